What follows belongs to an exercise in optimizing a design on an open flow for small area; a production flow would make more cautious choices. Where RTL was checked, it was by simulation tests only, not by an equivalence proof against the original. Runs are listed by start time; runs that overlapped did not see each other's results, and the first one shown may already differ from the original design. Not every run is shown, and edits may drop behaviour that the tests do not exercise. For runs 2 to 6, only the layout was checked, not whether the RTL still works. The clock cells of runs 11 to 15 come from the design's own scripts or RTL, not from TritonCTS. The clock port is modelled as an ideal driver, which makes a skipped or thinned clock tree look cheaper than it is; a real chip needs a root buffer or a tree.

==> design/flow/config.mk <==
export PLATFORM = sky130hd
export DESIGN_NAME = clock
export DESIGN_NICKNAME = clock
export VERILOG_FILES = /design/flow/design.v
export SDC_FILE = /design/flow/constraint.sdc
export NUM_CORES = 4
export LEC_CHECK = 0
export CAP_MARGIN = 20
export CORE_MARGIN = 2
export CORE_UTILIZATION = 40
export SLEW_MARGIN = 20
==> design/flow/constraint.sdc <==
create_clock -name core_clock -period 10.0 [get_ports {clk}]
set_input_delay 2.0000 -clock core_clock [delete_from_list [all_inputs] [get_ports {clk}]]
set_output_delay 2.0000 -clock core_clock [all_outputs]
set_load 0.01 [all_outputs]
==> design/flow/design.v <==
`timescale 1ns / 1ps
module sev_seg(
input clk,
input rst,
input [3:0] s_hourten, s_hour, s_minten, s_min,
output reg[3:0] an,  
output reg[6:0] seg  
    );
reg[1:0] current_place;  
reg[6:0] seg_out [3:0];  
reg [18:0] count;  
parameter max_count = 50;  
wire [3:0] four_b_data [3:0];
assign four_b_data[0] = s_min;
assign four_b_data[1] = s_minten;
assign four_b_data[2] = s_hour;
assign four_b_data[3] = s_hourten;
reg [6:0] dec;
always @(*) begin
    case(four_b_data[current_place])
        4'b0000: dec = 7'b1000000;
        4'b0001: dec = 7'b1111001;
        4'b0010: dec = 7'b0100100;
        4'b0011: dec = 7'b0110000;
        4'b0100: dec = 7'b0011001;
        4'b0101: dec = 7'b0010010;
        4'b0110: dec = 7'b0000010;
        4'b0111: dec = 7'b1111000;
        4'b1000: dec = 7'b0000000;
        4'b1001: dec = 7'b0011000;
        default: dec = 7'b0000000;
    endcase
end
always @(posedge clk) begin
    if(rst)
        begin
            count <= 0;
            current_place <= 0;
            seg_out[0] <= 7'b0000000;
            seg_out[1] <= 7'b0000000;
            seg_out[2] <= 7'b0000000;
            seg_out[3] <= 7'b0000000;
            an <= 4'b0000;
            seg <= 7'b0000000;
        end
    else
        begin
            if(count <= max_count)
                count <= count + 1;
            else
                begin
                    current_place <= current_place + 1;
                    count <= 0;
                end
            seg_out[current_place] <= dec;
            case(current_place)
                2'd0: begin an <= 4'b1110; seg <= seg_out[0]; end
                2'd1: begin an <= 4'b1101; seg <= seg_out[1]; end
                2'd2: begin an <= 4'b1011; seg <= seg_out[2]; end
                2'd3: begin an <= 4'b0111; seg <= seg_out[3]; end
            endcase
        end
end
endmodule
`timescale 1ns / 1ps
module clock(
input clk,
input rst,
input btnC, btnU, btnD, btnR, btnL,
input [3:0] sw,
output [6:0] seg,
output [3:0] an,
output reg [3:0] led
    );
reg [31:0] count;
parameter max_count = 100;
parameter set_count = 2500;
reg [5:0] mins, secs;
reg [5:0] hours;
reg [5:0] a_mins, a_hours;
reg [5:0] og_hours, og_secs, og_mins;
reg [3:0] c_hourten, c_hour, c_minten, c_min;
sev_seg display(.clk(clk), .rst(rst), .s_hourten(c_hourten), .s_hour(c_hour), .s_minten(c_minten), .s_min(c_min), .an(an), .seg(seg));
localparam normal_mode = 2'b00;
localparam set_alarm_clock = 2'b01;
localparam alarm_mode = 2'b10;
reg [1:0] current_mode;
reg [31:0] n_count;
reg [5:0] n_secs, n_mins, n_hours, n_a_mins, n_a_hours, n_og_secs, n_og_mins, n_og_hours;
reg [1:0] n_mode;
reg [3:0] n_led;
reg [5:0] v_secs, v_mins, v_hours;
always @(*) begin
    n_count = count;
    n_secs = secs;
    n_mins = mins;
    n_hours = hours;
    n_a_mins = a_mins;
    n_a_hours = a_hours;
    n_og_secs = og_secs;
    n_og_mins = og_mins;
    n_og_hours = og_hours;
    n_mode = current_mode;
    n_led = 4'b0000;
    v_secs = secs;
    v_mins = mins;
    v_hours = hours;
    case(current_mode)
        normal_mode:
            begin
                if(a_hours == hours && a_mins == mins)
                    n_led = 4'b1111;
                if(btnC)  
                    begin
                        n_count = 0;
                        n_secs = 0;
                        n_mode = set_alarm_clock;
                    end
                if(count < max_count)
                    n_count = count + 1;
                else
                    begin
                        n_count = 0;
                        n_secs = secs + 1;
                        n_og_secs = secs;
                        n_og_mins = mins;
                        n_og_hours = hours;
                    end
            end
        set_alarm_clock:
            begin
                n_count = 0;
                n_secs = 0;
                n_a_mins = mins;
                n_a_hours = hours;
                if(count < set_count)
                    n_count = count + 1;
                else
                    begin
                        if(btnU)  
                            n_mins = mins + 1;
                        if(btnD && mins > 0)  
                            n_mins = mins - 1;
                        if(btnL)
                            n_hours = hours + 1;
                        if(btnR && hours > 1)
                            n_hours = hours - 1;
                    end
                if(sw == 4'b0001)
                    n_mode = alarm_mode;
                else
                    n_mode = set_alarm_clock;
            end
        alarm_mode:
            begin
                if(sw == 4'b0000)
                    n_mode = normal_mode;
                if(sw == 4'b0001)
                    begin
                        v_secs = og_secs;
                        v_mins = og_mins;
                        v_hours = og_hours;
                        n_secs = og_secs;
                        n_mins = og_mins;
                        n_hours = og_hours;
                    end
            end
        default: ;
    endcase
    if(v_secs >= 60)
        begin
            n_secs = 0;
            n_mins = v_mins + 1;
        end
    if(v_mins >= 60)
        begin
            n_mins = 0;
            n_hours = v_hours + 1;
        end
    if(v_hours == 13)
        n_hours = 1;
end
always @(posedge clk) begin
    if(rst)
        begin
            count <= 0;
            secs <= 0;
            mins <= 0;
            hours <= 12;
            a_mins <= 0;
            a_hours <= 0;
            og_secs <= 0;
            og_mins <= 0;
            og_hours <= 0;
            current_mode <= normal_mode;
            led <= 4'b0000;
            c_min <= 0;
            c_minten <= 0;
            c_hour <= 0;
            c_hourten <= 0;
        end
    else
        begin
            count <= n_count;
            secs <= n_secs;
            mins <= n_mins;
            hours <= n_hours;
            a_mins <= n_a_mins;
            a_hours <= n_a_hours;
            og_secs <= n_og_secs;
            og_mins <= n_og_mins;
            og_hours <= n_og_hours;
            current_mode <= n_mode;
            led <= n_led;
            c_min <= v_mins % 10;
            c_minten <= v_mins / 10;
            c_hour <= v_hours % 10;
            c_hourten <= v_hours / 10;
        end
end
endmodule
==> design/flow/run.sh <==
#!/bin/bash
# synth_recipe.tcl (not shown) runs the flow's synth.tcl, then flattens the netlist and writes it again
# the make line also repeats each setting of config.mk as NAME=value (left out here)
make -C /OpenROAD-flow-scripts/flow DESIGN_CONFIG=/design/flow/config.mk WORK_HOME=/design/flow/orfs CLKGATE_MAP_FILE= SYNTH_SCRIPT=/design/flow/synth_recipe.tcl finish
==> flow_summary_export.csv, run 1 <==
group,metric,value,unit
synthesis,ys_warn_count,2,
job,maxCapViolCount,0,
grt,grt_usage,18.25,%
route,top_layer_used,"met4",
route,ant_nets,0,
clocking,htree_num_levels,4,
route,drc,0,
hold_path,hp-class,"register to register",
grt,grt_first_pass_wirelength,33040,um
sta,hold_viol_final,0,
sta,final.period_utilization,61.16,%
place,gp_congestion,0.8338,
worst_setup_path,r2r_start,"current_mode[0]",
clocking,post_cts_buffers,0,
place,hpwlAfterDp,13420,um
worst_setup_path,worst_setup_path_end_kind,"register",
clocking,root_buffer,"clkbuf_16",
sta,fin_tns_setup,0,ns
sta,tightest_slew,0.9866,ns
synthesis,ys_async_sr_fraction,0,%
worst_setup_path,critPathLaunchType,"primary input",
place,portBuffers,25,
grt,grt_max_degree,63,
floorplanning,core,21150,um^2
clocking,ctsLongestPathBuffers,2,
synthesis,synth_cell_type_count,75,
grt,grt_pass1_vias,6597,
synthesis,synth-seq-cells,157,
route,wl_met2,9114,um
synthesis,synth.cell_area,8665,um^2
floorplanning,io-pin-count,26,
synthesis,synth_edf_count,28,
clocking,clock-sinks,157,
worst_setup_path,r2r_slack,5.75,ns
synthesis,synth.area.top_cells,"dfxtp_1, edfxtp_1, nor2_1, ha_1, mux2i_1",
worst_setup_path,r2r-end,"c_hour[3]",
clocking,clk_latency,0.43,ns
clocking,cts_tree,"built",
sta,final-setup-viol-count,0,
synthesis,syn_inst,1016,
place,place_area,9104,um^2
final_layout,area_growth,12.13,%
run_status,status,"finished clean",
final_layout,drive_gt1_share,6.226,%
worst_setup_path,arrival,6.45,ns
floorplanning,die_h,151.2,um
sta,fmax,163.5,MHz
grt,grt-ovfl-total,0,
place,place_inst,1271,
clocking,postCtsHoldBufs,0,
worst_setup_path,critPathMaxFanout,28,
sta,slew_violations,0,
worst_setup_path,worstSetupPathType,"primary input to register",
floorplanning,die-area,22860,um^2
synthesis,synthFlopType,"dfxtp_1",
route,drt-met1-wl,9760,um
synthesis,synth_largest_area_cell,"dfxtp_1",
floorplanning,initial_core_util,40.96,%
route,wire_per_inst,15.41,um
worst_setup_path,endpoint,"c_min[3]",
sta,fin_worst_skew,0.01423,ns
worst_setup_path,crit_start,"sw[1]",
final_layout,utilization,45.93,%
worst_setup_path,cp.required,10.34,ns
sta,relSlewSlack,34.23,%
sta,grt_setup_unrepaired,"false",
route,vias,7086,
floorplanning,dieWidth,151.2,um
final_layout,fin_nets,1072,
clocking,path_clk_slew,0.06,ns
synthesis,seq_area_frac_synth,39.51,%
route,routed_wirelength,20080,um
final_layout,final_area,9716,um^2
final_layout,fillers,2048,
final_layout,diodes,0,
floorplanning,row_count,53,
clocking,cts_resized,0,
synthesis,syn_avg_cell_area,8.528,um^2
clocking,cts_made_buffers,17,
route,drtPass1Iterations,6,
grt,antenna_found_initial,0,
route,routed_via_density,5.438,
sta,min_period,6.116,ns
worst_setup_path,worstRegToRegCells,16,
route,wl_met3,784,um
synthesis,synth_top_area_share,29.81,%
final_layout,fin_cells,1303,
route,drt-initial-drc-count,480,
## critical path, cell delays in order
cell and delay [ns]:
clkdlybuf4s50_1 0.48, or4b_1 0.54, buf_4 0.25, nor2_8 0.39
mux2i_1 0.41, inv_1 0.11, ha_1 0.29, inv_1 0.05
a2111oi_2 0.35, a21o_1 0.21, a21bo_1 0.23, nor3b_2 0.19
xnor2_1 0.18, ha_1 0.24, or3_1 0.36, a31oi_1 0.17
## placed cells by master (no fill, tap or decap), types with 4 or more instances in the layout
| cell | n |
|---|---|
| nor3_1 | 16 |
| o32ai_1 | 4 |
| nand3_1 | 20 |
| o31ai_1 | 4 |
| clkbuf_16 | 17 |
| or3_1 | 12 |
| and3_1 | 10 |
| or2_2 | 5 |
| nor4_1 | 12 |
| mux2_2 | 6 |
| o21a_1 | 5 |
| buf_4 | 9 |
| xor2_1 | 17 |
| a41oi_1 | 4 |
| o22ai_1 | 8 |
| o21ai_1 | 4 |
| a22oi_1 | 10 |
| ha_1 | 45 |
| nand2b_1 | 17 |
| dfxtp_1 | 129 |
| a222oi_1 | 10 |
| clkdlybuf4s50_1 | 24 |
| edfxtp_1 | 28 |
| a311oi_1 | 4 |
| or4_1 | 4 |
| nand3b_1 | 6 |
| conb_1 | 13 |
| nand4_1 | 20 |
| nand2_1 | 59 |
| xnor2_1 | 33 |
| o21ai_0 | 33 |
| o211ai_1 | 5 |
| inv_1 | 53 |
| a31oi_1 | 13 |
| a221oi_1 | 7 |
| nor2_1 | 175 |
| mux2i_1 | 38 |
| a21oi_1 | 69 |
| a21o_1 | 12 |
## final cells by class
type	count	area [um^2]	area share [%]
Clock buffer	22	474.2	4.881
Clock inverter	10	137.6	1.417
Inverter	54	202.7	2.086
Multi-Input combinational cell	751	4821	49.62
Sequential cell	157	3423	35.23
Tap cell	275	344.1	3.542
Timing Repair Buffer	34	312.8	3.220
## per-stage QoR
stage,worst slack [ns],hold slack (ns)
floorplan,4.244,0.4256
global placement,3.648,0.4423
detailed placement,3.503,0.4514
CTS,3.931,0.4659
global route,3.613,0.4871
finish,3.884,0.4615
## registers in the layout, summed over array words and instances, names as in the netlist, 4 cells and up
| name | cells |
|---|---|
| og_mins | 6 |
| c_min | 4 |
| a_mins | 6 |
| og_hours | 6 |
| a_hours | 6 |
| c_hour | 4 |
| display.seg | 7 |
| display.count | 19 |
| display.seg_out | 28 |
| count | 32 |
| mins | 6 |
| hours | 6 |
| secs | 6 |
| og_secs | 6 |
| display.an | 4 |
## metal layers
metal	track usage, %	up-vias
li1	-	3582
met1	24.45	3329
met2	28.69	143
met3	4.157	32
met4	6.869	0
met5	0	-
## worst min path at each step
stage | start | to | depth (start not counted)
after global placement | display.count[0] | display.count[0] | 1
after CTS | display.count[0] | display.count[0] | 1
after detailed placement | display.count[0] | display.count[0] | 1
final | display.count[0] | display.count[0] | 1
after global routing | display.count[0] | display.count[0] | 1
after floorplan | display.count[0] | display.count[0] | 1
## synth_stat cells (5+ instances only)
master	n
a21o_1	12
a21oi_1	69
a221oi_1	7
a222oi_1	10
a22oi_1	10
a31oi_1	13
and3_1	10
buf_1	7
buf_4	5
clkbuf_1	50
dfxtp_1	129
edfxtp_1	28
ha_1	45
inv_1	53
mux2_2	6
mux2i_1	38
nand2_1	59
nand2b_1	17
nand3_1	20
nand3b_1	6
nand4_1	20
nor2_1	175
nor3_1	16
nor4_1	12
o211ai_1	5
o21a_1	5
o21ai_0	33
o22ai_1	8
or2_2	5
or3_1	12
xnor2_1	33
xor2_1	17
## logic make-up after synthesis
group	count (synthesis)	share of synthesized area, %
compound gates	225	17.57
xor+xnor	50	5.054
fa+ha+maj	46	6.729
buf+inv	120	5.473
flops	157	39.51
mux	44	5.170
other cells	1	0.04328
simple gates	373	20.45
Power of run 1 is not shown: the default activity estimate is doubtful for this run.
==> run 2, diff against run 1 <==
==> design/flow/design.v (replaced) <==
`timescale 1ns / 1ps
module sev_seg(
input clk,
input rst,
input s_hourten,
input [3:0] s_hour,
input [2:0] s_minten,
input [3:0] s_min,
output reg [3:0] an,
output [6:0] seg
    );
reg [1:0] current_place;
reg [5:0] count;
parameter max_count = 50;
wire wrap = (count > max_count);
wire [1:0] next_place = wrap ? current_place + 2'd1 : current_place;
function [3:0] code;
    input [3:0] d;
    code = {d[3] | (d[2] & d[1] & d[0]), d[2:0]};
endfunction
reg [3:0] sel;
always @(*) begin
    case(next_place)
        2'd0: sel = code(s_min);
        2'd1: sel = {1'b0, s_minten};
        2'd2: sel = code(s_hour);
        default: sel = {3'b000, s_hourten};
    endcase
end
reg [3:0] e;           
reg [3:0] so0, so2;    
reg [2:0] so1;
reg [1:0] so3;         
reg [3:0] s;           
reg [3:0] cur;
always @(*) begin
    case(current_place)
        2'd0: cur = so0;
        2'd1: cur = {1'b0, so1};
        2'd2: cur = so2;
        default: cur = {1'b0, so3[1], so3[1], so3[0]};
    endcase
end
always @(posedge clk) begin
    if(rst)
        begin
            count <= 0;
            current_place <= 0;
            e <= 0;
            so0 <= 4'd7;
            so1 <= 3'd7;
            so2 <= 4'd7;
            so3 <= 2'b11;
            s <= 4'd7;
            an <= 4'b0000;
        end
    else
        begin
            count <= wrap ? 6'd0 : count + 6'd1;
            current_place <= next_place;
            e <= sel;
            case(current_place)
                2'd0: so0 <= e;
                2'd1: so1 <= e[2:0];
                2'd2: so2 <= e;
                2'd3: so3 <= {1'b0, e[0]};
            endcase
            s <= cur;
            case(current_place)
                2'd0: an <= 4'b1110;
                2'd1: an <= 4'b1101;
                2'd2: an <= 4'b1011;
                2'd3: an <= 4'b0111;
            endcase
        end
end
reg [6:0] dec;
always @(*) begin
    case(s)
        4'd0: dec = 7'b1000000;
        4'd1: dec = 7'b1111001;
        4'd2: dec = 7'b0100100;
        4'd3: dec = 7'b0110000;
        4'd4: dec = 7'b0011001;
        4'd5: dec = 7'b0010010;
        4'd6: dec = 7'b0000010;
        4'd15: dec = 7'b1111000;
        4'd8: dec = 7'b0000000;
        4'd9: dec = 7'b0011000;
        4'd7: dec = 7'b0000000;
        default: dec = 7'bxxxxxxx;
    endcase
end
assign seg = dec;
endmodule
`timescale 1ns / 1ps
module clock(
input clk,
input rst,
input btnC, btnU, btnD, btnR, btnL,
input [3:0] sw,
output [6:0] seg,
output [3:0] an,
output [3:0] led
    );
reg [11:0] count;
reg [5:0] secs, og_secs;
reg [2:0] mt, a_mt, og_mt;      
reg [3:0] mu, a_mu, og_mu;      
reg [3:0] hr, a_hr, og_hr;      
reg [1:0] mode;                 
reg led_r;
assign led = {4{led_r}};
wire is_s = mode[0];
wire is_a = mode[1];
wire is_n = ~mode[0] & ~mode[1];
wire sw0 = (sw == 4'b0000);
wire sw1 = (sw == 4'b0001);
wire restore = is_a & sw1;
wire [5:0] v_s  = restore ? og_secs : secs;
wire [2:0] v_mt = restore ? og_mt : mt;
wire [3:0] v_mu = restore ? og_mu : mu;
wire [3:0] v_hr = restore ? og_hr : hr;
wire s60 = &v_s[5:2];
wire m60 = v_mt[2] & v_mt[1];
wire h13 = v_hr[3] & v_hr[2] & v_hr[0];
wire tick = (count >= 12'd100);
wire btn = (count >= 12'd2500);
wire m_pos = |{mt, mu};
wire h_gt1 = |hr[3:1];
wire step = is_s & btn;
wire m_dn = step & btnD & m_pos;
wire m_up = s60 | (step & btnU & ~m_dn);
wire h_dn = step & btnR & h_gt1;
wire h_up = m60 | (step & btnL & ~h_dn);
wire mu9 = v_mu[3] & v_mu[0];
wire mu0 = ~|v_mu;
wire [2:0] mt_inc = mu9 ? v_mt + 3'd1 : v_mt;
wire [3:0] mu_inc = mu9 ? 4'd0 : v_mu + 4'd1;
wire [2:0] mt_dec = mu0 ? v_mt - 3'd1 : v_mt;
wire [3:0] mu_dec = mu0 ? 4'd9 : v_mu - 4'd1;
reg [5:0] n_secs;
reg [2:0] n_mt;
reg [3:0] n_mu, n_hr;
always @(*) begin
    if (s60 | is_s | (is_n & btnC & ~tick))
        n_secs = 6'd0;
    else if (is_n & tick)
        n_secs = secs + 6'd1;
    else
        n_secs = v_s;
    if (m60)
        begin n_mt = 3'd0; n_mu = 4'd0; end
    else if (m_up)
        begin n_mt = mt_inc; n_mu = mu_inc; end
    else if (m_dn & ~s60)
        begin n_mt = mt_dec; n_mu = mu_dec; end
    else
        begin n_mt = v_mt; n_mu = v_mu; end
    if (h13)
        n_hr = 4'd1;
    else if (h_up)
        n_hr = v_hr + 4'd1;
    else if (h_dn & ~m60)
        n_hr = v_hr - 4'd1;
    else
        n_hr = v_hr;
end
always @(posedge clk) begin
    if (rst)
        begin
            count <= 0;
            secs <= 0;
            mt <= 0; mu <= 0;
            hr <= 4'd12;
            a_mt <= 0; a_mu <= 0; a_hr <= 0;
            og_secs <= 0; og_mt <= 0; og_mu <= 0; og_hr <= 0;
            mode <= 2'b00;
            led_r <= 1'b0;
        end
    else
        begin
            if (~is_a)
                count <= ((is_n & tick) | (is_s & btn)) ? 12'd0 : count + 12'd1;
            secs <= n_secs;
            mt <= n_mt; mu <= n_mu;
            hr <= n_hr;
            if (is_s)
                begin a_mt <= mt; a_mu <= mu; a_hr <= hr; end
            if (is_n & tick)
                begin og_secs <= secs; og_mt <= mt; og_mu <= mu; og_hr <= hr; end
            case (mode)
                2'b00: mode <= btnC ? 2'b01 : 2'b00;
                2'b01: mode <= sw1 ? 2'b10 : 2'b01;
                default: mode <= sw0 ? 2'b00 : 2'b10;
            endcase
            led_r <= is_n & (a_mt == mt) & (a_mu == mu) & (a_hr == hr);
        end
end
wire hten = v_hr[3] & (v_hr[2] | v_hr[1]);
wire [3:0] hun = hten ? {2'b00, v_hr[2], v_hr[0]} : v_hr;
sev_seg display(.clk(clk), .rst(rst), .s_hourten(hten), .s_hour(hun), .s_minten(v_mt), .s_min(v_mu), .an(an), .seg(seg));
endmodule
==> flow_summary_export.csv, run 2 <==
group,metric,value,unit
floorplanning,initial_core_util,40.84,%
clocking,cts_made_buffers,9,
sta,fin_worst_skew,0.007359,ns
clocking,postCtsHoldBufs,0,
grt,grt-ovfl-total,0,
floorplanning,dieWidth,114.5,um
grt,grt_first_pass_wirelength,18380,um
sta,final.period_utilization,52.52,%
grt,antenna_found_initial,0,
floorplanning,die-area,13110,um^2
sta,fin_tns_setup,0,ns
synthesis,syn_inst,544,
sta,min_period,5.252,ns
route,wire_per_inst,15.72,um
worst_setup_path,critPathLaunchType,"primary input",
sta,fmax,190.4,MHz
run_status,status,"finished clean",
clocking,clk_latency,0.34,ns
route,top_layer_used,"met4",
clocking,ctsLongestPathBuffers,2,
route,drt-met1-wl,5366,um
route,routed_wirelength,11040,um
synthesis,seq_area_frac_synth,39.34,%
worst_setup_path,arrival,5.49,ns
worst_setup_path,r2r_start,"mode[1]",
synthesis,yosysMostFrequentCell,"dfxtp_1",
final_layout,regMostFlops,"count",
final_layout,largest_reg_flops,12,
worst_setup_path,worst_setup_path_end_kind,"register",
worst_setup_path,cp.required,10.23,ns
route,wl_met2,5049,um
synthesis,synthFlopType,"dfxtp_1",
worst_setup_path,critPathMaxStageDelay,0.64,ns
sta,relSlewSlack,37.09,%
route,vias,3962,
final_layout,final_common_cell,"dfxtp_1",
job,maxCapViolCount,0,
synthesis,syn_avg_cell_area,8.979,um^2
clocking,cts_tree,"built",
sta,hold_viol_final,0,
worst_setup_path,critPathSlowestCell,"nand2_1",
final_layout,fin_nets,581,
route,ant_nets,0,
hold_path,holdPathEnd,"display.so3[1]",
synthesis,synth-seq-cells,96,
route,wl_met3,397,um
place,portBuffers,25,
synthesis,synth.area.top_cells,"dfxtp_1, mux2i_1, nor2_1, ha_1, xnor2_1",
grt,grt_max_degree,54,
sta,final-setup-viol-count,0,
worst_setup_path,crit_path_cell_trace,"clkdlybuf4s50_1, nor3_4, nand2_1, mux2i_1, ha_1, and4_1, a31oi_1, nor3_2, a22oi_1, mux2_1",
worst_setup_path,worstSetupPathType,"primary input to register",
synthesis,ys_async_sr_fraction,0,%
final_layout,multiInputGateArea,2749,um^2
clocking,post_cts_buffers,0,
synthesis,synth.cell_area,4885,um^2
final_layout,area_growth,12.24,%
clocking,root_buffer,"clkbuf_16",
grt,grt_usage,17.59,%
route,drt-initial-drc-count,353,
worst_setup_path,r2r_slack,6.41,ns
synthesis,synth_largest_area_cell,"dfxtp_1",
worst_setup_path,critPathMaxFanout,22,
route,routed_via_density,5.644,
sta,slew_violations,0,
clocking,clock-sinks,96,
final_layout,fillers,1167,
synthesis,synth_top_area_share,39.34,%
sta,grt_setup_unrepaired,"false",
place,gp_congestion,0.9028,
route,drtPass1Iterations,5,
floorplanning,core,11960,um^2
clocking,htree_num_levels,3,
final_layout,final_cell_mix,"dfxtp_1, nor2_1, mux2i_1, nand2_1, clkdlybuf4s50_1",
floorplanning,io-pin-count,26,
grt,grt_pass1_vias,3735,
final_layout,register_area,1922,um^2
synthesis,synth.top_cells.by_count,"dfxtp_1, nor2_1, mux2i_1, nand2_1",
sta,tightest_slew,0.9414,ns
floorplanning,die_h,114.5,um
worst_setup_path,worstRegToRegCells,9,
synthesis,synth_edf_count,0,
hold_path,worstHoldStart,"display.so3[1]",
hold_path,hp-class,"register to register",
clocking,path_clk_slew,0.07,ns
place,hpwlAfterDp,7721,um
hold_path,hold_depth,2,
synthesis,ys_warn_count,2,
clocking,cts_resized,0,
floorplanning,row_count,40,
route,drc,0,
final_layout,diodes,0,
synthesis,synth_cell_type_count,74,
worst_setup_path,r2r-end,"mt[2]",
final_layout,drive_gt1_share,7.387,%
run 2: cell types whose count changed after synthesis, sizes merged, moves of 11 or more:
cell	change
edfxtp	-28
mux2i	+17
ha	-26
nand2	-24
dfxtp	-33
nor2	-89
nand4	-12
nand2b	-11
xnor2	-16
inv	-38
clkbuf	-31
o21ai	-18
a21oi	-52
run 2: cell type report:
class,count,share of cell area [%]
repair buffers,27,4.747
flip-flops and latches,96,35.05
clock inverters,2,0.6846
well taps,147,3.355
inverters,16,1.095
clock buffers,13,4.929
multi-input cells,401,50.14
run 2: stage by stage:
step | cell area (um^2) | instances | hold WS (ns) | setup WS, ns | util (%)
global route | 5483 | 702 | 0.4870 | 4.490 | 45.84
global placement | 5175 | 687 | 0.4398 | 4.611 | 43.26
finish | 5483 | 702 | 0.4607 | 4.748 | 45.84
floorplan | 4885 | 544 | 0.4258 | 5.788 | -
detailed placement | 5175 | 687 | 0.4558 | 4.435 | 43.26
CTS | 5483 | 702 | 0.4656 | 4.788 | 45.84
run 2: worst max-delay path by stage:
stage | start | end | slack [ns] | cells past startpoint
3_3_place_gp | sw[1] | mt[2] | 4.61 | 10
3_5_place_dp | sw[1] | mt[2] | 4.43 | 10
6_report | sw[1] | mt[2] | 4.75 | 10
5_1_grt | sw[1] | mt[2] | 4.49 | 10
2_1_floorplan | sw[1] | mt[2] | 5.79 | 10
4_1_cts | sw[1] | mt[2] | 4.79 | 10
run 2: worst max-delay path, delay by kind of cell:
family	cells	cell delay, ns
AOI/OAI and AO/OA	2	0.25
adders and majority gates	1	0.31
buffers and inverters	1	0.47
muxes	2	0.87
and+or+nand+nor	4	1.59
run 2: routing by layer:
metal  GRT usage, %  vias up
met5              0        -
met4          8.699        0
met3          3.017       15
met2          27.69       98
met1          23.29     1900
li1               -     1949
run 2: logic make-up after synthesis:
logic type	count (synthesis)	synth area share, %
AND/OR/NAND/NOR	207	21.00
XOR/XNOR	25	4.483
flip-flops	96	39.34
buffers and inverters	47	4.662
multiplexers	59	12.19
AO/OA/AOI/OAI	91	13.45
adder cells (fa/ha/maj)	19	4.867
Power of run 2 is not shown: the default activity estimate is doubtful for this run.
==> run 3, diff against run 2 <==
--- a/design/flow/design.v
+++ b/design/flow/design.v
@@ -13,9 +13,4 @@
 reg [5:0] count;
-parameter max_count = 50;
-wire wrap = (count > max_count);
-wire [1:0] next_place = wrap ? current_place + 2'd1 : current_place;
-function [3:0] code;
-    input [3:0] d;
-    code = {d[3] | (d[2] & d[1] & d[0]), d[2:0]};
-endfunction
+wire wrap = count[5] & count[4] & count[1] & count[0];    
+wire [1:0] next_place = current_place + {1'b0, wrap};
 reg [3:0] sel;
@@ -23,5 +18,5 @@
     case(next_place)
-        2'd0: sel = code(s_min);
+        2'd0: sel = {s_min[3] | (s_min[2] & s_min[1] & s_min[0]), s_min[2:0]};
         2'd1: sel = {1'b0, s_minten};
-        2'd2: sel = code(s_hour);
+        2'd2: sel = {s_hour[3] | (s_hour[2] & s_hour[1] & s_hour[0]), s_hour[2:0]};
         default: sel = {3'b000, s_hourten};
@@ -68,28 +63,15 @@
             s <= cur;
-            case(current_place)
-                2'd0: an <= 4'b1110;
-                2'd1: an <= 4'b1101;
-                2'd2: an <= 4'b1011;
-                2'd3: an <= 4'b0111;
-            endcase
+            an[0] <= ~(current_place == 2'd0);
+            an[1] <= ~(current_place == 2'd1);
+            an[2] <= ~(current_place == 2'd2);
+            an[3] <= ~(current_place == 2'd3);
         end
 end
-reg [6:0] dec;
-always @(*) begin
-    case(s)
-        4'd0: dec = 7'b1000000;
-        4'd1: dec = 7'b1111001;
-        4'd2: dec = 7'b0100100;
-        4'd3: dec = 7'b0110000;
-        4'd4: dec = 7'b0011001;
-        4'd5: dec = 7'b0010010;
-        4'd6: dec = 7'b0000010;
-        4'd15: dec = 7'b1111000;
-        4'd8: dec = 7'b0000000;
-        4'd9: dec = 7'b0011000;
-        4'd7: dec = 7'b0000000;
-        default: dec = 7'bxxxxxxx;
-    endcase
-end
-assign seg = dec;
+assign seg[0] = (s[2] & ~s[1] & ~s[0]) | (~s[3] & ~s[2] & ~s[1] & s[0]);
+assign seg[1] = (s[2] & ~s[1] & s[0]) | (s[2] & s[1] & ~s[0]);
+assign seg[2] = (~s[2] & s[1] & ~s[0]);
+assign seg[3] = (s[3] & s[1]) | (s[2] & ~s[1] & ~s[0]) | (~s[2] & ~s[1] & s[0]);
+assign seg[4] = (s[3] & s[1]) | (~s[2] & s[0]) | (s[2] & ~s[1]);
+assign seg[5] = (~s[2] & s[1]) | (s[3] & s[1]) | (~s[3] & ~s[2] & s[0]);
+assign seg[6] = (~s[3] & ~s[2] & ~s[1]) | (s[3] & s[1]);
 endmodule
@@ -127,3 +109,3 @@
 wire tick = (count >= 12'd100);
-wire btn = (count >= 12'd2500);
+wire btn = count[11] & count[8] & count[7] & count[6] & count[2];
 wire m_pos = |{mt, mu};
@@ -147,6 +129,6 @@
         n_secs = 6'd0;
-    else if (is_n & tick)
-        n_secs = secs + 6'd1;
+    else if (restore)
+        n_secs = og_secs;
     else
-        n_secs = v_s;
+        n_secs = secs + {5'd0, is_n & tick};
     if (m60)
@@ -182,4 +164,3 @@
         begin
-            if (~is_a)
-                count <= ((is_n & tick) | (is_s & btn)) ? 12'd0 : count + 12'd1;
+            count <= ((is_n & tick) | (is_s & btn)) ? 12'd0 : count + {11'd0, ~is_a};
             secs <= n_secs;
--- a/design/flow/config.mk
+++ b/design/flow/config.mk
@@ -7,2 +7,3 @@
 export LEC_CHECK = 0
+export ABC_AREA = 1
 export CAP_MARGIN = 20
@@ -10,2 +11,5 @@
 export CORE_UTILIZATION = 40
+export CTS_BUF_LIST = sky130_fd_sc_hd__clkbuf_16
+export CTS_CLUSTER_DIAMETER = 500
+export CTS_CLUSTER_SIZE = 100
 export SLEW_MARGIN = 20
==> flow_summary_export.csv, run 3 <==
group,metric,value,unit
sta,hold_viol_final,0,
place,gp_congestion,0.8159,
synthesis,synthFlopType,"dfxtp_1",
synthesis,synth-xor-area-share,1.891,%
final_layout,fin_nets,676,
worst_setup_path,arrival,4.46,ns
synthesis,synth_compound_area_share,15.10,%
sta,slew_violations,0,
job,maxCapViolCount,0,
route,routed_via_density,5.044,
worst_setup_path,endpoint,"mt[1]",
synthesis,synth_top_area_share,40.19,%
floorplanning,initial_core_util,40.74,%
synthesis,synth.top_cells.by_count,"nand2_1, dfxtp_1, inv_1, nor2_1, a21oi_1",
worst_setup_path,worst_setup_path_end_kind,"register",
worst_setup_path,crit_start,"sw[0]",
sta,fmax,237.1,MHz
synthesis,yosysMostFrequentCell,"nand2_1",
clocking,post_cts_buffers,0,
clocking,ctsLongestPathBuffers,2,
floorplanning,dieWidth,111.6,um
synthesis,synth-seq-cells,93,
floorplanning,die-area,12460,um^2
clocking,root_buffer,"clkbuf_16",
sta,grt_setup_unrepaired,"false",
grt,grt-ovfl-total,0,
synthesis,seq_area_frac_synth,40.19,%
worst_setup_path,cp.required,10.24,ns
synthesis,syn_avg_cell_area,7.283,um^2
synthesis,synth_edf_count,0,
grt,antenna_found_initial,0,
synthesis,synth.cell_area,4632,um^2
clocking,htree_num_levels,3,
worst_setup_path,critPathMaxStageDelay,0.48,ns
worst_setup_path,worstSetupPathType,"primary input to register",
worst_setup_path,critPathSlowestCell,"clkdlybuf4s50_1",
sta,fin_tns_setup,0,ns
worst_setup_path,crit_path_cell_trace,"clkdlybuf4s50_1, inv_1, nor2_4, nand3_4, o21ai_2, inv_1, ha_1, o21ai_0, a21oi_1, nand2_1, inv_1",
place,portBuffers,25,
route,drc,0,
sta,final-setup-viol-count,0,
worst_setup_path,critPathLaunchType,"primary input",
worst_setup_path,critPathMaxFanout,33,
place,hpwlAfterDp,7138,um
route,vias,4030,
clocking,cts_made_buffers,9,
grt,grt_max_degree,47,
clocking,cts_tree,"built",
floorplanning,die_h,111.6,um
final_layout,regMostFlops,"count",
route,ant_nets,0,
final_layout,drive_gt1_share,9.909,%
route,drt-initial-drc-count,322,
clocking,clk_latency,0.34,ns
floorplanning,row_count,39,
sta,tightest_slew,0.8384,ns
hold_path,hp-class,"register to register",
worst_setup_path,r2r_slack,7.06,ns
run_status,status,"finished clean",
final_layout,largest_reg_flops,12,
final_layout,diodes,0,
synthesis,muxShareOfSynthArea,0,%
route,drtPass1Iterations,5,
synthesis,syn_inst,636,
sta,final.period_utilization,42.17,%
place,place_area,4950,um^2
synthesis,synth.area.top_cells,"dfxtp_1, nand2_1, inv_1, a21oi_1, nor2_1",
route,routed_wirelength,9870,um
grt,grt_pass1_vias,3745,
synthesis,ys_async_sr_fraction,0,%
final_layout,final_cell_mix,"nand2_1, dfxtp_1, inv_1, nor2_1, a21oi_1",
final_layout,final_area,5233,um^2
final_layout,utilization,46.02,%
sta,fin_worst_skew,0.006712,ns
clocking,postCtsHoldBufs,0,
synthesis,synth_top_family_by_area,"simple AND/OR/NAND/NOR gates",
synthesis,ys_warn_count,2,
sta,relSlewSlack,43.93,%
synthesis,synth_largest_area_cell,"dfxtp_1",
clocking,cts_resized,0,
grt,grt_first_pass_wirelength,17320,um
synthesis,synth_cell_type_count,46,
grt,grt_usage,16.71,%
worst_setup_path,crit_top_cell,"inv_1",
final_layout,area_growth,12.97,%
floorplanning,core,11370,um^2
synthesis,synthAdderAreaFrac,3.512,%
floorplanning,io-pin-count,26,
clocking,path_clk_slew,0.06,ns
worst_setup_path,worstRegToRegCells,11,
route,wire_per_inst,12.35,um
sta,min_period,4.217,ns
worst_setup_path,r2r-end,"secs[4]",
clocking,clock-sinks,93,
synthesis,synth-simple-area-share,29.93,%
final_layout,final_common_cell,"nand2_1",
worst_setup_path,r2r_start,"count[2]",
run 3: cell types whose count changed in the layout (fill, tap and decap cells not counted), moves of 10 or more:
cell,delta
nand4_1,+14
inv_1,+60
xnor2_1,-10
a21oi_1,+36
nand3_1,+22
nor2_1,-24
nand2_2,+12
o21ai_0,+22
nand2_1,+89
mux2i_1,-55
run 3: logic make-up after synthesis:
family          count (synthesis)
flops                          93
xor+xnor                       10
fa+ha+maj                      13
buf+inv                       103
simple gates                  294
compound gates                123
run 3: worst min-delay path by stage:
stage	endpoint	start	cells past startpoint
after floorplan	display.so3[1]	display.so3[1]	2
final	display.so0[2]	display.so0[2]	2
after CTS	display.so0[2]	display.so0[2]	2
after global placement	display.so3[1]	display.so3[1]	2
after detailed placement	display.so0[2]	display.so0[2]	2
after global routing	display.s[3]	display.so2[3]	2
run 3: cell type report:
cell class                      instances  area [um^2]
Fill cell                            1112         6137
Sequential cell                        93         1862
Multi-Input combinational cell        440         2336
Inverter                               81        307.8
Clock inverter                          6        57.56
Clock buffer                            9        225.2
Tap cell                              143        178.9
Timing Repair Buffer                   27        265.3
run 3: layer usage:
| layer | wire length (um) | track usage [%] |
|---|---|---|
| met4 | 165 | 5.679 |
| met3 | 369 | 3.756 |
| met2 | 4391 | 26.26 |
| met5 | 0 | 0 |
| met1 | 4943 | 22.80 |
run 3: through the flow:
step	setup slack [ns]	hold WS, ns	instances
floorplan	6.502	0.4191	636
detailed placement	5.523	0.4459	784
global route	5.587	0.4854	799
CTS	5.852	0.4620	799
global placement	5.626	0.4364	784
finish	5.783	0.4571	799
run 3: worst max-delay path, delay by kind of cell:
| kind | cells | cell delay (ns) |
|---|---|---|
| fa+ha+maj | 1 | 0.33 |
| simple gates | 3 | 0.69 |
| buf+inv | 4 | 0.74 |
| compound gates | 3 | 0.68 |
Power of run 3 is not shown: the default activity estimate is doubtful for this run.
==> run 4, diff against run 3 <==
--- a/design/flow/config.mk
+++ b/design/flow/config.mk
@@ -11,5 +11,5 @@
 export CORE_UTILIZATION = 40
-export CTS_BUF_LIST = sky130_fd_sc_hd__clkbuf_16
-export CTS_CLUSTER_DIAMETER = 500
-export CTS_CLUSTER_SIZE = 100
+export CTS_BUF_LIST = sky130_fd_sc_hd__clkbuf_8
+export CTS_CLUSTER_DIAMETER = 100
+export CTS_CLUSTER_SIZE = 30
 export SLEW_MARGIN = 20
==> flow_summary_export.csv, run 4 <==
group,metric,value,unit
sta,fin_worst_skew,0.01340,ns
synthesis,synthAdderAreaFrac,3.512,%
synthesis,ys_warn_count,2,
synthesis,synthFlopType,"dfxtp_1",
sta,fin_tns_setup,0,ns
final_layout,final_cell_mix,"nand2_1, dfxtp_1, inv_1, nor2_1, a21oi_1",
sta,slew_violations,0,
synthesis,synth_top_family_by_area,"simple AND/OR/NAND/NOR gates",
sta,final.period_utilization,41.64,%
clocking,cts_made_buffers,9,
synthesis,synth.top_cells.by_count,"nand2_1, dfxtp_1, inv_1, nor2_1, a21oi_1",
worst_setup_path,crit_top_cell,"inv_1",
floorplanning,initial_core_util,40.74,%
route,ant_nets,0,
final_layout,diodes,0,
synthesis,synth_edf_count,0,
final_layout,fillers,1123,
final_layout,final_common_cell,"nand2_1",
worst_setup_path,crit_path_cell_trace,"clkdlybuf4s50_1, inv_1, nor2_4, nand3_4, o21ai_2, inv_1, ha_1, o21ai_0, a21oi_1, nand2_1, inv_1",
synthesis,synth-xor-area-share,1.891,%
clocking,path_clk_slew,0.08,ns
synthesis,synth-simple-area-share,29.93,%
clocking,postCtsHoldBufs,0,
synthesis,muxShareOfSynthArea,0,%
final_layout,largest_reg_flops,12,
sta,hold_viol_final,0,
worst_setup_path,cp.required,10.28,ns
grt,antenna_found_initial,0,
synthesis,syn_inst,636,
final_layout,fin_nets,676,
clocking,clk_latency,0.38,ns
worst_setup_path,critPathMaxStageDelay,0.48,ns
synthesis,synth-seq-cells,93,
route,drc,0,
final_layout,register_area,1862,um^2
final_layout,utilization,45.22,%
synthesis,synth.area.top_cells,"dfxtp_1, nand2_1, inv_1, a21oi_1, nor2_1",
final_layout,final_area,5141,um^2
run_status,status,"finished clean",
route,drt-initial-drc-count,255,
route,wire_per_inst,12.35,um
sta,tightest_slew,0.8340,ns
synthesis,synth.cell_area,4632,um^2
job,maxCapViolCount,0,
route,routed_wirelength,9870,um
clocking,cts_resized,0,
final_layout,area_growth,10.99,%
worst_setup_path,critPathSlowestCell,"clkdlybuf4s50_1",
clocking,root_buffer,"clkbuf_8",
floorplanning,dieWidth,111.6,um
synthesis,ys_async_sr_fraction,0,%
route,drtPass1Iterations,5,
sta,relSlewSlack,44.23,%
synthesis,synth_compound_area_share,15.10,%
clocking,cts_tree,"built",
hold_path,hp-class,"register to register",
sta,min_period,4.164,ns
synthesis,synth_top_area_share,40.19,%
floorplanning,row_count,39,
sta,final-setup-viol-count,0,
final_layout,regMostFlops,"count",
clocking,ctsLongestPathBuffers,2,
place,place_area,4950,um^2
sta,holdWs,0.4596,ns
grt,grt_first_pass_wirelength,17280,um
synthesis,seq_area_frac_synth,40.19,%
final_layout,multiInputGateArea,2336,um^2
floorplanning,io-pin-count,26,
floorplanning,core,11370,um^2
worst_setup_path,critPathMaxFanout,33,
floorplanning,die-area,12460,um^2
clocking,htree_num_levels,3,
synthesis,syn_avg_cell_area,7.283,um^2
grt,grt_usage,16.83,%
clocking,clock-sinks,93,
synthesis,synth_cell_type_count,46,
sta,fmax,240.2,MHz
route,vias,4039,
clocking,post_cts_buffers,0,
grt,grt_max_degree,47,
place,gp_congestion,0.8159,
synthesis,synth_largest_area_cell,"dfxtp_1",
worst_setup_path,worstSetupPathType,"primary input to register",
grt,grt-ovfl-total,0,
worst_setup_path,arrival,4.44,ns
route,routed_via_density,5.055,
place,hpwlAfterDp,7138,um
worst_setup_path,critPathLaunchType,"primary input",
synthesis,yosysMostFrequentCell,"nand2_1",
floorplanning,die_h,111.6,um
grt,grt_pass1_vias,3753,
place,portBuffers,25,
final_layout,drive_gt1_share,10.06,%
sta,grt_setup_unrepaired,"false",
worst_setup_path,worst_setup_path_end_kind,"register",
==> run 4: cell counts after synthesis <==
Identical to the previous run, type by type.
==> run 4: worst max-delay path: cells and delay by family <==
| family | cells | cell delay (ns) |
|---|---|---|
| buf+inv | 4 | 0.74 |
| simple gates | 3 | 0.69 |
| compound gates | 3 | 0.67 |
| fa+ha+maj | 1 | 0.33 |
==> run 4: worst paths after layout <==
kind	startpoint	end	slack (ns)	cells after the start
max	sw[0]	mt[1]	5.84	11
min	display.so3[1]	display.so3[1]	0.46	2
max reg2reg	count[2]	secs[4]	6.99	11
min reg2reg	display.so3[1]	display.so3[1]	0.46	2
==> run 4: final cells by class <==
cell class                      instances  area share [%]
Clock inverter                          5           1.046
Clock buffer                           10           2.677
Timing Repair Buffer                   27           5.159
Multi-Input combinational cell        440           45.44
Inverter                               81           5.987
Tap cell                              143           3.480
Sequential cell                        93           36.21
==> run 4: stage by stage <==
| step | setup slack [ns] | std cells |
|---|---|---|
| after floorplan | 6.502 | 636 |
| after global placement | 5.626 | 784 |
| after detailed placement | 5.523 | 784 |
| after CTS | 5.901 | 799 |
| after global routing | 5.635 | 799 |
| final | 5.836 | 799 |
==> run 4: routing by layer <==
| metal | up-vias | track usage, % | wire length, um |
|---|---|---|---|
| li1 | 2119 | - | - |
| met1 | 1823 | 22.63 | 4843 |
| met4 | 0 | 7.160 | 214 |
| met5 | - | 0 | 0 |
| met3 | 16 | 3.702 | 441 |
| met2 | 81 | 26.22 | 4371 |
==> run 4: logic make-up after synthesis <==
family,Yosys count
and+or+nand+nor,294
AOI/OAI and AO/OA,123
buffers and inverters,103
DFF,93
adders and majority gates,13
xor gates and xnor gates,10
Power of run 4 is not shown: the default activity estimate is doubtful for this run.
==> run 5, diff against run 4 <==
--- a/design/flow/design.v
+++ b/design/flow/design.v
@@ -88,3 +88,4 @@
 reg [11:0] count;
-reg [5:0] secs, og_secs;
+reg [5:0] og_secs;
+reg [1:0] sf;
 reg [2:0] mt, a_mt, og_mt;      
@@ -101,3 +102,2 @@
 wire restore = is_a & sw1;
-wire [5:0] v_s  = restore ? og_secs : secs;
 wire [2:0] v_mt = restore ? og_mt : mt;
@@ -105,30 +105,19 @@
 wire [3:0] v_hr = restore ? og_hr : hr;
-wire s60 = &v_s[5:2];
+wire s60 = ~restore & sf[1] & og_secs[5] & og_secs[4] & og_secs[3] & ~og_secs[2] & og_secs[1] & og_secs[0];
 wire m60 = v_mt[2] & v_mt[1];
 wire h13 = v_hr[3] & v_hr[2] & v_hr[0];
-wire tick = (count >= 12'd100);
-wire btn = count[11] & count[8] & count[7] & count[6] & count[2];
+wire tick = is_n & (count >= 12'd100);
+wire btn = is_s & count[11] & count[8] & count[7] & count[6] & count[2];
 wire m_pos = |{mt, mu};
 wire h_gt1 = |hr[3:1];
-wire step = is_s & btn;
-wire m_dn = step & btnD & m_pos;
-wire m_up = s60 | (step & btnU & ~m_dn);
-wire h_dn = step & btnR & h_gt1;
-wire h_up = m60 | (step & btnL & ~h_dn);
+wire m_dn = btn & btnD & m_pos & ~s60;
+wire m_up = s60 | (btn & btnU & ~(btnD & m_pos));
+wire h_dn = btn & btnR & h_gt1 & ~m60;
+wire h_up = m60 | (btn & btnL & ~(btnR & h_gt1));
 wire mu9 = v_mu[3] & v_mu[0];
 wire mu0 = ~|v_mu;
-wire [2:0] mt_inc = mu9 ? v_mt + 3'd1 : v_mt;
-wire [3:0] mu_inc = mu9 ? 4'd0 : v_mu + 4'd1;
-wire [2:0] mt_dec = mu0 ? v_mt - 3'd1 : v_mt;
-wire [3:0] mu_dec = mu0 ? 4'd9 : v_mu - 4'd1;
-reg [5:0] n_secs;
 reg [2:0] n_mt;
 reg [3:0] n_mu, n_hr;
+reg [1:0] n_sf;
 always @(*) begin
-    if (s60 | is_s | (is_n & btnC & ~tick))
-        n_secs = 6'd0;
-    else if (restore)
-        n_secs = og_secs;
-    else
-        n_secs = secs + {5'd0, is_n & tick};
     if (m60)
@@ -136,5 +125,5 @@
     else if (m_up)
-        begin n_mt = mt_inc; n_mu = mu_inc; end
-    else if (m_dn & ~s60)
-        begin n_mt = mt_dec; n_mu = mu_dec; end
+        begin n_mt = v_mt + {2'd0, mu9}; n_mu = mu9 ? 4'd0 : v_mu + 4'd1; end
+    else if (m_dn)
+        begin n_mt = v_mt - {2'd0, mu0}; n_mu = mu0 ? 4'd9 : v_mu - 4'd1; end
     else
@@ -145,3 +134,3 @@
         n_hr = v_hr + 4'd1;
-    else if (h_dn & ~m60)
+    else if (h_dn)
         n_hr = v_hr - 4'd1;
@@ -149,2 +138,10 @@
         n_hr = v_hr;
+    if (s60 | is_s | (is_n & btnC & ~tick))
+        n_sf = 2'b00;
+    else if (tick)
+        n_sf = 2'b10;
+    else if (restore)
+        n_sf = 2'b01;
+    else
+        n_sf = sf;
 end
@@ -154,7 +151,8 @@
             count <= 0;
-            secs <= 0;
+            og_secs <= 0;
+            sf <= 2'b00;
             mt <= 0; mu <= 0;
             hr <= 4'd12;
-            a_mt <= 0; a_mu <= 0; a_hr <= 0;
-            og_secs <= 0; og_mt <= 0; og_mu <= 0; og_hr <= 0;
+            a_hr[3:1] <= 3'b111;    
+            og_mt <= 0; og_mu <= 0; og_hr <= 0;
             mode <= 2'b00;
@@ -164,4 +162,5 @@
         begin
-            count <= ((is_n & tick) | (is_s & btn)) ? 12'd0 : count + {11'd0, ~is_a};
-            secs <= n_secs;
+            count <= (tick | btn) ? 12'd0 : count + {11'd0, ~is_a};
+            og_secs <= (tick & ~sf[1] & ~sf[0]) ? 6'd0 : og_secs + {5'd0, tick & sf[1]};
+            sf <= n_sf;
             mt <= n_mt; mu <= n_mu;
@@ -169,5 +168,5 @@
             if (is_s)
-                begin a_mt <= mt; a_mu <= mu; a_hr <= hr; end
-            if (is_n & tick)
-                begin og_secs <= secs; og_mt <= mt; og_mu <= mu; og_hr <= hr; end
+                a_hr[3:1] <= hr[3:1];
+            if (tick)
+                begin og_mt <= mt; og_mu <= mu; og_hr <= hr; end
             case (mode)
@@ -180,2 +179,6 @@
 end
+always @(posedge clk) begin
+    if (is_s)
+        begin a_mt <= mt; a_mu <= mu; a_hr[0] <= hr[0]; end
+end
 wire hten = v_hr[3] & (v_hr[2] | v_hr[1]);
==> flow_summary_export.csv, run 5 <==
group,metric,value,unit
route,ant_nets,0,
clocking,ctsLongestPathBuffers,2,
synthesis,synth.cell_area,4295,um^2
synthesis,seq_area_frac_synth,43.34,%
synthesis,synth_edf_count,8,
synthesis,syn_inst,569,
synthesis,synthFlopType,"dfxtp_1",
final_layout,regMostFlops,"count",
grt,grt_max_degree,37,
synthesis,synth_top_family_by_area,"simple AND/OR/NAND/NOR gates",
final_layout,largest_reg_flops,12,
synthesis,muxShareOfSynthArea,0,%
worst_setup_path,critPathLaunchType,"primary input",
floorplanning,die_h,107.6,um
sta,final-setup-viol-count,0,
grt,antenna_found_initial,0,
place,portBuffers,25,
synthesis,synth_compound_area_share,10.25,%
floorplanning,initial_core_util,41.42,%
synthesis,synth.top_cells.by_count,"nand2_1, dfxtp_1, inv_1, nor2_1, nand3_1",
worst_setup_path,cp.required,10.24,ns
clocking,cts_made_buffers,9,
final_layout,diodes,0,
clocking,clock-sinks,89,
grt,grt-ovfl-total,0,
clocking,root_buffer,"clkbuf_8",
synthesis,synth_cell_type_count,40,
clocking,cts_resized,0,
route,vias,3563,
synthesis,yosysMostFrequentCell,"nand2_1",
synthesis,synth.area.top_cells,"dfxtp_1, nand2_1, inv_1, edfxtp_1, nor2_1",
final_layout,drive_gt1_share,7.370,%
route,drtPass1Iterations,4,
sta,grt_setup_unrepaired,"false",
route,drt-initial-drc-count,188,
synthesis,synth-seq-cells,89,
route,wire_per_inst,12.07,um
clocking,clk_latency,0.37,ns
sta,tightest_slew,0.8376,ns
final_layout,final_common_cell,"nand2_1",
hold_path,hp-class,"register to register",
sta,fmax,240.1,MHz
synthesis,synth_top_area_share,37.75,%
final_layout,final_cell_mix,"nand2_1, dfxtp_1, inv_1, nor2_1, nand3_1",
worst_setup_path,worstSetupPathType,"primary input to register",
sta,hold_viol_final,0,
worst_setup_path,worst_setup_path_end_kind,"register",
final_layout,area_growth,12.03,%
synthesis,synth-xor-area-share,4.486,%
synthesis,syn_avg_cell_area,7.549,um^2
grt,grt_usage,16.82,%
route,routed_wirelength,8850,um
run_status,status,"finished clean",
worst_setup_path,critPathMaxFanout,19,
clocking,htree_num_levels,3,
clocking,post_cts_buffers,0,
synthesis,ys_warn_count,2,
clocking,postCtsHoldBufs,0,
place,pre_cts_slack,5.481,ns
grt,grt_first_pass_wirelength,15410,um
worst_setup_path,arrival,4.41,ns
floorplanning,io-pin-count,26,
sta,slew_violations,0,
sta,fin_tns_setup,0,ns
sta,min_period,4.165,ns
floorplanning,die-area,11580,um^2
sta,fin_worst_skew,0.01761,ns
sta,setup_slack,5.835,ns
worst_setup_path,crit_path_cell_trace,"clkdlybuf4s50_1, inv_1, nor2_4, nand3_4, nand2_1, nand2_1, ha_1, nand3_1, inv_1, ha_1, ha_1, nand2_1, o211ai_1, a21oi_1",
place,hpwlAfterDp,6489,um
clocking,path_clk_slew,0.08,ns
sta,relSlewSlack,43.99,%
job,maxCapViolCount,0,
synthesis,synth_largest_area_cell,"dfxtp_1",
place,gp_congestion,0.8604,
final_layout,fin_nets,618,
worst_setup_path,critPathMaxStageDelay,0.48,ns
synthesis,synth-simple-area-share,29.51,%
route,drc,0,
floorplanning,dieWidth,107.6,um
route,routed_via_density,4.861,
floorplanning,row_count,37,
worst_setup_path,critPathSlowestCell,"clkdlybuf4s50_1",
sta,final.period_utilization,41.65,%
clocking,cts_tree,"built",
synthesis,synthAdderAreaFrac,4.369,%
synthesis,ys_async_sr_fraction,0,%
grt,grt_pass1_vias,3331,
floorplanning,core,10370,um^2
## run 5: critical path: cells and delay by family
family | cells | cell delay, ns
compound gates | 2 | 0.17
buf+inv | 3 | 0.61
simple gates | 6 | 0.92
fa+ha+maj | 3 | 0.71
## run 5: kinds of logic (layout without fill, tap and decap cells)
kind of cell,Yosys count,count (layout)
AOI/OAI and AO/OA,74,74
xor gates and xnor gates,22,22
adders and majority gates,15,15
buffers and inverters,85,113
DFF,89,89
and+or+nand+nor,284,284
## run 5: routing by layer
layer  GRT usage, %  part of all wire, %
met5              0                    0
met4          6.868                  1.6
met2          25.97                   44
met3          3.874                  4.7
met1          22.64                   50
## run 5: cell type report
cell class,count,area [um^2]
clock buffers,10,137.6
clock inverters,6,28.78
fillers,1062,5558
inverters,71,267.8
multi-input cells,395,2088
flip-flops and latches,89,1862
well taps,136,170.2
repair buffers,26,257.7
## run 5: final timing paths
check,startpoint,to,slack [ns],cells past startpoint
max,sw[0],mt[1],5.84,14
min,display.so3[1],display.so3[1],0.46,2
max reg2reg,mode[1],mt[1],7.62,11
min reg2reg,display.so3[1],display.so3[1],0.46,2
## run 5: through the flow
step           hold WS (ns)  instances  util, %  instance area [um^2]
3_3_place_gp         0.4371        717    44.80                  4646
3_5_place_dp         0.4407        717    44.80                  4646
2_1_floorplan        0.4191        569        -                  4295
5_1_grt              0.4713        733    46.40                  4812
6_report             0.4574        733    46.40                  4812
4_1_cts              0.4587        733    46.40                  4812
Power of run 5 is not shown: the default activity estimate is doubtful for this run.
==> run 6, diff against run 5 <==
==> design/flow/flow/run.sh (new file) <==
#!/bin/bash
# Standard layout with smaller port buffers and a clock tree without dummy loads.
# Every tool's output goes to flow_make.log here; ORFS keeps its own logs under orfs/logs.
set -euo pipefail
export BUFFER_PORTS_ARGS="-buffer_cell sky130_fd_sc_hd__buf_1"
export CTS_ARGS="-sink_clustering_enable -repair_clock_nets -dont_use_dummy_load -buf_list sky130_fd_sc_hd__clkbuf_8 -sink_clustering_size 30 -sink_clustering_max_diameter 100"
bash standard.sh > flow_make.log 2>&1
==> design/flow/standard.sh (new file) <==
#!/bin/bash
# synth_recipe.tcl (not shown) runs the flow's synth.tcl, then flattens the netlist and writes it again
# the make line also repeats each setting of config.mk as NAME=value (left out here)
make -C /OpenROAD-flow-scripts/flow DESIGN_CONFIG=/design/flow/config.mk WORK_HOME=/design/flow/orfs CLKGATE_MAP_FILE= SYNTH_SCRIPT=/design/flow/synth_recipe.tcl "${@:-finish}"
removed: design/flow/run.sh
==> flow_summary_export.csv, run 6 <==
group,metric,value,unit
grt,grt-ovfl-total,0,
worst_setup_path,r2r_start,"mode[1]",
worst_setup_path,critPathMaxFanout,19,
floorplanning,row_count,37,
sta,fmax,264.6,MHz
clocking,cts_resized,0,
sta,fin_worst_skew,0.01770,ns
grt,antenna_found_initial,0,
clocking,clock-sinks,89,
grt,grt_max_degree,25,
sta,grt_setup_unrepaired,"false",
synthesis,synthFlopType,"dfxtp_1",
worst_setup_path,worst_setup_path_end_kind,"register",
worst_setup_path,critPathMaxStageDelay,0.27,ns
clocking,post_cts_buffers,0,
final_layout,fin_nets,618,
floorplanning,core,10370,um^2
floorplanning,die-area,11580,um^2
sta,slew_violations,0,
sta,tightest_slew,0.8378,ns
worst_setup_path,worstSetupPathType,"primary input to register",
route,drtPass1Iterations,4,
synthesis,yosysMostFrequentCell,"nand2_1",
synthesis,syn_inst,569,
final_layout,final_common_cell,"nand2_1",
final_layout,largest_reg_flops,12,
synthesis,synth_top_area_share,37.75,%
synthesis,ys_async_sr_fraction,0,%
floorplanning,die_h,107.6,um
place,hpwlAfterDp,6624,um
sta,setup_slack,6.221,ns
worst_setup_path,arrival,4.05,ns
hold_path,hp-class,"register to register",
hold_path,worstHoldStart,"display.so2[1]",
synthesis,synth.top_cells.by_count,"nand2_1, dfxtp_1, inv_1, nor2_1, nand3_1",
clocking,postCtsHoldBufs,0,
floorplanning,initial_core_util,41.42,%
grt,grt_usage,16.29,%
clocking,path_clk_slew,0.08,ns
route,ant_nets,0,
final_layout,diodes,0,
final_layout,drive_gt1_share,6.780,%
synthesis,syn_avg_cell_area,7.549,um^2
sta,min_period,3.779,ns
worst_setup_path,crit_path_cell_trace,"buf_1, inv_1, nor2_4, nand3_4, nand2_1, nand2_1, ha_1, nand3_1, inv_1, ha_1, ha_1, nand2_1, o211ai_1, a21oi_1",
synthesis,synth_largest_area_cell,"dfxtp_1",
sta,final-setup-viol-count,0,
place,pre_cts_slack,5.868,ns
sta,relSlewSlack,44.15,%
final_layout,regMostFlops,"count",
worst_setup_path,critPathSlowestCell,"ha_1",
route,routed_wirelength,8832,um
clocking,clk_latency,0.35,ns
sta,fin_tns_setup,0,ns
sta,final.period_utilization,37.79,%
synthesis,synth.area.top_cells,"dfxtp_1, nand2_1, inv_1, edfxtp_1, nor2_1",
grt,grt_first_pass_wirelength,15060,um
sta,hold_viol_final,0,
worst_setup_path,cp.required,10.27,ns
synthesis,synth_cell_type_count,40,
synthesis,synth-seq-cells,89,
floorplanning,io-pin-count,26,
synthesis,seq_area_frac_synth,43.34,%
place,portBuffers,25,
route,routed_via_density,4.877,
run_status,status,"finished clean",
grt,grt_pass1_vias,3309,
clocking,root_buffer,"clkbuf_8",
route,drt-initial-drc-count,154,
route,wire_per_inst,12.17,um
final_layout,final_cell_mix,"nand2_1, dfxtp_1, inv_1, nor2_1, nand3_1",
worst_setup_path,critPathLaunchType,"primary input",
synthesis,synth.cell_area,4295,um^2
clocking,cts_tree,"built",
job,maxCapViolCount,0,
route,vias,3541,
worst_setup_path,crit_start,"sw[0]",
clocking,ctsLongestPathBuffers,2,
final_layout,area_growth,7.399,%
clocking,htree_num_levels,3,
synthesis,synth_edf_count,8,
place,gp_congestion,0.8829,
synthesis,ys_warn_count,2,
route,drc,0,
floorplanning,dieWidth,107.6,um
clocking,cts_made_buffers,9,
-- run 6: cell count changes in the layout (fill, tap and decap cells not counted), sizes merged --
cell / change
buf: +25
clkinv: -2
inv: -3
clkdlybuf4s50: -25
clkbuf: -1
clkinvlp: -1
-- run 6: cell type report --
class / instances / area [um^2]
inverters: 71 / 267.8
multi-input cells: 395 / 2088
clock buffers: 9 / 123.9
flip-flops and latches: 89 / 1862
fillers: 1085 / 5757
well taps: 136 / 170.2
repair buffers: 26 / 101.3
-- run 6: per-stage QoR --
step / hold slack, ns / util, % / instances / cell area, um^2
2_1_floorplan: 0.4191 / - / 569 / 4295
3_3_place_gp: 0.4375 / 43.29 / 717 / 4489
3_5_place_dp: 0.4436 / 43.29 / 717 / 4489
4_1_cts: 0.4638 / 44.49 / 726 / 4613
5_1_grt: 0.4750 / 44.49 / 726 / 4613
6_report: 0.4629 / 44.49 / 726 / 4613
-- run 6: final timing paths --
kind | end | slack [ns] | cells after the start
worst min-delay path | display.so2[1] | 0.46 | 2
worst min register to register | display.so2[1] | 0.46 | 2
worst max-delay path | mt[1] | 6.22 | 14
worst max register to register | mt[1] | 7.62 | 11
-- run 6: critical path: cells and delay by family --
kind | cells | cell delay, ns
buffers and inverters | 3 | 0.23
AO/OA/AOI/OAI | 2 | 0.21
AND/OR/NAND/NOR | 6 | 0.91
adder cells (fa/ha/maj) | 3 | 0.71
-- run 6: cell families after synthesis --
logic type / after synthesis / share of synthesized area, %
AND/OR/NAND/NOR: 284 / 29.51
adder cells (fa/ha/maj): 15 / 4.369
XOR/XNOR: 22 / 4.486
buffers and inverters: 85 / 8.039
flip-flops: 89 / 43.34
AO/OA/AOI/OAI: 74 / 10.25
-- run 6: per-layer routing --
layer / up-vias / global-route usage, % / routed length (um)
li1: 1876 / - / -
met1: 1586 / 23.22 / 4524
met2: 72 / 23.99 / 3783
met3: 7 / 3.087 / 438
met4: 0 / 6.868 / 86
met5: - / 0 / 0
Power of run 6 is not shown: the default activity estimate is doubtful for this run.
==> run 7, diff against run 6 <==
--- a/design/flow/design.v
+++ b/design/flow/design.v
@@ -8,3 +8,3 @@
 input [3:0] s_min,
-output reg [3:0] an,
+output [3:0] an,
 output [6:0] seg
@@ -13,3 +13,3 @@
 reg [5:0] count;
-wire wrap = count[5] & count[4] & count[1] & count[0];    
+wire wrap = &count[3:0];
 wire [1:0] next_place = current_place + {1'b0, wrap};
@@ -29,2 +29,4 @@
 reg [3:0] s;           
+reg [1:0] place_d;     
+reg an_on;             
 reg [3:0] cur;
@@ -49,3 +51,2 @@
             s <= 4'd7;
-            an <= 4'b0000;
         end
@@ -53,3 +54,3 @@
         begin
-            count <= wrap ? 6'd0 : count + 6'd1;
+            count <= wrap ? 6'd0 : {count[4:0], ~(count[5] ^ count[0])};
             current_place <= next_place;
@@ -63,8 +64,12 @@
             s <= cur;
-            an[0] <= ~(current_place == 2'd0);
-            an[1] <= ~(current_place == 2'd1);
-            an[2] <= ~(current_place == 2'd2);
-            an[3] <= ~(current_place == 2'd3);
-        end
-end
+        end
+end
+always @(posedge clk) begin
+    an_on <= ~rst;
+    place_d <= current_place;
+end
+assign an[0] = an_on & (place_d != 2'd0);
+assign an[1] = an_on & (place_d != 2'd1);
+assign an[2] = an_on & (place_d != 2'd2);
+assign an[3] = an_on & (place_d != 2'd3);
 assign seg[0] = (s[2] & ~s[1] & ~s[0]) | (~s[3] & ~s[2] & ~s[1] & s[0]);
@@ -87,3 +92,3 @@
     );
-reg [11:0] count;
+reg [6:0] count;                
 reg [5:0] og_secs;
@@ -108,4 +113,10 @@
 wire h13 = v_hr[3] & v_hr[2] & v_hr[0];
-wire tick = is_n & (count >= 12'd100);
-wire btn = is_s & count[11] & count[8] & count[7] & count[6] & count[2];
+wire [4:0] hi = {a_mt[0], a_mu};
+wire tick = is_n & count[6] & count[5] & (count[4] | count[3] | count[2]);
+wire btn = is_s & hi[4] & hi[1] & hi[0] & count[6] & count[2];
+wire [7:0] lo_inc = {1'b0, count} + {7'd0, ~is_a};
+wire [4:0] hi_inc = hi + {4'd0, lo_inc[7]};
+wire load_a = is_s & sw1;
+wire sat = load_a & (lo_inc[7] | (|hi));
+wire [4:0] n_hi = (is_s & ~load_a) ? (btn ? 5'd0 : hi_inc) : 5'd0;
 wire m_pos = |{mt, mu};
@@ -116,4 +127,18 @@
 wire h_up = m60 | (btn & btnL & ~(btnR & h_gt1));
-wire mu9 = v_mu[3] & v_mu[0];
-wire mu0 = ~|v_mu;
+wire [3:0] tg_mu;
+assign tg_mu[0] = m_up | m_dn;
+assign tg_mu[1] = (m_up & v_mu[0] & ~v_mu[3]) | (m_dn & ~v_mu[0] & (v_mu[1] | v_mu[2] | v_mu[3]));
+assign tg_mu[2] = (m_up & v_mu[1] & v_mu[0]) | (m_dn & ~v_mu[1] & ~v_mu[0] & (v_mu[2] | v_mu[3]));
+assign tg_mu[3] = (m_up & v_mu[0] & (v_mu[3] | (v_mu[2] & v_mu[1]))) | (m_dn & ~v_mu[2] & ~v_mu[1] & ~v_mu[0]);
+wire c_up = m_up & v_mu[3] & v_mu[0];
+wire c_dn = m_dn & ~v_mu[3] & ~v_mu[2] & ~v_mu[1] & ~v_mu[0];
+wire [3:0] tg_hr;
+assign tg_hr[0] = h_up | h_dn;
+assign tg_hr[1] = (h_up & v_hr[0]) | (h_dn & ~v_hr[0]);
+assign tg_hr[2] = (h_up & v_hr[1] & v_hr[0]) | (h_dn & ~v_hr[1] & ~v_hr[0]);
+assign tg_hr[3] = (h_up & v_hr[2] & v_hr[1] & v_hr[0]) | (h_dn & ~v_hr[2] & ~v_hr[1] & ~v_hr[0]);
+wire [2:0] tg_mt;
+assign tg_mt[0] = c_up | c_dn;
+assign tg_mt[1] = (c_up & v_mt[0]) | (c_dn & ~v_mt[0]);
+assign tg_mt[2] = (c_up & v_mt[1] & v_mt[0]) | (c_dn & ~v_mt[1] & ~v_mt[0]);
 reg [2:0] n_mt;
@@ -122,18 +147,5 @@
 always @(*) begin
-    if (m60)
-        begin n_mt = 3'd0; n_mu = 4'd0; end
-    else if (m_up)
-        begin n_mt = v_mt + {2'd0, mu9}; n_mu = mu9 ? 4'd0 : v_mu + 4'd1; end
-    else if (m_dn)
-        begin n_mt = v_mt - {2'd0, mu0}; n_mu = mu0 ? 4'd9 : v_mu - 4'd1; end
-    else
-        begin n_mt = v_mt; n_mu = v_mu; end
-    if (h13)
-        n_hr = 4'd1;
-    else if (h_up)
-        n_hr = v_hr + 4'd1;
-    else if (h_dn)
-        n_hr = v_hr - 4'd1;
-    else
-        n_hr = v_hr;
+    n_mu = m60 ? 4'd0 : v_mu ^ tg_mu;
+    n_mt = m60 ? 3'd0 : v_mt ^ tg_mt;
+    n_hr = h13 ? 4'd1 : v_hr ^ tg_hr;
     if (s60 | is_s | (is_n & btnC & ~tick))
@@ -162,3 +174,3 @@
         begin
-            count <= (tick | btn) ? 12'd0 : count + {11'd0, ~is_a};
+            count <= (tick | btn) ? 7'd0 : (lo_inc[6:0] | {sat, sat, 2'b00, sat, 2'b00});
             og_secs <= (tick & ~sf[1] & ~sf[0]) ? 6'd0 : og_secs + {5'd0, tick & sf[1]};
@@ -167,3 +179,3 @@
             hr <= n_hr;
-            if (is_s)
+            if (load_a)
                 a_hr[3:1] <= hr[3:1];
@@ -180,4 +192,8 @@
 always @(posedge clk) begin
-    if (is_s)
-        begin a_mt <= mt; a_mu <= mu; a_hr[0] <= hr[0]; end
+    if (load_a)
+        begin a_mt[2:1] <= mt[2:1]; a_hr[0] <= hr[0]; end
+    if (load_a)
+        {a_mt[0], a_mu} <= {mt[0], mu};
+    else if (is_s | (is_n & btnC))
+        {a_mt[0], a_mu} <= n_hi;
 end
==> flow_summary_export.csv, run 7 <==
group,metric,value,unit
worst_setup_path,r2r_start,"mode[1]",
floorplanning,core,9774,um^2
route,drt-initial-drc-count,179,
worst_setup_path,worstSetupPathType,"register to primary output",
grt,grt_first_pass_wirelength,14480,um
final_layout,diodes,0,
worst_setup_path,critPathMaxFanout,4,
job,maxCapViolCount,0,
final_layout,fillers,1032,
route,ant_nets,0,
synthesis,synth_largest_area_cell,"dfxtp_1",
place,gp_congestion,0.8281,
sta,final-setup-viol-count,0,
place,hpwlAfterDp,6408,um
final_layout,drive_gt1_share,6.039,%
sta,fmax,304.6,MHz
sta,min_period,3.283,ns
final_layout,fin_cells,696,
sta,relSlewSlack,49.08,%
final_layout,largest_reg_flops,7,
worst_setup_path,arrival,1.28,ns
clocking,cts_made_buffers,9,
grt,grt_max_degree,34,
grt,grt_pass1_vias,3170,
clocking,path_clk_slew,0.09,ns
grt,grt-ovfl-total,0,
floorplanning,initial_core_util,41.15,%
synthesis,ys_async_sr_fraction,0,%
sta,grt_setup_unrepaired,"false",
synthesis,synth_edf_count,8,
synthesis,ys_warn_count,2,
final_layout,final_common_cell,"nand2_1",
clocking,cts_resized,0,
route,wire_per_inst,12.24,um
synthesis,synthFlopType,"dfxtp_1",
clocking,root_buffer,"clkbuf_8",
synthesis,synth.area.top_cells,"dfxtp_1, nand2_1, edfxtp_1, inv_1, nor2_1",
synthesis,seq_area_frac_synth,43.30,%
final_layout,area_growth,7.807,%
sta,fin_tns_setup,0,ns
sta,slew_violations,0,
sta,hold_viol_final,0,
final_layout,regMostFlops,"count",
worst_setup_path,critPathLaunchType,"register",
synthesis,yosysMostFrequentCell,"nand2_1",
final_layout,register_area,1742,um^2
sta,final.period_utilization,32.83,%
worst_setup_path,worst_setup_path_end_kind,"primary output",
grt,grt_usage,16.35,%
clocking,post_cts_buffers,0,
synthesis,syn_inst,541,
synthesis,synth_cell_type_count,40,
route,drtPass1Iterations,4,
floorplanning,die_h,104.3,um
place,place_inst,687,
floorplanning,row_count,36,
worst_setup_path,crit_start,"display.s[2]",
route,routed_via_density,4.934,
grt,antenna_found_initial,0,
floorplanning,io-pin-count,26,
sta,fin_worst_skew,0.03051,ns
synthesis,synth_top_area_share,37.33,%
clocking,postCtsHoldBufs,0,
hold_path,worstHoldStart,"display.count[4]",
final_layout,multiInputGateArea,1934,um^2
synthesis,synth.top_cells.by_count,"nand2_1, dfxtp_1, inv_1, nor2_1, nand3_1",
synthesis,syn_avg_cell_area,7.436,um^2
floorplanning,dieWidth,104.3,um
worst_setup_path,cp.required,8.00,ns
clocking,cts_tree,"built",
place,portBuffers,25,
final_layout,final_cell_mix,"nand2_1, dfxtp_1, inv_1, nor2_1, nand3_1",
clocking,clock-sinks,83,
route,vias,3434,
run_status,status,"finished clean",
clocking,htree_num_levels,3,
route,routed_wirelength,8519,um
worst_setup_path,r2r_slack,7.69,ns
hold_path,hp-class,"register to register",
floorplanning,die-area,10870,um^2
synthesis,synth.cell_area,4023,um^2
sta,tightest_slew,0.7574,ns
final_layout,fin_nets,583,
clocking,clk_latency,0.36,ns
synthesis,synth-seq-cells,83,
route,drc,0,
clocking,ctsLongestPathBuffers,2,
==> run 7: changes by cell type in the layout (fill, tap and decap cells not counted), sizes merged, moves of 3 or more <==
cell,before,now
xnor2,3,17
nand2,138,129
o211ai,12,6
dfxtp,81,75
ha,15,7
xor2,19,8
o21ai,25,35
or2,4,1
a21oi,32,28
nor3,9,4
==> run 7: final cells by class <==
type / instances / area share (%)
Sequential cell: 83 / 40.16
Clock buffer: 9 / 2.856
Inverter: 69 / 6.030
Multi-Input combinational cell: 375 / 44.60
Timing Repair Buffer: 27 / 2.510
Tap cell: 133 / 3.837
==> run 7: final timing paths <==
check	endpoint	cells past startpoint
worst max-delay path	seg[0]	4
worst min-delay path	display.count[5]	2
worst max register to register	og_secs[4]	12
worst min register to register	display.count[5]	2
==> run 7: logic make-up after synthesis <==
group | count (synthesis) | share of synthesized area [%]
XOR/XNOR | 25 | 5.443
AO/OA/AOI/OAI | 80 | 11.98
AND/OR/NAND/NOR | 263 | 28.49
adder cells (fa/ha/maj) | 7 | 2.177
buffers and inverters | 83 | 8.616
flip-flops | 83 | 43.30
==> run 7: layer usage <==
layer  wire length (um)  track usage, %  up-vias  part of all wire [%]
met5                  0               0        -                     0
met3                440           2.632       11                   5.2
met4                153           7.529        0                   1.8
met1               4139           22.00     1569                    49
met2               3786           25.63       62                    44
li1                   -               -     1792                     -
==> run 7: worst max-delay path, stage by stage, from the launching register on <==
cell	delay, ns
dfxtp_1	0.34
nor2_1	0.15
nand2_1	0.09
o21ai_0	0.17
buf_1	0.17
==> run 7: through the flow <==
stage,util (%),setup WS (ns),instance area [um^2],hold slack (ns)
detailed placement,43.10,6.365,4213,0.4004
CTS,44.37,6.695,4337,0.4137
global placement,43.10,6.319,4213,0.3960
global route,44.37,6.529,4337,0.4281
finish,44.37,6.717,4337,0.4107
floorplan,-,6.791,4023,0.3880
Power of run 7 is not shown: the default activity estimate is doubtful for this run.
==> run 8, diff against run 7 <==
==> design/flow/flow/run.sh (replaced) <==
#!/bin/bash
# Standard layout with smaller port buffers and a clock tree without dummy loads.
# Every tool's output goes to flow_make.log here; ORFS keeps its own logs under orfs/logs.
set -euo pipefail
export BUFFER_PORTS_ARGS="-buffer_cell sky130_fd_sc_hd__buf_1"
export CTS_ARGS="-sink_clustering_enable -repair_clock_nets -dont_use_dummy_load -root_buf sky130_fd_sc_hd__clkbuf_16 -buf_list sky130_fd_sc_hd__clkbuf_4 -sink_clustering_size 30 -sink_clustering_max_diameter 100"
bash standard.sh > flow_make.log 2>&1
==> flow_summary_export.csv, run 8 <==
group,metric,value,unit
clocking,postCtsHoldBufs,0,
synthesis,synth.top_cells.by_count,"nand2_1, dfxtp_1, inv_1, nor2_1, nand3_1",
worst_setup_path,critPathMaxStageDelay,0.26,ns
worst_setup_path,worst_setup_path_end_kind,"register",
grt,grtUsageMet1,21.96,%
route,routed_wirelength,8620,um
synthesis,syn_avg_cell_area,7.436,um^2
route,wire_per_inst,12.39,um
sta,fin_worst_skew,0.01815,ns
worst_setup_path,worstSetupPathType,"primary input to register",
final_layout,fin_nets,583,
final_layout,area_growth,10.33,%
route,drtPass1Iterations,5,
sta,min_period,3.298,ns
floorplanning,core,9774,um^2
clocking,clk_latency,0.34,ns
synthesis,syn_inst,541,
worst_setup_path,r2r-end,"og_secs[4]",
grt,use_met3,3.571,%
clocking,post_cts_buffers,0,
sta,grt_setup_unrepaired,"false",
sta,setup_slack,6.702,ns
worst_setup_path,critPathSlowestCell,"nand3_4",
grt,grt_first_pass_wirelength,14520,um
sta,fin_tns_setup,0,ns
synthesis,synth_largest_area_cell,"dfxtp_1",
grt,antenna_found_initial,0,
grt,use_met2,25.96,%
worst_setup_path,r2r_slack,7.66,ns
sta,relSlewSlack,47.04,%
synthesis,synth.area.top_cells,"dfxtp_1, nand2_1, edfxtp_1, inv_1, nor2_1",
clocking,cts_resized,0,
synthesis,synth_edf_count,8,
sta,final-setup-viol-count,0,
synthesis,ys_warn_count,2,
synthesis,synth_cell_type_count,40,
synthesis,synth-seq-cells,83,
synthesis,seq_area_frac_synth,43.30,%
run_status,status,"finished clean",
worst_setup_path,r2r_start,"mode[1]",
synthesis,yosysMostFrequentCell,"nand2_1",
grt,grt_pass1_vias,3171,
sta,tightest_slew,0.7877,ns
clocking,htree_num_levels,3,
place,pre_cts_slack,6.365,ns
worst_setup_path,worstRegToRegCells,12,
grt,grt_max_degree,34,
worst_setup_path,crit_path_cell_trace,"buf_1, nor2_4, nand3_4, nand2_1, nand2_1, nand2_1, nand2_1, nand3_1, nand2_1, nand2_1, nand2_1, nand3_1, nand2_1",
clocking,cts_tree,"built",
final_layout,fillers,1021,
worst_setup_path,cp.required,10.22,ns
route,drc,0,
place,portBuffers,25,
synthesis,synth_top_area_share,37.33,%
final_layout,final_cell_mix,"nand2_1, dfxtp_1, inv_1, nor2_1, nand3_1",
floorplanning,die_h,104.3,um
floorplanning,row_count,36,
grt,top_usage_layer,"met2",
worst_setup_path,arrival,3.51,ns
final_layout,regMostFlops,"count",
floorplanning,dieWidth,104.3,um
final_layout,drive_gt1_share,6.039,%
grt,grt-ovfl-total,0,
final_layout,largest_reg_flops,7,
clocking,cts_made_buffers,9,
sta,hold_viol_final,0,
sta,fmax,303.2,MHz
worst_setup_path,crit_top_cell,"nand2_1",
floorplanning,initial_core_util,41.15,%
hold_path,holdPathEnd,"display.count[5]",
synthesis,synthFlopType,"dfxtp_1",
synthesis,ys_async_sr_fraction,0,%
job,maxCapViolCount,0,
hold_path,hold_depth,2,
floorplanning,die-area,10870,um^2
hold_path,worstHoldStart,"display.count[4]",
grt,grt_usage,16.51,%
clocking,path_clk_slew,0.06,ns
synthesis,synth.cell_area,4023,um^2
place,hpwlAfterDp,6408,um
sta,final.period_utilization,32.98,%
final_layout,final_area,4438,um^2
worst_setup_path,critPathMaxFanout,17,
place,place_area,4213,um^2
floorplanning,io-pin-count,26,
route,drt-initial-drc-count,175,
clocking,root_buffer,"clkbuf_16",
clocking,clock-sinks,83,
final_layout,diodes,0,
clocking,ctsLongestPathBuffers,2,
route,ant_nets,0,
place,gp_congestion,0.8281,
route,vias,3425,
route,routed_via_density,4.921,
hold_path,hp-class,"register to register",
final_layout,final_common_cell,"nand2_1",
worst_setup_path,critPathLaunchType,"primary input",
sta,slew_violations,0,
-- run 8: cell count changes in the layout (fill, tap and decap cells not counted) --
cell and change:
clkbuf_16 +9, clkbuf_8 -9
-- run 8: metal layers --
layer | vias up | wire length, um
li1 | 1788 | -
met1 | 1562 | 4213
met2 | 63 | 3827
met3 | 12 | 450
met4 | 0 | 128
met5 | - | 0
-- run 8: through the flow --
step / utilization (%) / hold WS (ns) / cells
2_1_floorplan: - / 0.3880 / 541
3_3_place_gp: 43.10 / 0.3960 / 687
3_5_place_dp: 43.10 / 0.4004 / 687
4_1_cts: 45.40 / 0.4104 / 696
5_1_grt: 45.40 / 0.4239 / 696
6_report: 45.40 / 0.4083 / 696
-- run 8: critical path: cells and delay by family --
family                 cells  cell delay (ns)
AND/OR/NAND/NOR           12             1.40
buffers and inverters      1             0.11
-- run 8: area by class of cell --
cell class | count | area, um^2 | area share, %
inverter | 69 | 261.5 | 5.892
timing repair buffer | 27 | 108.9 | 2.453
multi-input combinational | 375 | 1934 | 43.59
sequential | 83 | 1742 | 39.24
clock buffer | 9 | 225.2 | 5.075
tap | 133 | 166.4 | 3.750
-- run 8: cells by family (layout without fill, tap and decap cells) --
group | Yosys count | after routing | synth area share [%]
compound gates | 80 | 80 | 11.98
xor+xnor | 25 | 25 | 5.443
flops | 83 | 83 | 43.30
buf+inv | 83 | 105 | 8.616
simple gates | 263 | 263 | 28.49
fa+ha+maj | 7 | 7 | 2.177
-- run 8: how the worst max path moves through the flow --
stage / start / to / cells past startpoint
global placement: rst / mu[3] / 7
CTS: sw[3] / mt[2] / 10
global route: sw[3] / mt[2] / 12
detailed placement: rst / mu[3] / 7
finish: sw[3] / hr[3] / 13
floorplan: sw[3] / hr[3] / 11
Power of run 8 is not shown: the default activity estimate is doubtful for this run.
==> run 9, diff against run 8 <==
==> design/flow/flow/run.sh (replaced) <==
#!/bin/bash
# Standard layout with smaller port buffers and a clock tree without dummy loads.
# Every tool's output goes to flow_make.log here; ORFS keeps its own logs under orfs/logs.
set -euo pipefail
export BUFFER_PORTS_ARGS="-buffer_cell sky130_fd_sc_hd__buf_1"
export CTS_ARGS="-sink_clustering_enable -repair_clock_nets -dont_use_dummy_load -root_buf sky130_fd_sc_hd__clkbuf_8 -tree_buf sky130_fd_sc_hd__clkbuf_4 -buf_list sky130_fd_sc_hd__clkbuf_4 -sink_clustering_size 30 -sink_clustering_max_diameter 100"
bash standard.sh > flow_make.log 2>&1
==> flow_summary_export.csv, run 9 <==
group,metric,value,unit
run_status,status,"finished clean",
place,place_area,4213,um^2
synthesis,yosysMostFrequentCell,"nand2_1",
clocking,htree_num_levels,3,
worst_setup_path,cp_num_buf_inv,1,
clocking,clk_latency,0.36,ns
final_layout,final_area,4337,um^2
synthesis,synthFlopType,"dfxtp_1",
floorplanning,initial_core_util,41.15,%
place,portBuffers,25,
route,drt-initial-drc-count,179,
floorplanning,die-area,10870,um^2
grt,grt_max_degree,34,
job,maxCapViolCount,0,
clocking,post_cts_buffers,0,
worst_setup_path,worst_setup_path_end_kind,"primary output",
floorplanning,die_h,104.3,um
synthesis,synth_cell_type_count,40,
synthesis,synth_top_area_share,37.33,%
synthesis,syn_inst,541,
grt,grt_first_pass_wirelength,14480,um
sta,hold_viol_final,0,
route,vias,3434,
final_layout,drive_gt1_share,6.039,%
synthesis,ys_async_sr_fraction,0,%
final_layout,diodes,0,
floorplanning,core,9774,um^2
route,drtPass1Iterations,4,
sta,tightest_slew,0.7574,ns
synthesis,synth-seq-cells,83,
sta,final.period_utilization,32.83,%
final_layout,final_common_cell,"nand2_1",
sta,final-setup-viol-count,0,
clocking,path_clk_slew,0.09,ns
clocking,cts_tree,"built",
final_layout,final_cell_mix,"nand2_1, dfxtp_1, inv_1, nor2_1, nand3_1",
sta,fin_tns_setup,0,ns
floorplanning,dieWidth,104.3,um
worst_setup_path,crit_path_cell_trace,"nor2_1, nand2_1, o21ai_0, buf_1",
route,wl_met3,440,um
route,wl_met2,3786,um
grt,grt_usage,16.35,%
place,place_inst,687,
route,top_layer_used,"met4",
route,wire_per_inst,12.24,um
floorplanning,row_count,36,
synthesis,syn_avg_cell_area,7.436,um^2
worst_setup_path,critPathMaxStageDelay,0.34,ns
synthesis,synth.cell_area,4023,um^2
route,drc,0,
clocking,clock-sinks,83,
final_layout,largest_reg_flops,7,
worst_setup_path,worstSetupPathType,"register to primary output",
route,routed_wirelength,8519,um
route,ant_nets,0,
synthesis,synth_edf_count,8,
synthesis,ys_warn_count,2,
worst_setup_path,critPathTopFamily,"flip-flops",
clocking,cts_made_buffers,9,
sta,fmax,304.6,MHz
synthesis,seq_area_frac_synth,43.30,%
floorplanning,io-pin-count,26,
final_layout,regMostFlops,"count",
final_layout,fin_cells,696,
final_layout,area_growth,7.807,%
synthesis,synth_largest_area_cell,"dfxtp_1",
route,routed_via_density,4.934,
synthesis,synth.area.top_cells,"dfxtp_1, nand2_1, edfxtp_1, inv_1, nor2_1",
sta,grt_setup_unrepaired,"false",
hold_path,hp-class,"register to register",
worst_setup_path,critPathLaunchType,"register",
synthesis,synth.top_cells.by_count,"nand2_1, dfxtp_1, inv_1, nor2_1, nand3_1",
grt,grt_pass1_vias,3170,
sta,fin_worst_skew,0.03051,ns
sta,min_period,3.283,ns
place,gp_congestion,0.8281,
worst_setup_path,critPathSlowestCell,"dfxtp_1",
route,drt-met1-wl,4139,um
clocking,cts_resized,0,
worst_setup_path,critPathMaxFanout,4,
clocking,postCtsHoldBufs,0,
sta,slew_violations,0,
clocking,ctsLongestPathBuffers,2,
final_layout,fin_nets,583,
grt,grt-ovfl-total,0,
worst_setup_path,arrival,1.28,ns
clocking,root_buffer,"clkbuf_8",
grt,antenna_found_initial,0,
worst_setup_path,cp.required,8.00,ns
sta,relSlewSlack,49.08,%
place,hpwlAfterDp,6408,um
[run 9: cell count changes in the layout (fill, tap and decap cells not counted)]
cell       before  now
clkbuf_16       9    0
clkbuf_8        0    9
[run 9: layout make-up]
type,instances,area [um^2]
fill,1032,5438
clock buffer,9,123.9
inverter,69,261.5
timing repair buffer,27,108.9
sequential,83,1742
multi-input combinational,375,1934
tap,133,166.4
[run 9: worst paths after layout]
| check | startpoint | end | slack, ns | cells after the start |
|---|---|---|---|---|
| worst max-delay path | display.s[2] | seg[0] | 6.72 | 4 |
| worst max register to register | mode[1] | og_secs[4] | 7.69 | 12 |
| worst min register to register | display.count[4] | display.count[5] | 0.41 | 2 |
| worst min-delay path | display.count[4] | display.count[5] | 0.41 | 2 |
[run 9: cell families (layout without fill, tap and decap cells)]
kind of cell	count (synthesis)	in the layout	synth area share (%)
buffers and inverters	83	105	8.616
and+or+nand+nor	263	263	28.49
AOI/OAI and AO/OA	80	80	11.98
DFF	83	83	43.30
adders and majority gates	7	7	2.177
xor gates and xnor gates	25	25	5.443
[run 9: metrics by stage]
| stage | setup WS (ns) | utilization, % | hold slack (ns) |
|---|---|---|---|
| 2_1_floorplan | 6.791 | - | 0.3880 |
| 3_3_place_gp | 6.319 | 43.10 | 0.3960 |
| 3_5_place_dp | 6.365 | 43.10 | 0.4004 |
| 4_1_cts | 6.695 | 44.37 | 0.4137 |
| 5_1_grt | 6.529 | 44.37 | 0.4281 |
| 6_report | 6.717 | 44.37 | 0.4107 |
[run 9: routing by layer]
metal,vias up,track usage (%)
met5,-,0
met4,0,7.529
met3,11,2.632
met2,62,25.63
met1,1569,22.00
li1,1792,-
[run 9: tightest hold or removal path, stage by stage (launching register included)]
cell	delay (ns)
dfxtp_1	0.30
inv_1	0.04
nor2_1	0.03
Power of run 9 is not shown: the default activity estimate is doubtful for this run.
==> run 10, diff against run 9 <==
==> design/flow/flow/run.sh (replaced) <==
#!/bin/bash
# The standard layout (standard.sh) with three changes:
#  - synthesis maps the logic with an area-only ABC script (flow/synth_area.tcl, flow/area.abc);
#  - every port still gets a buffer, but the smallest one, sky130_fd_sc_hd__buf_1;
#  - the clock tree is built without dummy loads.
# The make output of all steps goes to flow_make.log here; ORFS keeps each step's log under orfs/logs.
set -euo pipefail
work=$(pwd)
export FLOW_WORK="$work"
export AREA_ABC_SCRIPT="$work/flow/area.abc"
export BUFFER_PORTS_ARGS="-buffer_cell sky130_fd_sc_hd__buf_1"
export CTS_ARGS="-sink_clustering_enable -repair_clock_nets -dont_use_dummy_load -buf_list sky130_fd_sc_hd__clkbuf_8 -sink_clustering_size 30 -sink_clustering_max_diameter 100"
sed "s#SYNTH_SCRIPT=[^ ]*#SYNTH_SCRIPT=$work/flow/synth_area.tcl#" standard.sh > flow_standard_area.sh
grep -q "SYNTH_SCRIPT=$work/flow/synth_area.tcl" flow_standard_area.sh
bash flow_standard_area.sh > flow_make.log 2>&1
==> design/flow/flow/area.abc (new file) <==
strash
balance -l; resub -K 6 -l; rewrite -l; resub -K 6 -N 2 -l; refactor -l; resub -K 8 -l; balance -l; resub -K 8 -N 2 -l; rewrite -l; resub -K 10 -l; rewrite -z -l; resub -K 10 -N 2 -l; balance -l; resub -K 12 -l; refactor -z -l; resub -K 12 -N 2 -l; rewrite -z -l; balance -l
dch -f
amap
strash
dch -f
amap
topo
==> design/flow/flow/synth_area.tcl (new file) <==
# The standard synthesis (synth_recipe.tcl, sourced unchanged) with one change: ABC maps
# the logic with flow/area.abc, an area-only script, instead of ORFS's own ABC script.
# Registers are mapped before ABC runs, so they come out as in the standard synthesis.
proc abc {args} {
  set i [lsearch -exact $args -script]
  if { $i >= 0 } {
    set args [lreplace $args [expr {$i + 1}] [expr {$i + 1}] $::env(AREA_ABC_SCRIPT)]
  }
  puts "abc with the area script: $args"
  yosys abc {*}$args
}
source $::env(FLOW_WORK)/synth_recipe.tcl
==> flow_summary_export.csv, run 10 <==
group,metric,value,unit
job,maxCapViolCount,0,
sta,tightest_slew,0.9537,ns
grt,grt_pass1_vias,2989,
final_layout,fillers,914,
worst_setup_path,worstSetupPathType,"primary input to register",
grt,grt_first_pass_wirelength,14160,um
place,portBuffers,25,
clocking,cts_tree,"built",
clocking,root_buffer,"clkbuf_8",
grt,grt_usage,17.89,%
route,routed_wirelength,8239,um
final_layout,multiInputGateArea,1600,um^2
sta,grt_setup_unrepaired,"false",
sta,slew_violations,0,
worst_setup_path,arrival,5.72,ns
synthesis,ys_async_sr_fraction,0,%
place,hpwlAfterDp,6019,um
route,wire_per_inst,14.38,um
floorplanning,core,8763,um^2
sta,final.period_utilization,54.69,%
worst_setup_path,critPathMaxFanout,14,
synthesis,synth.top_cells.by_count,"dfxtp_1, clkinv_1, nor2_1, o21ai_0, a21oi_1",
final_layout,regMostFlops,"count",
clocking,cts_made_buffers,9,
clocking,postCtsHoldBufs,0,
clocking,htree_num_levels,3,
place,pre_cts_slack,4.257,ns
grt,antenna_found_initial,0,
sta,hold_viol_final,0,
final_layout,utilization,45.16,%
clocking,cts_resized,0,
floorplanning,die-area,9817,um^2
synthesis,synthFlopType,"dfxtp_1",
place,gp_congestion,0.8736,
synthesis,seq_area_frac_synth,48.17,%
final_layout,final_cell_mix,"dfxtp_1, clkinv_1, nor2_1, o21ai_0, a21oi_1",
hold_path,hp-class,"register to register",
worst_setup_path,r2r-end,"mt[0]",
synthesis,syn_avg_cell_area,8.332,um^2
route,vias,3172,
synthesis,synth-seq-cells,83,
clocking,ctsLongestPathBuffers,2,
worst_setup_path,r2r_slack,6.09,ns
floorplanning,die_h,99.08,um
floorplanning,initial_core_util,41.26,%
clocking,clk_latency,0.36,ns
worst_setup_path,worstRegToRegCells,11,
sta,final-setup-viol-count,0,
clocking,post_cts_buffers,0,
hold_path,holdPathEnd,"display.place_d[0]",
sta,fin_worst_skew,0.03209,ns
run_status,status,"finished clean",
route,drtPass1Iterations,5,
final_layout,final_common_cell,"dfxtp_1",
route,routed_via_density,5.536,
floorplanning,dieWidth,99.08,um
worst_setup_path,cp.required,10.25,ns
final_layout,area_growth,9.446,%
worst_setup_path,critPathLaunchType,"primary input",
floorplanning,io-pin-count,26,
grt,grt-ovfl-total,0,
place,place_inst,564,
final_layout,diodes,0,
sta,min_period,5.469,ns
route,ant_nets,0,
synthesis,synth.area.top_cells,"dfxtp_1, clkinv_1, edfxtp_1, nor2_1, o22ai_1",
synthesis,synth_cell_type_count,38,
synthesis,synth_largest_area_cell,"dfxtp_1",
sta,relSlewSlack,36.18,%
sta,fmax,182.9,MHz
synthesis,synth.cell_area,3616,um^2
grt,grt_max_degree,30,
final_layout,fin_nets,485,
synthesis,ys_warn_count,2,
final_layout,largest_reg_flops,7,
hold_path,hold_depth,0,
floorplanning,row_count,34,
worst_setup_path,r2r_start,"mode[1]",
final_layout,drive_gt1_share,2.366,%
synthesis,yosysMostFrequentCell,"dfxtp_1",
route,drt-initial-drc-count,100,
final_layout,fin_cells,573,
synthesis,synth_top_area_share,41.52,%
sta,setup_slack,4.531,ns
route,drc,0,
worst_setup_path,crit_start,"sw[3]",
sta,fin_tns_setup,0,ns
hold_path,worstHoldStart,"display.current_place[0]",
final_layout,register_area,1742,um^2
worst_setup_path,worst_setup_path_end_kind,"register",
clocking,clock-sinks,83,
clocking,path_clk_slew,0.09,ns
synthesis,synth_edf_count,8,
synthesis,syn_inst,434,
## run 10: logic make-up after synthesis
kind of cell               count (synthesis)  share of synthesized area [%]
DFF                                       83                          48.17
AOI/OAI and AO/OA                        142                          25.29
and+or+nand+nor                          130                          16.23
adders and majority gates                  7                          2.422
buffers and inverters                     72                          7.889
## run 10: metal layers
layer	share of wire [%]	track usage (%)	up-vias
met4	1.2	5.058	0
li1	-	-	1639
met1	47	23.09	1457
met5	0	0	-
met2	47	29.52	67
met3	5.4	4.823	9
## run 10: final cells by class
cell class / instances / share of cell area, %
Sequential cell: 83 / 44.01
Multi-Input combinational cell: 279 / 40.44
Inverter: 68 / 6.450
Tap cell: 108 / 3.414
Clock buffer: 9 / 3.130
Timing Repair Buffer: 26 / 2.561
## run 10: how the worst max path moves through the flow
stage,endpoint,cells after the start
after floorplan,mt[0],12
after global placement,mt[0],13
after detailed placement,mt[0],13
after CTS,mt[0],13
after global routing,mt[0],13
final,mt[0],13
## run 10: metrics by stage
step	instance area, um^2	hold WS, ns
2_1_floorplan	3616	0.3830
3_3_place_gp	3827	0.4117
3_5_place_dp	3827	0.4126
4_1_cts	3951	0.4025
5_1_grt	3958	0.4135
6_report	3958	0.4062
## run 10: worst max-delay path: stages
cell and delay (ns):
buf_1 0.07, nor2_1 0.14, nand3b_1 0.16, nor2_1 0.76
clkinv_1 0.58, o22ai_1 0.36, clkinv_1 0.19, or4_1 0.54
o32ai_1 0.34, clkinv_1 0.15, nor2_1 0.16, nor2_1 0.05
a211oi_1 0.21
Power of run 10 is not shown: the default activity estimate is doubtful for this run.
==> run 11, diff against run 10 <==
--- a/design/flow/flow/run.sh
+++ b/design/flow/flow/run.sh
@@ -4,3 +4,4 @@
 #  - every port still gets a buffer, but the smallest one, sky130_fd_sc_hd__buf_1;
-#  - the clock tree is built without dummy loads.
+#  - the clock tree is flow/clock_tree.tcl: the clock port drives a few clkbuf_8, each
+#    driving the flip-flops nearest to it (ORFS runs it in place of its own CTS command).
 # The make output of all steps goes to flow_make.log here; ORFS keeps each step's log under orfs/logs.
@@ -11,3 +12,6 @@
 export BUFFER_PORTS_ARGS="-buffer_cell sky130_fd_sc_hd__buf_1"
-export CTS_ARGS="-sink_clustering_enable -repair_clock_nets -dont_use_dummy_load -buf_list sky130_fd_sc_hd__clkbuf_8 -sink_clustering_size 30 -sink_clustering_max_diameter 100"
+export PRE_CTS_TCL="$work/flow/clock_tree.tcl"
+export CLOCK_LEAVES=4
+export CLOCK_LEAF_CELL=sky130_fd_sc_hd__clkbuf_16
+export CTS_ARGS="-sink_clustering_enable"
 sed "s#SYNTH_SCRIPT=[^ ]*#SYNTH_SCRIPT=$work/flow/synth_area.tcl#" standard.sh > flow_standard_area.sh
==> design/flow/flow/clock_tree.tcl (new file) <==
# Replaces ORFS's clock tree with a small one: the clock port drives a few
# sky130_fd_sc_hd__clkbuf_8 buffers, each driving the flip-flops nearest to it.
# Sourced by ORFS's cts.tcl as PRE_CTS_TCL; the rest of cts.tcl runs as usual.
proc clock_tree_synthesis { args } {
  set nleaf 3
  if { [info exists ::env(CLOCK_LEAVES)] } { set nleaf $::env(CLOCK_LEAVES) }
  set block [ord::get_db_block]
  set db [ord::get_db]
  set cell sky130_fd_sc_hd__clkbuf_8
  if { [info exists ::env(CLOCK_LEAF_CELL)] } { set cell $::env(CLOCK_LEAF_CELL) }
  set master [$db findMaster $cell]
  set clk [$block findNet clk]
  set sinks {}
  foreach it [$clk getITerms] {
    if { [$it isInputSignal] } {
      set inst [$it getInst]
      set loc [$inst getLocation]
      lappend sinks [list [lindex $loc 0] [lindex $loc 1] $it]
    }
  }
  # k-means on the sink locations, started from sinks spread along x
  set sinks [lsort -integer -index 0 $sinks]
  set n [llength $sinks]
  set cent {}
  for { set k 0 } { $k < $nleaf } { incr k } {
    set s [lindex $sinks [expr { int(($k + 0.5) * $n / $nleaf) }]]
    lappend cent [list [lindex $s 0] [lindex $s 1]]
  }
  for { set iter 0 } { $iter < 30 } { incr iter } {
    set groups {}
    for { set k 0 } { $k < $nleaf } { incr k } { lappend groups {} }
    foreach s $sinks {
      set best 0
      set bd 1e18
      for { set k 0 } { $k < $nleaf } { incr k } {
        set c [lindex $cent $k]
        set d [expr { abs([lindex $s 0] - [lindex $c 0]) + abs([lindex $s 1] - [lindex $c 1]) }]
        if { $d < $bd } { set bd $d; set best $k }
      }
      lset groups $best [concat [lindex $groups $best] [list $s]]
    }
    set cent {}
    foreach g $groups {
      set sx 0; set sy 0
      foreach s $g { set sx [expr { $sx + [lindex $s 0] }]; set sy [expr { $sy + [lindex $s 1] }] }
      set m [expr { max(1, [llength $g]) }]
      lappend cent [list [expr { int($sx / $m) }] [expr { int($sy / $m) }]]
    }
  }
  for { set k 0 } { $k < $nleaf } { incr k } {
    set g [lindex $groups $k]
    if { [llength $g] == 0 } { continue }
    set buf [odb::dbInst_create $block $master "clkbuf_leaf_$k"]
    set net [odb::dbNet_create $block "clknet_leaf_$k"]
    $net setSigType CLOCK
    [$buf findITerm A] connect $clk
    [$buf findITerm X] connect $net
    foreach s $g {
      set it [lindex $s 2]
      $it disconnect
      $it connect $net
    }
    set c [lindex $cent $k]
    $buf setLocation [lindex $c 0] [lindex $c 1]
    $buf setPlacementStatus PLACED
    puts "clock leaf $k: [llength $g] sinks at $c"
  }
  set_propagated_clock [all_clocks]
}
==> flow_summary_export.csv, run 11 <==
group,metric,value,unit
clocking,clk_latency,0.16,ns
hold_path,hp-class,"register to register",
run_status,status,"finished clean",
worst_setup_path,arrival,5.68,ns
sta,fmax,178.1,MHz
worst_setup_path,critPathLaunchType,"primary input",
final_layout,fillers,916,
worst_setup_path,worst_setup_path_end_kind,"register",
synthesis,synth_edf_count,8,
synthesis,synth.cell_area,3616,um^2
synthesis,synth.area.top_cells,"dfxtp_1, clkinv_1, edfxtp_1, nor2_1, o22ai_1",
sta,min_period,5.614,ns
floorplanning,core,8763,um^2
route,routed_wirelength,8025,um
final_layout,regMostFlops,"count",
floorplanning,dieWidth,99.08,um
route,drtPass1Iterations,5,
floorplanning,die_h,99.08,um
route,vias,3133,
place,hpwlAfterDp,6019,um
route,routed_via_density,5.516,
grt,antenna_found_initial,0,
grt,grt_pass1_vias,2911,
sta,tightest_slew,0.9409,ns
floorplanning,row_count,34,
worst_setup_path,worstSetupPathType,"primary input to register",
synthesis,synthFlopType,"dfxtp_1",
sta,grt_setup_unrepaired,"false",
worst_setup_path,r2r_slack,6.14,ns
clocking,postCtsHoldBufs,0,
synthesis,ys_async_sr_fraction,0,%
sta,final.period_utilization,56.14,%
worst_setup_path,cp.required,10.06,ns
worst_setup_path,critPathMaxFanout,14,
grt,grt_max_degree,30,
final_layout,diodes,0,
job,maxCapViolCount,0,
clocking,path_clk_slew,0.09,ns
sta,relSlewSlack,37.04,%
sta,hold_viol_final,0,
route,drt-initial-drc-count,107,
sta,fin_worst_skew,0.01719,ns
place,gp_congestion,0.8736,
synthesis,seq_area_frac_synth,48.17,%
floorplanning,die-area,9817,um^2
final_layout,drive_gt1_share,1.304,%
synthesis,synth_cell_type_count,38,
final_layout,final_common_cell,"dfxtp_1",
synthesis,synth-seq-cells,83,
synthesis,ys_warn_count,2,
final_layout,multiInputGateArea,1600,um^2
final_layout,largest_reg_flops,7,
sta,final-setup-viol-count,0,
synthesis,yosysMostFrequentCell,"dfxtp_1",
grt,grt_usage,16.48,%
sta,fin_tns_setup,0,ns
route,wire_per_inst,14.13,um
grt,grt_first_pass_wirelength,13840,um
clocking,cts_resized,0,
synthesis,synth_largest_area_cell,"dfxtp_1",
final_layout,register_area,1742,um^2
place,portBuffers,25,
synthesis,syn_inst,434,
place,pre_cts_slack,4.257,ns
route,drc,0,
grt,grt-ovfl-total,0,
synthesis,synth_top_area_share,41.52,%
floorplanning,initial_core_util,41.26,%
final_layout,area_growth,8.789,%
final_layout,final_cell_mix,"dfxtp_1, clkinv_1, nor2_1, o21ai_0, a21oi_1",
synthesis,syn_avg_cell_area,8.332,um^2
final_layout,fin_nets,480,
route,ant_nets,0,
sta,slew_violations,0,
sta,setup_slack,4.386,ns
floorplanning,io-pin-count,26,
synthesis,synth.top_cells.by_count,"dfxtp_1, clkinv_1, nor2_1, o21ai_0, a21oi_1",
clocking,post_cts_buffers,0,
run 11: cell counts after synthesis:
No cell type changed its count.
run 11: worst paths after layout:
path / to / cells after the start / startpoint
min: display.count[4] / 2 / display.count[3]
max: mt[0] / 13 / sw[3]
max reg2reg: mt[0] / 11 / mode[1]
min reg2reg: display.count[4] / 2 / display.count[3]
run 11: routing by layer:
layer	GRT usage, %	part of all wire, %	vias to the layer above
li1	-	-	1629
met1	22.96	48	1444
met2	28.64	46	50
met3	1.560	3.8	10
met4	2.002	1.4	0
met5	0	0	-
run 11: metrics by stage:
step                cells  hold WS, ns  util [%]  instance area, um^2
floorplan             434       0.3830         -                 3616
global placement      564       0.4117     43.68                 3827
detailed placement    564       0.4126     43.68                 3827
CTS                   568       0.4261     44.82                 3928
global route          568       0.4442     44.89                 3934
finish                568       0.4230     44.89                 3934
run 11: area by class of cell:
class | count | area share, %
plain buffers | 4 | 2.545
inverters | 68 | 6.489
multi-input cells | 279 | 40.68
flip-flops and latches | 83 | 44.27
well taps | 108 | 3.435
repair buffers | 26 | 2.576
run 11: critical path, stage by stage:
cell,delay (ns)
buf_1,0.07
nor2_1,0.14
nand3b_1,0.16
nor2_1,0.75
clkinv_1,0.56
o22ai_1,0.37
clkinv_1,0.19
or4_1,0.54
o32ai_1,0.33
clkinv_1,0.14
nor2_1,0.16
nor2_1,0.05
a211oi_1,0.21
run 11: kinds of logic (layout without fill, tap and decap cells):
logic type / Yosys count / count (layout) / synth area share (%)
AOI/OAI and AO/OA: 142 / 142 / 25.29
and+or+nand+nor: 130 / 130 / 16.23
DFF: 83 / 83 / 48.17
buffers and inverters: 72 / 98 / 7.889
adders and majority gates: 7 / 7 / 2.422
Power of run 11 is not shown: the default activity estimate is doubtful for this run.
==> run 12, diff against run 11 <==
--- a/design/flow/flow/run.sh
+++ b/design/flow/flow/run.sh
@@ -13,3 +13,3 @@
 export PRE_CTS_TCL="$work/flow/clock_tree.tcl"
-export CLOCK_LEAVES=4
+export CLOCK_LEAVES=3
 export CLOCK_LEAF_CELL=sky130_fd_sc_hd__clkbuf_16
==> flow_summary_export.csv, run 12 <==
group,metric,value,unit
run_status,status,"finished clean",
sta,setup_slack,4.379,ns
hold_path,holdPathEnd,"display.count[4]",
synthesis,syn_avg_cell_area,8.332,um^2
final_layout,area_growth,8.097,%
worst_setup_path,critPathMaxFanout,14,
synthesis,synth_cell_type_count,38,
place,place_inst,564,
worst_setup_path,worstSetupPathType,"primary input to register",
grt,grt_usage,16.41,%
worst_setup_path,worstRegToRegCells,11,
route,vias,3142,
final_layout,regMostFlops,"count",
floorplanning,dieWidth,99.08,um
synthesis,ys_warn_count,2,
hold_path,hold_depth,2,
worst_setup_path,worst_setup_path_end_kind,"register",
sta,final-setup-viol-count,0,
sta,hold_viol_final,0,
clocking,path_clk_slew,0.11,ns
synthesis,synth.cell_area,3616,um^2
clocking,post_cts_buffers,0,
synthesis,ys_async_sr_fraction,0,%
final_layout,final_cell_mix,"dfxtp_1, clkinv_1, nor2_1, o21ai_0, a21oi_1",
synthesis,synth.top_cells.by_count,"dfxtp_1, clkinv_1, nor2_1, o21ai_0, a21oi_1",
final_layout,diodes,0,
synthesis,synth_top_area_share,41.52,%
grt,grt-ovfl-total,0,
worst_setup_path,cp.required,10.07,ns
hold_path,hp-class,"register to register",
route,wire_per_inst,14.10,um
final_layout,largest_reg_flops,7,
grt,grt_pass1_vias,2928,
sta,fin_worst_skew,0.02698,ns
grt,grt_first_pass_wirelength,13830,um
clocking,postCtsHoldBufs,0,
sta,fin_tns_setup,0,ns
route,drtPass1Iterations,4,
synthesis,syn_inst,434,
sta,fmax,177.9,MHz
synthesis,synth_largest_area_cell,"dfxtp_1",
sta,final.period_utilization,56.21,%
sta,tightest_slew,0.9046,ns
sta,grt_setup_unrepaired,"false",
final_layout,final_common_cell,"dfxtp_1",
route,routed_wirelength,7994,um
place,gp_congestion,0.8736,
synthesis,synthFlopType,"dfxtp_1",
grt,grt_max_degree,34,
worst_setup_path,arrival,5.69,ns
grt,antenna_found_initial,0,
floorplanning,die-area,9817,um^2
route,drt-initial-drc-count,100,
place,portBuffers,25,
clocking,clk_latency,0.17,ns
synthesis,synth_edf_count,8,
floorplanning,die_h,99.08,um
sta,slew_violations,0,
place,pre_cts_slack,4.257,ns
worst_setup_path,r2r_start,"mode[1]",
floorplanning,io-pin-count,26,
synthesis,yosysMostFrequentCell,"dfxtp_1",
floorplanning,core,8763,um^2
final_layout,fin_nets,479,
floorplanning,row_count,34,
place,hpwlAfterDp,6019,um
route,routed_via_density,5.541,
route,ant_nets,0,
worst_setup_path,r2r-end,"mt[0]",
floorplanning,initial_core_util,41.26,%
synthesis,synth-seq-cells,83,
final_layout,drive_gt1_share,1.089,%
final_layout,fin_cells,567,
worst_setup_path,critPathLaunchType,"primary input",
synthesis,synth.area.top_cells,"dfxtp_1, clkinv_1, edfxtp_1, nor2_1, o22ai_1",
sta,min_period,5.621,ns
synthesis,seq_area_frac_synth,48.17,%
sta,relSlewSlack,39.47,%
hold_path,worstHoldStart,"display.count[3]",
worst_setup_path,r2r_slack,6.09,ns
route,drc,0,
job,maxCapViolCount,0,
clocking,cts_resized,0,
-- run 12: cell count changes in the layout (fill, tap and decap cells not counted) --
| cell | delta |
|---|---|
| clkbuf_16 | -1 |
-- run 12: how the worst max path moves through the flow --
| stage | from | to | cells past startpoint |
|---|---|---|---|
| final | sw[3] | mt[0] | 13 |
| after CTS | sw[3] | mt[0] | 13 |
| after global placement | sw[3] | mt[0] | 13 |
| after floorplan | sw[3] | mt[0] | 12 |
| after detailed placement | sw[3] | mt[0] | 13 |
| after global routing | sw[3] | mt[0] | 13 |
-- run 12: area by class of cell --
cell class                 instances  area (um^2)
buffer                             3        75.07
fill                             921         4855
inverter                          68        255.2
multi-input combinational        279         1600
sequential                        83         1742
tap                              108        135.1
timing repair buffer              26        101.3
-- run 12: cell families (layout without fill, tap and decap cells) --
logic type / Yosys count / in the layout / synth area share (%)
adder cells (fa/ha/maj): 7 / 7 / 2.422
buffers and inverters: 72 / 97 / 7.889
AND/OR/NAND/NOR: 130 / 130 / 16.23
AO/OA/AOI/OAI: 142 / 142 / 25.29
flip-flops: 83 / 83 / 48.17
-- run 12: worst max-delay path, cell delays in order --
cell and delay [ns]:
buf_1 0.07, nor2_1 0.14, nand3b_1 0.16, nor2_1 0.72
clkinv_1 0.56, o22ai_1 0.37, clkinv_1 0.19, or4_1 0.55
o32ai_1 0.35, clkinv_1 0.15, nor2_1 0.16, nor2_1 0.05
a211oi_1 0.21
-- run 12: per-layer routing --
| metal | global-route usage, % | routed length, um | vias to the layer above |
|---|---|---|---|
| li1 | - | - | 1627 |
| met1 | 22.51 | 3799 | 1450 |
| met2 | 28.74 | 3777 | 55 |
| met3 | 1.135 | 268 | 10 |
| met4 | 2.950 | 149 | 0 |
| met5 | 0 | 0 | - |
-- run 12: per-stage QoR --
step                hold slack (ns)  utilization (%)  cell area, um^2
global placement             0.4117            43.68             3827
finish                       0.4258            44.60             3909
CTS                          0.4297            44.53             3902
detailed placement           0.4126            43.68             3827
global route                 0.4463            44.60             3909
floorplan                    0.3830                -             3616
Power of run 12 is not shown: the default activity estimate is doubtful for this run.
==> run 13, diff against run 12 <==
==> design/flow/flow/area.abc (replaced) <==
strash
&get -n
&deepsyn -T 60
&put
balance -l; resub -K 6 -l; rewrite -l; resub -K 6 -N 2 -l; refactor -l; resub -K 8 -l; balance -l; resub -K 8 -N 2 -l; rewrite -l; resub -K 10 -l; rewrite -z -l; resub -K 10 -N 2 -l; balance -l; resub -K 12 -l; refactor -z -l; resub -K 12 -N 2 -l; rewrite -z -l; balance -l
dch -f
amap
strash
dch -f
amap
topo
==> flow_summary_export.csv, run 13 <==
group,metric,value,unit
run_status,status,"finished clean",
route,routed_via_density,5.442,
worst_setup_path,worstSetupPathType,"primary input to register",
sta,final.period_utilization,55.98,%
final_layout,fillers,868,
sta,grt_setup_unrepaired,"false",
grt,grt_max_degree,32,
floorplanning,die-area,9755,um^2
synthesis,synth.top_cells.by_count,"dfxtp_1, clkinv_1, nor2_1, o22ai_1, nand2_1",
synthesis,ys_async_sr_fraction,0,%
final_layout,drive_gt1_share,1.087,%
job,maxCapViolCount,0,
grt,grt_pass1_vias,2755,
hold_path,hp-class,"register to register",
sta,hold_viol_final,0,
synthesis,yosysMostFrequentCell,"dfxtp_1",
synthesis,synthFlopType,"dfxtp_1",
grt,antenna_found_initial,0,
final_layout,largest_reg_flops,7,
synthesis,syn_avg_cell_area,8.277,um^2
worst_setup_path,worst_setup_path_end_kind,"register",
sta,fin_worst_skew,0.009064,ns
floorplanning,core,8721,um^2
synthesis,synth.area.top_cells,"dfxtp_1, clkinv_1, nor2_1, edfxtp_1, o22ai_1",
synthesis,seq_area_frac_synth,48.48,%
floorplanning,dieWidth,98.77,um
final_layout,regMostFlops,"count",
sta,slew_violations,0,
worst_setup_path,critPathSlowestCell,"nor2_1",
final_layout,final_common_cell,"dfxtp_1",
floorplanning,io-pin-count,26,
synthesis,synth-seq-cells,83,
worst_setup_path,critPathLaunchType,"primary input",
route,vias,3091,
sta,min_period,5.598,ns
route,drtPass1Iterations,5,
route,ant_nets,0,
synthesis,syn_inst,434,
clocking,post_cts_buffers,0,
route,drc,0,
synthesis,synth.cell_area,3592,um^2
final_layout,diodes,0,
worst_setup_path,arrival,5.63,ns
worst_setup_path,crit_path_cell_trace,"buf_1, or3_1, nand2b_1, nor2_1, clkinv_1, nand4_1, o311ai_0, nor3_1, nand2_1, nor2_1, nand2_1, nor2_1, nor2_1, a2111oi_0",
final_layout,final_cell_mix,"dfxtp_1, clkinv_1, nor2_1, o22ai_1, nand2_1",
grt,grt_first_pass_wirelength,13120,um
route,wire_per_inst,13.65,um
final_layout,fin_nets,480,
route,routed_wirelength,7751,um
clocking,postCtsHoldBufs,0,
sta,fmax,178.6,MHz
clocking,cts_resized,0,
grt,grt-ovfl-total,0,
sta,relSlewSlack,45.62,%
synthesis,ys_warn_count,2,
synthesis,synth_cell_type_count,37,
worst_setup_path,crit_top_cell,"nor2_1",
floorplanning,row_count,34,
clocking,clk_latency,0.17,ns
synthesis,synth_largest_area_cell,"dfxtp_1",
floorplanning,die_h,98.77,um
final_layout,area_growth,8.046,%
worst_setup_path,cp.required,10.04,ns
sta,tightest_slew,0.8128,ns
place,hpwlAfterDp,6001,um
place,portBuffers,25,
worst_setup_path,critPathMaxStageDelay,0.63,ns
route,drt-initial-drc-count,154,
sta,final-setup-viol-count,0,
worst_setup_path,critPathMaxFanout,13,
synthesis,synth_edf_count,8,
clocking,path_clk_slew,0.11,ns
sta,fin_tns_setup,0,ns
synthesis,synth_top_area_share,41.80,%
place,gp_congestion,0.9542,
grt,grt_usage,15.66,%
floorplanning,initial_core_util,41.19,%
[run 13: worst max-delay path, delay by kind of cell]
family          cells  cell delay [ns]
compound gates      2             0.63
buf+inv             2             0.61
simple gates       10             2.39
[run 13: worst paths after layout]
kind | to | startpoint | cells past startpoint | slack, ns
setup / recovery | mt[2] | sw[1] | 14 | 4.40
hold / removal | display.count[2] | display.count[1] | 2 | 0.42
setup reg to reg | mt[2] | mode[1] | 12 | 6.25
hold reg to reg | display.count[2] | display.count[1] | 2 | 0.42
[run 13: cells by family (layout without fill, tap and decap cells)]
kind of cell | after synthesis | count (layout) | share of synthesized area, %
simple gates | 144 | 144 | 17.66
compound gates | 125 | 125 | 23.16
flops | 83 | 83 | 48.48
buf+inv | 75 | 101 | 8.255
fa+ha+maj | 7 | 7 | 2.438
[run 13: layer usage]
layer  vias to the layer above  global-route usage, %  part of all wire, %  wire [um]
li1                       1594                      -                    -          -
met1                      1420                  23.76                   51       3920
met2                        70                  25.16                   44       3415
met3                         7                 0.9220                  4.0        308
met4                         0                  2.424                  1.4        107
met5                         -                      0                    0          0
[run 13: final cells by class]
cell class	count	area (um^2)	share of cell area, %
buffer	3	75.07	1.934
inverter	71	266.5	6.867
timing repair buffer	27	108.9	2.805
multi-input combinational	276	1554	40.04
sequential	83	1742	44.87
tap	108	135.1	3.482
[run 13: through the flow]
step                      utilization [%]  instances  hold WS (ns)  area (um^2)  worst slack [ns]
final                               44.51        568        0.4201         3881             4.402
after global routing                44.51        568        0.4440         3881             4.040
after CTS                           44.51        568        0.4244         3881             4.546
after detailed placement            43.64        565        0.4176         3806             4.380
after global placement              43.64        565        0.4076         3806             4.637
after floorplan                         -        434        0.3859         3592             5.087
Power of run 13 is not shown: the default activity estimate is doubtful for this run.
==> run 14, diff against run 13 <==
--- a/design/flow/design.v
+++ b/design/flow/design.v
@@ -27,6 +27,8 @@
 reg [2:0] so1;
-reg [1:0] so3;         
+reg so3;               
 reg [3:0] s;           
 reg [1:0] place_d;     
-reg an_on;             
+reg first;
+wire visit_start = ~|count;
+wire an_on = ~(first & visit_start & ~current_place[1] & ~current_place[0]);
 reg [3:0] cur;
@@ -37,3 +39,3 @@
         2'd2: cur = so2;
-        default: cur = {1'b0, so3[1], so3[1], so3[0]};
+        default: cur = {3'b000, so3};
     endcase
@@ -46,6 +48,3 @@
             e <= 0;
-            so0 <= 4'd7;
-            so1 <= 3'd7;
-            so2 <= 4'd7;
-            so3 <= 2'b11;
+            first <= 1'b1;
             s <= 4'd7;
@@ -57,13 +56,14 @@
             e <= sel;
-            case(current_place)
-                2'd0: so0 <= e;
-                2'd1: so1 <= e[2:0];
-                2'd2: so2 <= e;
-                2'd3: so3 <= {1'b0, e[0]};
-            endcase
-            s <= cur;
-        end
-end
-always @(posedge clk) begin
-    an_on <= ~rst;
+            s <= (first & visit_start) ? 4'd7 : cur;
+            if (wrap & current_place[1] & current_place[0])
+                first <= 1'b0;
+        end
+end
+always @(posedge clk) begin
+    case(current_place)
+        2'd0: so0 <= e;
+        2'd1: so1 <= e[2:0];
+        2'd2: so2 <= e;
+        2'd3: so3 <= e[0];
+    endcase
     place_d <= current_place;
==> flow_summary_export.csv, run 14 <==
group,metric,value,unit
floorplanning,io-pin-count,26,
run_status,status,"finished clean",
route,wl_met2,3218,um
floorplanning,row_count,34,
worst_setup_path,critPathLaunchType,"primary input",
worst_setup_path,worst_setup_path_end_kind,"register",
worst_setup_path,critPathTopFamily,"simple AND/OR/NAND/NOR gates",
worst_setup_path,r2r_slack,6.15,ns
worst_setup_path,cp.depth,14,
synthesis,syn_inst,413,
synthesis,synth_top_area_share,34.84,%
route,drc,0,
synthesis,ys_async_sr_fraction,0,%
route,wl_met3,324,um
sta,min_period,5.661,ns
final_layout,largest_reg_flops,7,
clocking,cts_resized,0,
grt,antenna_found_initial,0,
final_layout,drive_gt1_share,0.6865,%
clocking,postCtsHoldBufs,0,
hold_path,hp-class,"register to register",
synthesis,syn_avg_cell_area,8.625,um^2
final_layout,final_cell_mix,"clkinv_1, dfxtp_1, nor2_1, o22ai_1, nand2_1",
final_layout,fin_nets,457,
synthesis,seq_area_frac_synth,51.70,%
floorplanning,die_h,98.37,um
synthesis,synth.area.top_cells,"dfxtp_1, edfxtp_1, clkinv_1, nor2_1, o22ai_1",
route,drt-initial-drc-count,179,
route,drt-met1-wl,3754,um
sta,final.period_utilization,56.61,%
final_layout,diodes,0,
worst_setup_path,crit_start,"sw[1]",
place,hpwlAfterDp,5759,um
route,top_layer_used,"met4",
worst_setup_path,cp.required,10.03,ns
synthesis,ys_warn_count,2,
worst_setup_path,critPathSlowestCell,"nor2_1",
worst_setup_path,cp_num_buf_inv,4,
route,ant_nets,0,
clocking,clk_latency,0.17,ns
final_layout,regMostFlops,"count",
worst_setup_path,crit_top_cell,"clkinv_1",
sta,hold_viol_final,0,
synthesis,synth-seq-cells,82,
place,portBuffers,25,
grt,grt_pass1_vias,2610,
route,drtPass1Iterations,5,
route,routed_via_density,5.314,
synthesis,synth.top_cells.by_count,"clkinv_1, dfxtp_1, nor2_1, o22ai_1, nand2_1",
synthesis,synth_cell_type_count,34,
worst_setup_path,critPathMaxFanout,14,
sta,fmax,176.6,MHz
sta,final-setup-viol-count,0,
job,maxCapViolCount,0,
worst_setup_path,critPathMaxStageDelay,0.72,ns
worst_setup_path,r2r_start,"mode[1]",
floorplanning,core,8678,um^2
worst_setup_path,arrival,5.69,ns
sta,tightest_slew,0.9244,ns
final_layout,area_growth,7.692,%
route,wire_per_inst,13.59,um
floorplanning,die-area,9677,um^2
sta,slew_violations,0,
synthesis,synthFlopType,"dfxtp_1",
worst_setup_path,worstSetupPathType,"primary input to register",
grt,grt_usage,14.97,%
sta,relSlewSlack,38.14,%
synthesis,yosysMostFrequentCell,"clkinv_1",
sta,grt_setup_unrepaired,"false",
final_layout,final_common_cell,"clkinv_1",
synthesis,synth.cell_area,3562,um^2
sta,fin_worst_skew,0.02170,ns
route,vias,2896,
worst_setup_path,endpoint,"hr[2]",
route,routed_wirelength,7409,um
worst_setup_path,crit_path_cell_trace,"buf_1, nor3_1, nand2_1, nor2_1, clkinv_1, o22ai_1, clkinv_1, nor2_1, a21o_1, nand2_1, o21ai_0, clkinv_1, a22oi_1, o21ai_0",
grt,grt-ovfl-total,0,
hold_path,hold_depth,0,
place,gp_congestion,0.8602,
sta,fin_tns_setup,0,ns
floorplanning,dieWidth,98.37,um
synthesis,synth_edf_count,20,
synthesis,synth_largest_area_cell,"dfxtp_1",
grt,grt_first_pass_wirelength,12470,um
worst_setup_path,worstRegToRegCells,12,
clocking,path_clk_slew,0.12,ns
floorplanning,initial_core_util,41.05,%
grt,grt_max_degree,35,
worst_setup_path,r2r-end,"hr[2]",
clocking,post_cts_buffers,0,
run 14: how the worst min path moves through the flow:
stage / to / startpoint / slack [ns]
6_report: display.place_d[1] / display.current_place[1] / 0.40
2_1_floorplan: display.place_d[1] / display.current_place[1] / 0.37
4_1_cts: display.place_d[1] / display.current_place[1] / 0.40
3_5_place_dp: display.place_d[1] / display.current_place[1] / 0.38
3_3_place_gp: display.place_d[1] / display.current_place[1] / 0.38
5_1_grt: display.place_d[1] / display.current_place[1] / 0.41
run 14: metrics by stage:
step | setup slack, ns | std cells | instance area, um^2 | hold slack, ns | util, %
after floorplan | 5.090 | 413 | 3562 | 0.3684 | -
after global placement | 4.490 | 542 | 3761 | 0.3794 | 43.34
after detailed placement | 4.247 | 542 | 3761 | 0.3822 | 43.34
after CTS | 4.408 | 545 | 3836 | 0.3978 | 44.20
after global routing | 3.860 | 545 | 3836 | 0.4129 | 44.20
final | 4.339 | 545 | 3836 | 0.3962 | 44.20
run 14: kinds of logic (layout without fill, tap and decap cells):
| group | Yosys count | after routing | synth area share (%) |
|---|---|---|---|
| AOI/OAI and AO/OA | 110 | 110 | 20.06 |
| adders and majority gates | 7 | 7 | 2.459 |
| buffers and inverters | 73 | 97 | 8.114 |
| DFF | 82 | 82 | 51.70 |
| xor gates and xnor gates | 1 | 1 | 0.2459 |
| and+or+nand+nor | 140 | 140 | 17.42 |
run 14: final cells by class:
cell class / count / area [um^2]
Multi-Input combinational cell: 258 / 1431
Fill cell: 889 / 4842
Timing Repair Buffer: 25 / 93.84
Tap cell: 108 / 135.1
Inverter: 69 / 259.0
Buffer: 3 / 75.07
Sequential cell: 82 / 1842
run 14: worst register-to-register path, delay by kind of cell (launching register included):
family	cells	cell delay, ns
buf+inv	4	1.07
flops	1	0.37
compound gates	5	1.17
simple gates	3	1.11
run 14: metal layers:
| layer | global-route usage, % | vias up |
|---|---|---|
| met5 | 0 | - |
| met4 | 1.791 | 0 |
| met3 | 0.6442 | 6 |
| met2 | 23.65 | 62 |
| met1 | 23.52 | 1306 |
| li1 | - | 1522 |
Power of run 14 is not shown: the default activity estimate is doubtful for this run.
==> run 15, diff against run 14 <==
--- a/design/flow/flow/run.sh
+++ b/design/flow/flow/run.sh
@@ -4,4 +4,6 @@
 #  - every port still gets a buffer, but the smallest one, sky130_fd_sc_hd__buf_1;
-#  - the clock tree is flow/clock_tree.tcl: the clock port drives a few clkbuf_8, each
+#  - the clock tree is flow/clock_tree.tcl: the clock port drives three clkbuf_16, each
 #    driving the flip-flops nearest to it (ORFS runs it in place of its own CTS command).
+# synth_area.tcl reads FLOW_WORK and AREA_ABC_SCRIPT; clock_tree.tcl reads CLOCK_LEAVES
+# and CLOCK_LEAF_CELL.
 # The make output of all steps goes to flow_make.log here; ORFS keeps each step's log under orfs/logs.
--- a/design/flow/flow/clock_tree.tcl
+++ b/design/flow/flow/clock_tree.tcl
@@ -1,3 +1,4 @@
-# Replaces ORFS's clock tree with a small one: the clock port drives a few
-# sky130_fd_sc_hd__clkbuf_8 buffers, each driving the flip-flops nearest to it.
+# Replaces ORFS's clock tree with a small one: the clock port drives CLOCK_LEAVES
+# buffers of type CLOCK_LEAF_CELL (default 3 sky130_fd_sc_hd__clkbuf_8), each driving
+# the flip-flops nearest to it (k-means on their placed locations).
 # Sourced by ORFS's cts.tcl as PRE_CTS_TCL; the rest of cts.tcl runs as usual.
==> flow_summary_export.csv, run 15 <==
group,metric,value,unit
final_layout,regMostFlops,"count",
route,wl_met3,324,um
grt,grt_max_degree,35,
floorplanning,die_h,98.37,um
route,drtPass1Iterations,5,
worst_setup_path,worstSetupPathType,"primary input to register",
floorplanning,row_count,34,
synthesis,muxShareOfSynthArea,0,%
route,routed_wirelength,7409,um
worst_setup_path,arrival,5.69,ns
worst_setup_path,worst_setup_path_end_kind,"register",
synthesis,synth_top_area_share,34.84,%
synthesis,yosysMostFrequentCell,"clkinv_1",
synthesis,synth-simple-area-share,17.42,%
sta,hold_viol_final,0,
synthesis,synth.cell_area,3562,um^2
sta,slew_violations,0,
sta,fin_worst_skew,0.02170,ns
final_layout,final_common_cell,"clkinv_1",
final_layout,largest_reg_flops,7,
clocking,post_cts_buffers,0,
final_layout,area_growth,7.692,%
route,routed_via_density,5.314,
grt,grt-ovfl-total,0,
route,drt-met1-wl,3754,um
synthesis,synth.area.top_cells,"dfxtp_1, edfxtp_1, clkinv_1, nor2_1, o22ai_1",
route,top_layer_used,"met4",
route,wl_met2,3218,um
synthesis,syn_avg_cell_area,8.625,um^2
hold_path,hp-class,"register to register",
clocking,postCtsHoldBufs,0,
final_layout,final_cell_mix,"clkinv_1, dfxtp_1, nor2_1, o22ai_1, nand2_1",
synthesis,synth_compound_area_share,20.06,%
worst_setup_path,critPathLaunchType,"primary input",
place,portBuffers,25,
clocking,clk_latency,0.17,ns
place,hpwlAfterDp,5759,um
grt,grt_usage,14.97,%
synthesis,synthAdderAreaFrac,2.459,%
synthesis,ys_async_sr_fraction,0,%
floorplanning,dieWidth,98.37,um
synthesis,synth_largest_area_cell,"dfxtp_1",
worst_setup_path,critPathMaxFanout,14,
worst_setup_path,cp.required,10.03,ns
synthesis,ys_warn_count,2,
floorplanning,core,8678,um^2
synthesis,synth_edf_count,20,
worst_setup_path,r2r_slack,6.15,ns
sta,min_period,5.661,ns
route,drc,0,
synthesis,synth-seq-cells,82,
grt,grt_pass1_vias,2610,
clocking,path_clk_slew,0.12,ns
sta,grt_setup_unrepaired,"false",
route,drt-initial-drc-count,179,
place,gp_congestion,0.8602,
synthesis,seq_area_frac_synth,51.70,%
floorplanning,initial_core_util,41.05,%
grt,antenna_found_initial,0,
synthesis,synth.top_cells.by_count,"clkinv_1, dfxtp_1, nor2_1, o22ai_1, nand2_1",
final_layout,fin_nets,457,
final_layout,drive_gt1_share,0.6865,%
floorplanning,die-area,9677,um^2
synthesis,synth-xor-area-share,0.2459,%
synthesis,synth_top_family_by_area,"compound AO/OA/AOI/OAI gates",
job,maxCapViolCount,0,
floorplanning,io-pin-count,26,
sta,fmax,176.6,MHz
run_status,status,"finished clean",
route,wire_per_inst,13.59,um
synthesis,synth_cell_type_count,34,
synthesis,synthFlopType,"dfxtp_1",
clocking,cts_resized,0,
sta,final-setup-viol-count,0,
sta,tightest_slew,0.9244,ns
grt,grt_first_pass_wirelength,12470,um
sta,relSlewSlack,38.14,%
route,vias,2896,
synthesis,syn_inst,413,
sta,final.period_utilization,56.61,%
sta,fin_tns_setup,0,ns
final_layout,diodes,0,
route,ant_nets,0,
run 15: final cells by class:
class / count / area [um^2]
Inverter: 69 / 259.0
Buffer: 3 / 75.07
Multi-Input combinational cell: 258 / 1431
Timing Repair Buffer: 25 / 93.84
Tap cell: 108 / 135.1
Fill cell: 889 / 4842
Sequential cell: 82 / 1842
run 15: cell families after synthesis:
kind of cell | Yosys count
AND/OR/NAND/NOR | 140
AO/OA/AOI/OAI | 110
flip-flops | 82
buffers and inverters | 73
adder cells (fa/ha/maj) | 7
XOR/XNOR | 1
run 15: critical path, stage by stage:
cell and delay (ns):
buf_1 0.07, nor3_1 0.31, nand2_1 0.14, nor2_1 0.72
clkinv_1 0.55, o22ai_1 0.37, clkinv_1 0.22, nor2_1 0.27
a21o_1 0.14, nand2_1 0.10, o21ai_0 0.38, clkinv_1 0.15
a22oi_1 0.19, o21ai_0 0.09
run 15: worst paths after layout:
path,startpoint,to,cells past startpoint
worst min-delay path,display.current_place[1],display.place_d[1],0
worst min register to register,display.current_place[1],display.place_d[1],0
worst max register to register,mode[1],hr[2],12
worst max-delay path,sw[1],hr[2],14
run 15: per-stage QoR:
| step | setup slack (ns) | std cells | instance area, um^2 | hold slack [ns] | util (%) |
|---|---|---|---|---|---|
| after floorplan | 5.090 | 413 | 3562 | 0.3684 | - |
| after detailed placement | 4.247 | 542 | 3761 | 0.3822 | 43.34 |
| final | 4.339 | 545 | 3836 | 0.3962 | 44.20 |
| after CTS | 4.408 | 545 | 3836 | 0.3978 | 44.20 |
| after global placement | 4.490 | 542 | 3761 | 0.3794 | 43.34 |
| after global routing | 3.860 | 545 | 3836 | 0.4129 | 44.20 |
run 15: per-layer routing:
metal  vias up  GRT usage (%)
li1       1522              -
met2        62          23.65
met4         0          1.791
met3         6         0.6442
met5         -              0
met1      1306          23.52
Power of run 15 is not shown: the default activity estimate is doubtful for this run.

[afterwards: timing with drivers on the ports]
The results above use ideal ports. As a check the final layouts listed here were re-extracted and re-timed, cells and wires unchanged.
Step 1 assumes that a clkbuf_16 drives the clock port and a buf_2 every other input.
Step 2 moves the port delays by t, midway between the first and last clock arrival at a register: inputs arrive t later, outputs are due t later. That takes back most of the time a late clock gives input paths.
Slacks: no drivers / after step 1 / after step 2; pairs: no drivers / after step 1.
run | shift t [ns] | slack for setup (ns) | worst setup path after step 2 | worst slew at a driven data input, ns
run 1 | 0.469 | 3.884 / 3.909 / 3.441 | input to register | 0.03
run 2 | 0.380 | 4.748 / 4.765 / 4.385 | input to register | 0.04
run 3 | 0.370 | 5.783 / 5.796 / 5.426 | input to register | 0.05
run 4 | 0.403 | 5.836 / 5.848 / 5.445 | input to register | 0.05
run 5 | 0.394 | 5.835 / 5.846 / 5.452 | input to register | 0.03
run 6 | 0.378 | 6.221 / 6.233 / 5.855 | input to register | 0.03
run 7 | 0.380 | 6.717 / 6.686 / 6.354 | input to register | 0.03
run 8 | 0.369 | 6.702 / 6.713 / 6.348 | input to register | 0.03
run 9 | 0.380 | 6.717 / 6.686 / 6.354 | input to register | 0.03
run 10 | 0.380 | 4.531 / 4.543 / 4.163 | input to register | 0.03
run 11 | 0.228 | 4.386 / 4.447 / 4.218 | input to register | 0.03
run 12 | 0.222 | 4.379 / 4.424 / 4.202 | input to register | 0.03
run 13 | 0.228 | 4.402 / 4.445 / 4.217 | input to register | 0.03
run 14 | 0.227 | 4.339 / 4.383 / 4.155 | input to register | 0.03
run 15 | 0.227 | 4.339 / 4.383 / 4.155 | input to register | 0.03
After both steps every run listed still meets setup and hold. For run 1, which loses most, drivers alone change the setup slack by +0.025 ns; drivers and shift together by -0.443 ns.
